Source: an optimization exercise on an open RTL-to-GDS flow (aim: small area, a short achievable clock period and few clock cycles). Production flows keep margins and buffers that such runs may drop.
At most, simulation tests tie the RTL to the original design; equivalence was not proved.
The runs stand in the order in which they began. Some may have run side by side, so a run need not build on the results above it, and the first need not be the original design.
The series may have gaps, and a smaller design here may also do less where the tests do not look.
The RTL of runs 5 and 6 was laid out without a check of its function.
No activity file was given, so power comes from the tool's default toggle rates.

--- design/flow/config.mk ---
export PLATFORM = sky130hd
export DESIGN_NAME = VSCPU
export DESIGN_NICKNAME = VSCPU
export VERILOG_FILES = /design/flow/design.v
export SDC_FILE = /design/flow/constraint.sdc
export NUM_CORES = 4
export LEC_CHECK = 0
export CAP_MARGIN = 20
export CORE_MARGIN = 2
export CORE_UTILIZATION = 40
export SETUP_SLACK_MARGIN = 0.3
export SLEW_MARGIN = 20
--- design/flow/constraint.sdc ---
create_clock -name core_clock -period 14.0 [get_ports {clk}]
set_input_delay 2.8000 -clock core_clock [delete_from_list [all_inputs] [get_ports {clk}]]
set_output_delay 2.8000 -clock core_clock [all_outputs]
set_load 0.01 [all_outputs]
--- design/flow/design.v ---
module VSCPU (clk, rst, data_fromRAM, wrEn, addr_toRAM, data_toRAM);
input clk, rst;
input [31:0] data_fromRAM;
output reg wrEn;
output reg [13:0] addr_toRAM;
output reg [31:0] data_toRAM;
reg [2:0] st, stN;
reg [13:0] PC, PCN;
reg [31:0] IW, IWN;
reg [31:0] R1, R1N;
parameter OP_ADD_SUB = 3'b000;  
parameter OP_NAND    = 3'b001;
parameter OP_SRL     = 3'b010;
parameter OP_LT      = 3'b011;
parameter OP_CP      = 3'b100;
parameter OP_MUL     = 3'b101;
parameter OP_BZJ     = 3'b110;
parameter OP_CPI     = 3'b111;
always @(posedge clk) begin
    st <= stN;
    PC <= PCN;
    IW <= IWN;
    R1 <= R1N;
end
always @ * begin
    stN = st;
    PCN = PC;
    IWN = IW;
    R1N = R1;
    wrEn = 1'b0;
    addr_toRAM = 14'h0;
    data_toRAM = 32'h0;
    if (rst) begin
        stN = 3'd0;
        PCN = 14'd0;
    end
    else begin
        case (st)
            3'd0: begin
                addr_toRAM = PC;
                stN = 3'd1;
            end
            3'd1: begin
                IWN = data_fromRAM;  
                case (data_fromRAM[31:29])
                    OP_ADD_SUB, OP_NAND, OP_SRL, OP_LT, OP_MUL, OP_CP, OP_CPI: begin
                        if (data_fromRAM[28] == 1'b0) begin
                            addr_toRAM = data_fromRAM[13:0];  
                            stN = 3'd2;
                        end
                        else begin
                            if (data_fromRAM[31:29] == OP_CP) begin
                                stN = 3'd2;
                            end else begin
                                addr_toRAM = data_fromRAM[27:14];  
                                stN = 3'd2;
                            end
                        end
                    end
                    OP_BZJ: begin
                         addr_toRAM = data_fromRAM[13:0];  
                         stN = 3'd2;
                    end
                endcase
            end
            3'd2: begin
                case (IW[31:29])
                    OP_ADD_SUB: begin
                        if (IW[13] == 1'b1) begin 
                            if (IW[28] == 1'b0) begin  
                                R1N = data_fromRAM;  
                                addr_toRAM = IW[27:14];  
                                stN = 3'd3;
                            end else begin  
                                wrEn = 1;
                                addr_toRAM = IW[27:14];
                                data_toRAM = data_fromRAM - (~IW[13:0]);
                                PCN = PC + 1;
                                stN = 3'd0;
                            end
                        end 
                        else begin 
                            if (IW[28] == 1'b0) begin  
                                R1N = data_fromRAM;  
                                addr_toRAM = IW[27:14];  
                                stN = 3'd3;
                            end else begin  
                                wrEn = 1;
                                addr_toRAM = IW[27:14];
                                data_toRAM = data_fromRAM + IW[13:0]; 
                                PCN = PC + 1;
                                stN = 3'd0;
                            end
                        end
                    end
                    OP_NAND: begin
                         if (IW[28] == 0) begin  
                             R1N = data_fromRAM;
                             addr_toRAM = IW[27:14];
                             stN = 3'd3;
                         end else begin  
                             wrEn = 1;
                             addr_toRAM = IW[27:14];
                             data_toRAM = ~(data_fromRAM & {18'b0, IW[13:0]});
                             PCN = PC + 1;
                             stN = 3'd0;
                         end
                    end
                    OP_SRL: begin
                         if (IW[28] == 0) begin  
                             R1N = data_fromRAM;
                             addr_toRAM = IW[27:14];
                             stN = 3'd3;
                         end else begin  
                             wrEn = 1;
                             addr_toRAM = IW[27:14];
                             data_toRAM = data_fromRAM >> IW[13:0];
                             PCN = PC + 1;
                             stN = 3'd0;
                         end
                    end
                    OP_LT: begin
                         if (IW[28] == 0) begin  
                             R1N = data_fromRAM;
                             addr_toRAM = IW[27:14];
                             stN = 3'd3;
                         end else begin  
                             wrEn = 1;
                             addr_toRAM = IW[27:14];
                             data_toRAM = (data_fromRAM < IW[13:0]) ? 1 : 0;
                             PCN = PC + 1;
                             stN = 3'd0;
                         end
                    end
                    OP_MUL: begin
                         if (IW[28] == 0) begin  
                             R1N = data_fromRAM;
                             addr_toRAM = IW[27:14];
                             stN = 3'd3;
                         end else begin  
                             wrEn = 1;
                             addr_toRAM = IW[27:14];
                             data_toRAM = data_fromRAM * IW[13:0];
                             PCN = PC + 1;
                             stN = 3'd0;
                         end
                    end
                    OP_CP: begin
                         if (IW[28] == 0) begin  
                             wrEn = 1;
                             addr_toRAM = IW[27:14];
                             data_toRAM = data_fromRAM; 
                             PCN = PC + 1;
                             stN = 3'd0;
                         end else begin  
                             wrEn = 1;
                             addr_toRAM = IW[27:14];
                             data_toRAM = IW[13:0];
                             PCN = PC + 1;
                             stN = 3'd0;
                         end
                    end
                    OP_CPI: begin
                         if (IW[28] == 0) begin  
                             R1N = data_fromRAM;  
                             addr_toRAM = IW[27:14];  
                             stN = 3'd3;
                         end else begin  
                             wrEn = 1;
                             addr_toRAM = data_fromRAM[13:0];  
                             data_toRAM = IW[13:0];
                             PCN = PC + 1;
                             stN = 3'd0;
                         end
                    end
                    OP_BZJ: begin
                        if (data_fromRAM == 0) begin
                            if (IW[28] == 0) PCN = IW[27:14];  
                            else PCN = PC + IW[13:0];        
                        end else begin
                            PCN = PC + 1;
                        end
                        stN = 3'd0;
                    end
                endcase
            end
            3'd3: begin
                wrEn = 1;
                if (IW[31:29] == OP_CPI) begin
                     addr_toRAM = data_fromRAM[13:0];
                     data_toRAM = R1;  
                end
                else begin
                     addr_toRAM = IW[27:14];  
                     case (IW[31:29])
                         OP_ADD_SUB: begin
                             if (IW[13]) data_toRAM = data_fromRAM - (~R1);  
                             else        data_toRAM = data_fromRAM + R1;  
                         end
                         OP_NAND: data_toRAM = ~(data_fromRAM & R1);
                         OP_SRL:  data_toRAM = data_fromRAM >> R1;
                         OP_LT:   data_toRAM = (data_fromRAM < R1) ? 1 : 0;
                         OP_MUL:  data_toRAM = data_fromRAM * R1;
                     endcase
                end
                PCN = PC + 1;
                stN = 3'd0;
            end
        endcase
    end
end
endmodule
--- design/flow/run.sh ---
#!/bin/bash
# synth_recipe.tcl (not shown) runs the flow's synth.tcl, then flattens the netlist and writes it again
# the make line also repeats each setting of config.mk as NAME=value (left out here)
make -C /OpenROAD-flow-scripts/flow DESIGN_CONFIG=/design/flow/config.mk WORK_HOME=/design/flow/orfs CLKGATE_MAP_FILE= SYNTH_SCRIPT=/design/flow/synth_recipe.tcl finish
==> notes.md, run 1 <==
outcome finished clean; drt total wl 179,000 µm; initial core utilization 0.403; Setup TNS 0 ns; top-count cell post-synth inv_1; fin cells between 6,000 and 7,000; mean post-synth cell area 8.16 µm²; vias in the first global route 38,300; pwr/cell area roughly 270 nW/µm²; Slew Viols, Final 0; internal power between 4 and 5 mW; clock latency (worst-skew pair) 0.41 ns; Routed Antenna Nets 0; gp weighted congestion roughly 1.0; row cnt roughly 120; Yosys cell types between 80 and 90; port buffer count 80; Final Hold Fails 0; via count between 30,000 and 40,000; met3 wire length between 15,000 and 20,000 µm; CP arrival ~11 ns; Layout area overhead 7.18%; type of origin of the critical path input pin; max cap viols 0; Iteration-0 DRC Markers 4,185; Max Fanout on Critical Path 17; CTS Sinks 80; dpl cells a little over 6,000; Nets 5,911; met1 wire length slightly above 70,000 µm; r2r worst-path depth 9; achievable clock frequency between 70 and 80 MHz; period utilization 0.973; Reg2Reg Launch Point IW[28]; CTS tree built; crit end category primary output; Post-route DRC 0; metal2 WL 80,800 µm; final setup fails 0; Flop pwr share 0.024; min-delay src PC[4]; CTS Buf Count 9; Hold/Removal Path Class reg2reg; DR pass1 iterations 6; relative slew slack 0.262; largest net degree at the start of global routing ~60; post-CTS setup buffer count 0; initial antenna violation count 18; Die Ht about 320 µm; clock share of power 0.024; dpl hpwl between 100,000 and 150,000 µm; Die W approximately 320 µm; Switching Share 0.604; first-pass GRT wire length around 260,000 µm; RSZ-0062 raised after global routing true; Max Used Layer met5; most frequent cells after synthesis 733 x inv_1, 684 x fa_1, 635 x nand2_1; H-tree levels 3; ranking of synthesized cells by area fa_1 34%, ha_1 9.9%, inv_1 6.8%; Final Skew about 0.018 ns; Mapped Area 40,300 µm²; deepest clock path buffer count 2; flop2flop setup slack a little under 10 ns; CP Data Required Time approximately 11 ns; cells after synthesis around 4,900; VDD IR max roughly 1100 µV; sequential area share after synthesis 0.0556; number of synthesized register bits 80; Net Sw Power 7.09 mW; R2R Path End PC[13]; layout cell share with drive strength beyond 1 0.0592; GR Overflow Total 0; Warnings, synthesis 1; I/O Pins roughly 80; Synthesized Nets about 6,000; Core ar. ~100,000 µm²; Via density approximately 6.1; drt wl/cell approximately 29 µm; Post-synth top flop edfxtp_1; top cell type's share of synthesized area 0.340; Post-synth EDFFs 64; Yosys top cell by area fa_1; leak pwr around 20 nW; Setup crit start data_fromRAM[0]; CTS Hold Bufs 0; root buffer cell clkbuf_16; Reg clk slew, reported paths 0.07 ns; critical path class in2out; CP endpoint data_toRAM[21]; FFs w/ async S/R, synth 0; gr usage total 0.349; die area 103,000 µm²; worst slew pin tran about 1.1 ns; combinational share of power 0.953; Final min period ~14 ns
==> final cells by class <==
type | count | area [µm²]
Fill cell | 10100 | 56800
Clock buffer | 9 | 225
Timing Repair Buffer | 255 | 2140
Tap cell | 1298 | 1620
Sequential cell | 80 | 2240
Clock inverter | 7 | 76.3
Multi-Input combinational cell | 3786 | 34100
Inverter | 742 | 2790
Antenna cell | 11 | 27.5
==> what timing repair did <==
action                     4_1_cts  5_1_grt
gates resized for setup          1       15
hold endpoints to repair         0        0
setup endpoints to repair        1       10
==> metrics by stage <==
stage                      util  setup WS (ns)  hold slack, ns  cell area, µm²  power, mW
final                     0.432          0.382           0.578           43200       11.7
after floorplan               -           1.74           0.503           40300       7.06
after global routing      0.432          0.228           0.609           43200       12.4
after detailed placement  0.428          0.107           0.559           42800       10.9
after CTS                 0.431          0.321           0.570           43100       11.2
after global placement    0.428         0.0798           0.544           42800       10.8
==> critical path, cell delays in order <==
cell	delay (ns)
clkdlybuf4s50_1	0.57
buf_6	0.36
nand2_1	0.13
fa_1	0.53
inv_1	0.05
fa_1	0.37
fa_1	0.48
inv_1	0.05
fa_1	0.47
inv_1	0.04
ha_1	0.27
ha_1	0.29
fa_1	0.50
fa_1	0.41
ha_1	0.34
o21a_1	0.21
o21a_1	0.17
o21ai_0	0.15
o211a_1	0.35
nor2_1	0.11
a31oi_1	0.32
xnor2_1	0.32
a21oi_1	0.31
nor4_1	0.39
buf_4	0.24
clkdlybuf4s50_1	0.55
==> metal layers <==
| metal | vias to the layer above | track usage |
|---|---|---|
| met5 | - | 0 |
| met4 | 8 | 0.192 |
| met3 | 460 | 0.0499 |
| met2 | 2144 | 0.551 |
| met1 | 19000 | 0.461 |
| li1 | 15800 | - |
==> worst min path at each step <==
| stage | slack, ns | depth (start not counted) | endpoint |
|---|---|---|---|
| 3_5_place_dp | 0.56 | 2 | PC[4] |
| 6_report | 0.58 | 2 | PC[4] |
| 5_1_grt | 0.61 | 2 | PC[4] |
| 2_1_floorplan | 0.50 | 2 | PC[4] |
| 3_3_place_gp | 0.54 | 2 | PC[4] |
| 4_1_cts | 0.57 | 2 | PC[4] |
==> cell usage in the layout, fill, tap and decap left out, types with 64 or more instances in the layout <==
cell type / netlist / final
a21oi_1: 264 / 264
and2_1: 357 / 357
buf_4: 0 / 164
edfxtp_1: 64 / 64
fa_1: 684 / 684
ha_1: 319 / 319
inv_1: 733 / 733
nand2_1: 635 / 635
nor2_1: 293 / 289
nor3_1: 65 / 64
o21ai_0: 181 / 181
xnor2_1: 163 / 161
==> power by group through the flow <==
stage | clock, mW | sequential (mW) | combinational [mW]
floorplan | 0 | 0.273 | 6.79
global placement | 0 | 0.281 | 10.5
detailed placement | 0 | 0.281 | 10.6
CTS | 0.278 | 0.276 | 10.7
global route | 0.286 | 0.277 | 11.9
finish | 0.280 | 0.276 | 11.2
==> cell families (layout without fill, tap and decap cells) <==
group / after synthesis / in the layout / share of synthesized area
AND/OR/NAND/NOR: 1596 / 1596 / 0.188
buffers and inverters: 1071 / 1013 / 0.101
adder cells (fa/ha/maj): 1003 / 1003 / 0.439
AO/OA/AOI/OAI: 893 / 893 / 0.141
XOR/XNOR: 213 / 213 / 0.0463
multiplexers: 81 / 81 / 0.0293
flip-flops: 80 / 80 / 0.0556
other: 0 / 11 / 0
==> registers in the layout, summed over array words and instances, names as in the netlist <==
signal  count
IW         32
R1         32
PC         14
st          2
Testbench counts, summed over its fixed seeds: cycles 197,851.
==> run 2, diff against run 1 <==
==> design/flow/design.v (replaced) <==
module VSCPU (clk, rst, data_fromRAM, wrEn, addr_toRAM, data_toRAM);
input clk, rst;
input [31:0] data_fromRAM;
output wrEn;
output [13:0] addr_toRAM;
output [31:0] data_toRAM;
localparam K = 2;
localparam [2:0] OP_ADD = 3'd0, OP_NAND = 3'd1, OP_SRL = 3'd2, OP_LT = 3'd3,
                 OP_CP = 3'd4, OP_MUL = 3'd5, OP_BZJ = 3'd6, OP_CPI = 3'd7;
localparam [2:0] S_START = 3'd0, S_RB = 3'd1, S_W1 = 3'd2, S_EX = 3'd3,
                 S_BZ1 = 3'd4, S_BZ2 = 3'd5, S_WAITF = 3'd6, S_MUL = 3'd7;
reg [2:0]  st;
reg [13:0] PC;
reg [31:0] IW;        
reg [31:0] R1;        
reg [31:0] D;         
reg [13:0] AO;        
reg        WE;
reg [13:0] lwa;       
reg        lwv;
reg        conflict;  
reg        latchR1;
reg        xselD;
reg        mlast;
assign wrEn = WE & ~rst;
assign addr_toRAM = AO;
assign data_toRAM = D;
wire [2:0]  d_op = data_fromRAM[31:29];
wire        d_im = data_fromRAM[28];
wire [13:0] d_A  = data_fromRAM[27:14];
wire [13:0] d_B  = data_fromRAM[13:0];
wire        hitA = lwv & (d_A == lwa);
wire        hitB = lwv & (d_B == lwa);
wire [13:0] PC1  = PC + 14'd1;
wire        d_cp = (d_op == OP_CP);
wire        d_readB = ~d_im & ~hitB & ~d_cp;
wire        d_readX = d_cp ? (~d_im & ~hitB) : (d_readB | ~hitA);
wire [2:0]  op = IW[31:29];
wire        mul = (st == S_MUL);
wire [31:0] X = xselD ? D : data_fromRAM;
wire [31:0] Y = R1;
wire [31:0] pa = R1[0] ? IW : 32'd0;
wire [31:0] pb = R1[1] ? {IW[30:0], 1'b0} : 32'd0;
wire [31:0] cs_s = D ^ pa ^ pb;
wire [31:0] cs_c = (D & pa) | (D & pb) | (pa & pb);
wire        is_lt = (op == OP_LT);
wire [31:0] P = xselD ? (mul ? cs_s : D) : data_fromRAM;
wire [31:0] Q = mul ? {cs_c[30:0], 1'b0} : (is_lt ? ~R1 : R1);
wire        cin = ~mul & (is_lt | IW[13]);
wire [32:0] sum = {1'b0, P} + {1'b0, Q} + {32'd0, cin};
reg  [31:0] res;
always @* begin
    case (op)
        OP_ADD:  res = sum[31:0];
        OP_NAND: res = ~(X & Y);
        OP_SRL:  res = X >> Y;
        OP_LT:   res = {31'd0, ~sum[32]};
        OP_CP:   res = IW[28] ? Y : X;
        default: res = Y;
    endcase
end
wire [13:0] waddr = (op == OP_CPI) ? X[13:0] : IW[27:14];
wire [1:0] Xc = (X[31:8] == 24'd0) ? 2'd0 : (X[31:16] == 16'd0) ? 2'd1 :
                (X[31:24] == 8'd0) ? 2'd2 : 2'd3;
wire [1:0] Yc = (Y[31:8] == 24'd0) ? 2'd0 : (Y[31:16] == 16'd0) ? 2'd1 :
                (Y[31:24] == 8'd0) ? 2'd2 : 2'd3;
wire       swap = Xc < Yc;
wire       lastX = (X[31:K] == 0);
wire       lastY = (Y[31:K] == 0);
wire [31:0] mstep = sum[31:0];
wire        mnext_last = (R1[31:2*K] == 0);
wire [13:0] d_tgt = d_im ? (PC + d_B) : d_A;
wire bz_pred = 0;
always @(posedge clk) begin
    WE <= 1'b0;
    if (rst) begin
        st <= S_WAITF;
        AO <= 14'd0;
        PC <= 14'd0;
        lwv <= 1'b0;
        conflict <= 1'b0;
    end else begin
        case (st)
        S_START: begin
            if (conflict) begin
                AO <= PC;
                conflict <= 1'b0;
                st <= S_WAITF;
            end else begin
                IW <= data_fromRAM;
                if (d_op == OP_BZJ) begin
                    R1[13:0] <= d_tgt;
                    if (hitB) begin
                        AO <= (D == 32'd0) ? d_tgt : PC1;
                        PC <= (D == 32'd0) ? d_tgt : PC1;
                        st <= S_WAITF;
                    end else begin
                        AO <= d_B;
                        st <= S_BZ1;
                    end
                end else begin
                    R1 <= d_im ? {18'd0, d_B} : D;
                    xselD <= ~d_readX;
                    latchR1 <= d_readB;
                    if (d_readB) begin
                        AO <= d_B;
                        st <= S_RB;
                    end else if (d_readX) begin
                        AO <= d_cp ? d_B : d_A;
                        st <= S_W1;
                    end else begin
                        if (d_op != OP_MUL) begin
                            AO <= PC1;
                            PC <= PC1;
                        end
                        st <= S_EX;
                    end
                end
            end
        end
        S_RB: begin
            AO <= IW[27:14];
            st <= S_W1;
        end
        S_W1: begin
            if (latchR1) R1 <= data_fromRAM;
            if (op != OP_MUL) begin
                AO <= PC1;
                PC <= PC1;
            end
            st <= S_EX;
        end
        S_EX: begin
            if (op == OP_MUL) begin
                IW <= swap ? Y : X;
                R1 <= swap ? X : Y;
                D <= 32'd0;
                xselD <= 1'b1;
                lwa <= IW[27:14];
                lwv <= 1'b0;
                mlast <= swap ? lastX : lastY;
                if (swap ? lastX : lastY) begin
                    AO <= PC1;
                    PC <= PC1;
                end
                st <= S_MUL;
            end else begin
                D <= res;
                AO <= waddr;
                WE <= 1'b1;
                lwa <= waddr;
                lwv <= 1'b1;
                conflict <= (waddr == PC);
                st <= S_START;
            end
        end
        S_MUL: begin
            D <= mstep;
            IW <= IW << K;
            R1 <= R1 >> K;
            if (mlast) begin
                AO <= lwa;
                WE <= 1'b1;
                lwv <= 1'b1;
                conflict <= (lwa == PC);
                st <= S_START;
            end else if (mnext_last) begin
                AO <= PC1;
                PC <= PC1;
                mlast <= 1'b1;
            end
        end
        S_BZ1: begin
            AO <= bz_pred ? R1[13:0] : PC1;
            PC <= bz_pred ? R1[13:0] : PC1;
            if (bz_pred) R1[13:0] <= PC1;
            st <= S_BZ2;
        end
        S_BZ2: begin
            if ((data_fromRAM == 32'd0) == bz_pred) begin
                st <= S_START;
            end else begin
                AO <= R1[13:0];
                PC <= R1[13:0];
                st <= S_WAITF;
            end
        end
        default: begin  
            st <= S_START;
        end
        endcase
    end
end
endmodule
==> notes.md, run 2 <==
period utilization 0.507 (-0.466); critical path class in2out; Mapped Area 18,400 µm² (-54%); Core ar. 45,400 µm² (-55%); flop2flop setup slack 7.64 ns (-2.19 ns); Hold Crit Endpoint AO[5]; FFs w/ async S/R, synth 0 (unchanged); row cnt 78 (-33%); top-count cell post-synth nand2_1; Nets 2,531 (-57%); total power 2.51 mW (-79%); Hold/Removal Path Class reg2reg; type of origin of the critical path input pin; most frequent cells after synthesis 333 x nand2_1, 255 x o21ai_0, 247 x a21oi_1; Die Ht 218 µm (-32%); CP Data Required Time 11.20 ns (about the same); GR Overflow Total 0 (unchanged); Slew Viols, Final 0 (unchanged); Setup crit start rst; sequential area share after synthesis 0.222 (+0.166); Max Fanout on Critical Path 32 (+15); Reg clk slew, reported paths 0.07 ns (about the same); via count 21,000 (-44%); I/O Pins 81 (unchanged); first-pass GRT wire length 136,000 µm (-48%); largest net degree at the start of global routing 141 (+130%); VDD IR max 103 µV (-90%); H-tree levels 4 (+1); Post-Synth XOR/XNOR Area 0.0592 (+0.0129); DR pass1 iterations 9 (+3); Final Skew 0.0227 ns (+0.00483 ns); ranking of synthesized cells by area edfxtp_1 18%, o21ai_0 7.0%, nand2_1 6.8%; Hold Path Stages 2 (unchanged); initial core utilization 0.404 (+0.00148); clock latency (worst-skew pair) 0.52 ns (+0.11 ns); root buffer cell clkbuf_16; largest family of logic cells by synthesized area compound AO/OA/AOI/OAI gates; relative slew slack 0.198 (-0.0644); final setup fails 0 (unchanged); CTS Hold Bufs 0 (unchanged); mux cell area share after synthesis 0.0950 (+0.0657); pwr/cell area 125 nW/µm² (-54%); min-delay src AO[5]; R2R Path End D[30]; post-synthesis compound-gate area fraction 0.295 (+0.154); outcome finished clean; CTS tree built; drt total wl 95,300 µm (-47%); layout cell share with drive strength beyond 1 0.0778 (+0.0185); cells after synthesis 2,495 (-49%); max cap viols 0 (unchanged); Post-synth top flop edfxtp_1; Synthesized Nets 2,609 (-56%); deepest clock path buffer count 2 (unchanged); gr usage total 0.394 (+0.0448); CP arrival 4.29 ns (-6.53 ns); commonest non-fill, non-tap cell in the layout nand2_1; initial antenna violation count 1 (-17); Post-synth EDFFs 113 (+77%); mean post-synth cell area 7.36 µm² (-9.9%); Reg2Reg Launch Point IW[29]; leak pwr 7.44 nW (-62%); worst slew pin tran 1.19 ns (+0.0880 ns); Yosys cell types 80 (-5.9%); gp weighted congestion 1.09 (+5.6%); Yosys top cell by area edfxtp_1; vias in the first global route 18,800 (-51%); port buffer count 80 (unchanged); cts repair resizes 0 (-1); CTS Buf Count 17 (+8); Die W 218 µm (-32%); simple-gate area share of the yosys netlist 0.186 (-0.00219); Sequential Area 4080 µm² (+82%); Via density 6.93 (+15%); dpl hpwl 67,600 µm (-51%); Warnings, synthesis 1 (unchanged); Post-Synth Adder-Cell Area 0.0680 (-0.371); post-CTS setup buffer count 0 (unchanged); Routed Antenna Nets 0 (unchanged); Iteration-0 DRC Markers 3,874 (-7.4%); RSZ-0062 raised after global routing false; top cell type's share of synthesized area 0.185 (-0.155); CTS Sinks 147 (+84%); Final min period 7.09 ns (-6.53 ns); achievable clock frequency 141 MHz (+92%); top flop regs D (32), IW (32), R1 (32); Setup TNS 0 ns (unchanged); drt wl/cell 31.5 µm (+8.5%); multi-input gate area in the final layout 13,000 µm² (-62%); # fillers 4,652 (-54%); Layout area overhead 9.75%; Post-route DRC 0 (unchanged); r2r worst-path depth 16 (+7); crit end category primary output; die area 47,600 µm² (-54%); most frequent cells in the layout 331 x nand2_1, 254 x o21ai_0, 245 x a21oi_1, 203 x nor2_1, 118 x mux2i_1; number of synthesized register bits 147 (+84%); Final Hold Fails 0 (unchanged)
run 2: logic make-up after synthesis:
kind of cell / Yosys count
AO/OA/AOI/OAI: 870
XOR/XNOR: 124
adder cells (fa/ha/maj): 80
buffers and inverters: 354
flip-flops: 147
multiplexers: 158
AND/OR/NAND/NOR: 762
run 2: power by group:
part / internal (mW) / leakage (nW) / total, mW / switching (mW)
clock network: 0.233 / 0.253 / 0.471 / 0.239
logic: 0.478 / 5.87 / 1.36 / 0.881
registers: 0.550 / 1.32 / 0.680 / 0.130
total: 1.26 / 7.44 / 2.51 / 1.25
run 2: layer usage:
metal,global-route usage,vias to the layer above,routed length [µm]
li1,-,8930,-
met1,0.535,10100,37600
met2,0.535,1734,37700
met3,0.164,284,15100
met4,0.182,0,4840
met5,0,-,0
run 2: per-stage QoR:
step	hold slack (ns)	cell area (µm²)	instances	util	setup slack (ns)
after global placement	0.446	19600	2998	0.432	6.73
after floorplan	0.476	18400	2495	-	6.48
final	0.459	20100	3031	0.444	6.91
after CTS	0.457	20100	3030	0.444	6.93
after detailed placement	0.447	19600	2998	0.432	6.64
after global routing	0.482	20100	3031	0.444	6.84
run 2: worst max path at each step:
stage	to	slack, ns	cells past startpoint
after CTS	wrEn	6.93	4
final	wrEn	6.91	4
after global placement	D[30]	6.73	15
after detailed placement	PC[11]	6.64	11
after floorplan	R1[14]	6.48	10
after global routing	D[0]	6.84	15
run 2: final cells by class:
cell class / instances / share of cell area
antenna: 1 / 0.000124
clock buffer: 19 / 0.0220
clock inverter: 13 / 0.00497
inverter: 100 / 0.0186
multi-input combinational: 1994 / 0.645
sequential: 147 / 0.202
tap: 600 / 0.0373
timing repair buffer: 157 / 0.0694
run 2: worst max-delay path, cell delays in order:
cell	delay, ns
clkdlybuf4s50_1	0.45
buf_4	0.43
nor2b_1	0.10
clkdlybuf4s50_1	0.50
Testbench counts for the RTL of run 2, summed over its fixed seeds: cycles 210,760.
==> run 3, diff against run 2 <==
==> design/flow/flow/run.sh (new file) <==
#!/bin/bash
set -euo pipefail
bash standard.sh synth > synth.log 2>&1
bash standard.sh SETUP_SLACK_MARGIN=7.5 finish > layout.log 2>&1
==> design/flow/standard.sh (new file) <==
#!/bin/bash
# synth_recipe.tcl (not shown) runs the flow's synth.tcl, then flattens the netlist and writes it again
# the make line also repeats each setting of config.mk as NAME=value (left out here)
make -C /OpenROAD-flow-scripts/flow DESIGN_CONFIG=/design/flow/config.mk WORK_HOME=/design/flow/orfs CLKGATE_MAP_FILE= SYNTH_SCRIPT=/design/flow/synth_recipe.tcl "${@:-finish}"
removed: design/flow/run.sh
==> notes.md, run 3 <==
die area 47,600 µm² (unchanged); Slew Viols, Final 0 (unchanged); GR Overflow Total 0 (unchanged); Final min period 6.49 ns (-0.603 ns); Iteration-0 DRC Markers 3,814 (-1.5%); number of synthesized register bits 147 (unchanged); Reg2Reg Launch Point st[1]; CTS Sinks 147 (unchanged); dpl cells 3,000 (+0.067%); Mapped Area 18,400 µm² (unchanged); gp weighted congestion 1.08 (-0.97%); Setup WS pre-CTS 6.39 ns (-0.252 ns); Post-synth top flop edfxtp_1; most frequent CP cell nor3_1; leak pwr 7.57 nW (+1.8%); first-pass GRT wire length 143,000 µm (+5.4%); CTS Buf Count 17 (unchanged); Max Fanout on Critical Path 16 (-50%); root buffer cell clkbuf_16; CP Depth 11 (+7); achievable clock frequency 154 MHz (+9.3%); Synthesized Nets 2,609 (unchanged); dpl hpwl 72,300 µm (+7.0%); mean post-synth cell area 7.36 µm² (unchanged); Setup crit start data_fromRAM[21]; I/O Pins 81 (unchanged); Die Ht 218 µm (unchanged); total power 2.59 mW (+3.3%); design area 20,400 µm² (+1.2%); drt total wl 102,000 µm (+6.6%); Final Hold Slack 0.459 ns (+0.0000220 ns); type of origin of the critical path input pin; r2r worst-path depth 19 (+3); fin util 0.449 (+0.00554); most frequent cells after synthesis 333 x nand2_1, 255 x o21ai_0, 247 x a21oi_1; CP endpoint AO[3]; deepest clock path buffer count 2 (unchanged); Nets 2,542 (+0.43%); CP Cell Sequence clkdlybuf4s50_1 > xnor2_1 > nand4_1 > nor4_1 > nor2_1 > buf_4 > mux2_2 > nor3_1 > nor3_1 > a311oi_2 > nor3_1; Slowest-stage cell, CP nor3_1; Final Hold Fails 0 (unchanged); RSZ-0062 raised after global routing true; CP arrival 6.93 ns (+2.64 ns); VDD IR max 86.7 µV (-16%); CP Data Required Time 14.44 ns (+3.24 ns); Core ar. 45,400 µm² (unchanged); most frequent cells in the layout 331 x nand2_1, 252 x o21ai_0, 243 x a21oi_1, 203 x nor2_1, 117 x mux2i_1; Layout area overhead 11.1%; final setup fails 0 (unchanged); port buffer count 80 (unchanged); crit-path max cell delay 0.91 ns (+0.41 ns); min-delay src AO[10]; max cap viols 0 (unchanged); Yosys top cell by area edfxtp_1; crit end category flip-flop; cells after synthesis 2,495 (unchanged); FFs w/ async S/R, synth 0 (unchanged); Yosys cell types 80 (unchanged); vias in the first global route 19,200 (+2.1%); pwr/cell area 127 nW/µm² (+2.0%); Post-route DRC 0 (unchanged); top-count cell post-synth nand2_1; row cnt 78 (unchanged); CTS tree built; gr usage total 0.420 (+0.0260); Critical path buffers and inverters 2 (-1); via count 21,400 (+2.0%); placed instance area 19,600 µm² (about the same); flop2flop setup slack 8.23 ns (+0.59 ns); R2R Path End D[31]; largest net degree at the start of global routing 141 (unchanged); worst slew pin tran 1.11 ns (-0.0813 ns); Die W 218 µm (unchanged); relative slew slack 0.255 (+0.0569); Warnings, synthesis 1 (unchanged); DR pass1 iterations 8 (-1); Reg clk slew, reported paths 0.07 ns (about the same); period utilization 0.464 (-0.0431); Top Family by Delay on Critical Path simple AND/OR/NAND/NOR gates; Setup WS post-layout 7.51 ns (+0.603 ns); top flop regs D (32), IW (32), R1 (32); top cell type's share of synthesized area 0.185 (unchanged); Post-synth EDFFs 113 (unchanged); fin cells 3,045 (+0.46%); critical path class in2reg; # fillers 4,604 (-1.0%); layout cell share with drive strength beyond 1 0.0868 (+0.00907); Via density 7.03 (+1.5%); Setup TNS 0 ns (unchanged); Final Skew 0.0152 ns (-0.00756 ns); initial core utilization 0.404 (unchanged); ranking of synthesized cells by area edfxtp_1 18%, o21ai_0 7.0%, nand2_1 6.8%; commonest non-fill, non-tap cell in the layout nand2_1; CTS Hold Bufs 0 (unchanged); sequential area share after synthesis 0.222 (unchanged); H-tree levels 4 (unchanged); initial antenna violation count 8 (+7); Hold/Removal Path Class reg2reg; clock latency (worst-skew pair) 0.52 ns (about the same); drt wl/cell 33.4 µm (+6.2%); outcome finished clean; Routed Antenna Nets 0 (unchanged)
## run 3: report_power, final
group          leakage, nW  total (mW)  switching [mW]  internal, mW
combinational         5.98        1.41           0.922         0.490
clock                0.272       0.495           0.233         0.262
sequential            1.32       0.687           0.137         0.550
## run 3: cells by family (layout without fill, tap and decap cells)
logic type / after synthesis / count (layout) / share of synthesized area
buffers and inverters: 354 / 299 / 0.0751
multiplexers: 158 / 158 / 0.0950
XOR/XNOR: 124 / 124 / 0.0592
flip-flops: 147 / 147 / 0.222
other: 0 / 4 / 0
AND/OR/NAND/NOR: 762 / 762 / 0.186
adder cells (fa/ha/maj): 80 / 80 / 0.0680
AO/OA/AOI/OAI: 870 / 871 / 0.295
## run 3: routing by layer
metal,up-vias,part of all wire,GRT usage
li1,8964,-,-
met1,10300,0.41,0.588
met2,1812,0.39,0.562
met3,288,0.15,0.158
met4,8,0.051,0.192
met5,-,0.00076,0.00729
## run 3: layout make-up
| cell class | instances | area (µm²) | area share |
|---|---|---|---|
| clock inverters | 15 | 158 | 0.00773 |
| diodes | 4 | 10.0 | 0.000491 |
| clock buffers | 17 | 425 | 0.0209 |
| well taps | 600 | 751 | 0.0368 |
| multi-input cells | 1995 | 13100 | 0.641 |
| flip-flops and latches | 147 | 4080 | 0.200 |
| inverters | 100 | 375 | 0.0184 |
| repair buffers | 167 | 1520 | 0.0744 |
## run 3: worst min path at each step
stage                  end  depth (start not counted)
floorplan            AO[9]                          2
global placement    AO[10]                          2
detailed placement  AO[10]                          2
CTS                 AO[10]                          2
global route        AO[10]                          2
finish              AO[10]                          2
## run 3: tightest hold or removal path: stages, from the launching register on
cell     delay [ns]
dfxtp_1        0.31
nand2_1        0.05
a21oi_1        0.05
## run 3: timing repair
action / 4_1_cts / 5_1_grt
hold endpoints to repair: 0 / 0
resized for setup: 11 / 13
pin swaps: 3 / 3
setup buffers: 2 / 4
endpoints found under the setup margin: 46 / 51
cloned: 2 / 0
==> run 4, diff against run 3 <==
--- a/design/flow/design.v
+++ b/design/flow/design.v
@@ -4,7 +4,6 @@
 output wrEn;
 output [13:0] addr_toRAM;
 output [31:0] data_toRAM;
-localparam K = 2;
 localparam [2:0] OP_ADD = 3'd0, OP_NAND = 3'd1, OP_SRL = 3'd2, OP_LT = 3'd3,
                  OP_CP = 3'd4, OP_MUL = 3'd5, OP_BZJ = 3'd6, OP_CPI = 3'd7;
 localparam [2:0] S_START = 3'd0, S_RB = 3'd1, S_W1 = 3'd2, S_EX = 3'd3,
@@ -22,6 +21,7 @@
 reg        latchR1;
 reg        xselD;
 reg        mlast;
+reg        bprev;     
 assign wrEn = WE & ~rst;
 assign addr_toRAM = AO;
 assign data_toRAM = D;
@@ -39,15 +39,16 @@
 wire        mul = (st == S_MUL);
 wire [31:0] X = xselD ? D : data_fromRAM;
 wire [31:0] Y = R1;
-wire [31:0] pa = R1[0] ? IW : 32'd0;
-wire [31:0] pb = R1[1] ? {IW[30:0], 1'b0} : 32'd0;
-wire [31:0] cs_s = D ^ pa ^ pb;
-wire [31:0] cs_c = (D & pa) | (D & pb) | (pa & pb);
 wire        is_lt = (op == OP_LT);
-wire [31:0] P = xselD ? (mul ? cs_s : D) : data_fromRAM;
-wire [31:0] Q = mul ? {cs_c[30:0], 1'b0} : (is_lt ? ~R1 : R1);
-wire        cin = ~mul & (is_lt | IW[13]);
-wire [32:0] sum = {1'b0, P} + {1'b0, Q} + {32'd0, cin};
+wire        b_one = R1[0] ^ bprev;
+wire        b_two = (R1[1] & ~R1[0] & ~bprev) | (~R1[1] & R1[0] & bprev);
+wire        b_neg = R1[1] & ~(R1[0] & bprev);
+wire [31:0] b_sel = b_two ? {IW[30:0], 1'b0} : (b_one ? IW : 32'd0);
+wire [31:0] Qb = mul ? b_sel : R1;
+wire        inv = mul ? b_neg : is_lt;
+wire [31:0] Q = inv ? ~Qb : Qb;
+wire        cin = mul ? b_neg : (is_lt | IW[13]);
+wire [32:0] sum = {1'b0, X} + {1'b0, Q} + {32'd0, cin};
 reg  [31:0] res;
 always @* begin
     case (op)
@@ -60,15 +61,17 @@
     endcase
 end
 wire [13:0] waddr = (op == OP_CPI) ? X[13:0] : IW[27:14];
-wire [1:0] Xc = (X[31:8] == 24'd0) ? 2'd0 : (X[31:16] == 16'd0) ? 2'd1 :
-                (X[31:24] == 8'd0) ? 2'd2 : 2'd3;
-wire [1:0] Yc = (Y[31:8] == 24'd0) ? 2'd0 : (Y[31:16] == 16'd0) ? 2'd1 :
-                (Y[31:24] == 8'd0) ? 2'd2 : 2'd3;
-wire       swap = Xc < Yc;
-wire       lastX = (X[31:K] == 0);
-wire       lastY = (Y[31:K] == 0);
+function [1:0] mclass(input [31:0] v);
+    if (v[31:7] == 25'd0 || v[31:7] == {25{1'b1}}) mclass = 2'd0;
+    else if (v[31:15] == 17'd0 || v[31:15] == {17{1'b1}}) mclass = 2'd1;
+    else if (v[31:23] == 9'd0 || v[31:23] == {9{1'b1}}) mclass = 2'd2;
+    else mclass = 2'd3;
+endfunction
+wire       swap = mclass(X) < mclass(Y);
+wire       lastX = (X[31:1] == 31'd0) | (X[31:1] == {31{1'b1}});
+wire       lastY = (Y[31:1] == 31'd0) | (Y[31:1] == {31{1'b1}});
 wire [31:0] mstep = sum[31:0];
-wire        mnext_last = (R1[31:2*K] == 0);
+wire        mnext_last = (R1[31:3] == 29'd0) | (R1[31:3] == {29{1'b1}});
 wire [13:0] d_tgt = d_im ? (PC + d_B) : d_A;
 wire bz_pred = 0;
 always @(posedge clk) begin
@@ -136,6 +139,7 @@
                 R1 <= swap ? X : Y;
                 D <= 32'd0;
                 xselD <= 1'b1;
+                bprev <= 1'b0;
                 lwa <= IW[27:14];
                 lwv <= 1'b0;
                 mlast <= swap ? lastX : lastY;
@@ -156,8 +160,9 @@
         end
         S_MUL: begin
             D <= mstep;
-            IW <= IW << K;
-            R1 <= R1 >> K;
+            IW <= IW << 2;
+            R1 <= {R1[31], R1[31], R1[31:2]};
+            bprev <= R1[1];
             if (mlast) begin
                 AO <= lwa;
                 WE <= 1'b1;
==> design/flow/flow/run.sh (replaced) <==
#!/bin/bash
set -euo pipefail
bash standard.sh synth > synth.log 2>&1
bash standard.sh SETUP_SLACK_MARGIN=8 "BUFFER_PORTS_ARGS=-buffer_cell sky130_fd_sc_hd__buf_4" finish > layout.log 2>&1
==> notes.md, run 4 <==
dpl cells 3,009 (+0.30%); Via density 7.29 (+3.7%); layout cell share with drive strength beyond 1 0.125 (+0.0383); Setup crit start rst; Final min period 5.99 ns (-0.501 ns); Yosys top cell by area edfxtp_1; CP arrival 3.19 ns (-3.74 ns); # fillers 4,674 (+1.5%); I/O Pins 81 (unchanged); pwr/cell area 133 nW/µm² (+4.7%); die area 47,400 µm² (-0.37%); Reg2Reg Launch Point st[0]; relative slew slack 0.209 (-0.0459); Die Ht 218 µm (-0.19%); RSZ-0062 raised after global routing true; most frequent cells in the layout 328 x a21oi_1, 230 x nand2_1, 205 x o21ai_0, 193 x nor2_1, 158 x buf_4; flop2flop setup slack 8.21 ns (-0.02 ns); r2r worst-path depth 21 (+2); deepest clock path buffer count 2 (unchanged); Setup WS pre-CTS 7.11 ns (+0.718 ns); ranking of synthesized cells by area edfxtp_1 19%, a21oi_1 9.0%, mux2i_1 5.7%; Warnings, synthesis 1 (unchanged); fin util 0.449 (about the same); Max Fanout on Critical Path 19 (+3); placed instance area 19,500 µm² (-0.66%); CTS Hold Bufs 0 (unchanged); commonest non-fill, non-tap cell in the layout a21oi_1; Yosys cell types 89 (+11%); Routed Antenna Nets 0 (unchanged); CTS Buf Count 17 (unchanged); gr usage total 0.441 (+0.0210); initial core utilization 0.404 (-0.000648); outcome finished clean; crit end category primary output; Synthesized Nets 2,572 (-1.4%); root buffer cell clkbuf_16; Hold Crit Endpoint AO[5]; initial antenna violation count 10 (+2); port buffer count 80 (unchanged); gp weighted congestion 1.05 (-2.8%); Iteration-0 DRC Markers 3,952 (+3.6%); R2R Path End D[0]; type of origin of the critical path input pin; GR Overflow Total 0 (unchanged); Hold/Removal Path Class reg2reg; Post-synth EDFFs 114 (+0.88%); clock latency (worst-skew pair) 0.48 ns (-0.04 ns); Hold Path Stages 2 (unchanged); Core ar. 45,300 µm² (-0.22%); achievable clock frequency 167 MHz (+8.4%); VDD IR max 82.7 µV (-4.7%); row cnt 78 (unchanged); period utilization 0.428 (-0.0358); fin cells 3,049 (+0.13%); CP Data Required Time 11.20 ns (-3.24 ns); Post-route DRC 0 (unchanged); Mapped Area 18,300 µm² (-0.37%); drt total wl 107,000 µm (+5.0%); leak pwr 7.46 nW (-1.5%); top-count cell post-synth a21oi_1; mean post-synth cell area 7.35 µm² (about the same); dpl hpwl 76,700 µm (+6.0%); Setup TNS 0 ns (unchanged); worst slew pin tran 1.18 ns (+0.0734 ns); Setup WS post-layout 8.01 ns (+0.501 ns); FFs w/ async S/R, synth 0 (unchanged); Post-synth top flop edfxtp_1; largest net degree at the start of global routing 81 (-43%); Final Skew 0.00884 ns (-0.00632 ns); sequential area share after synthesis 0.224 (+0.00248); final setup fails 0 (unchanged); first-pass GRT wire length 150,000 µm (+5.1%); Reg clk slew, reported paths 0.06 ns (about the same); vias in the first global route 20,400 (+6.2%); DR pass1 iterations 6 (-2); top cell type's share of synthesized area 0.187 (+0.00234); Nets 2,517 (-0.98%); H-tree levels 4 (unchanged); number of synthesized register bits 148 (+0.68%); CTS tree built; via count 22,200 (+3.8%); Final Hold Fails 0 (unchanged); critical path class in2out; design area 20,300 µm² (-0.27%); Layout area overhead 11.2%; most frequent cells after synthesis 330 x a21oi_1, 232 x nand2_1, 208 x o21ai_0; Die W 218 µm (-0.19%); CTS Sinks 148 (+0.68%); Slew Viols, Final 0 (unchanged); cells after synthesis 2,488 (-0.28%); drt wl/cell 35.0 µm (+4.8%); min-delay src AO[5]; top flop regs D (32), IW (32), R1 (32); max cap viols 0 (unchanged)
run 4: changes by cell type in the layout (fill, tap and decap cells not counted), moves of 20 or more:
cell,before,now
fa_1,33,3
inv_1,96,66
a21oi_1,243,328
o211ai_1,45,65
nand3_1,37,102
clkdlybuf4s50_1,74,0
o21ai_0,252,205
nand2_1,331,230
a211oi_1,44,64
buf_4,81,158
run 4: layout make-up:
class                           instances  area (µm²)  share of cell area
Antenna cell                            3        7.51            0.000369
Clock buffer                           27         571              0.0280
Clock inverter                          5        55.1             0.00271
Inverter                               73         274              0.0135
Multi-Input combinational cell       2026       13200               0.650
Sequential cell                       148        4110               0.202
Tap cell                              600         751              0.0369
Timing Repair Buffer                  167        1340              0.0660
run 4: worst max-delay path by stage:
stage	to	slack, ns	depth (start not counted)
finish	wrEn	8.01	3
global route	D[0]	7.91	14
CTS	D[0]	7.94	12
detailed placement	D[0]	7.11	12
global placement	PC[1]	6.85	11
floorplan	R1[14]	8.02	11
run 4: stage by stage:
step / total power [mW] / hold WS [ns]
global placement: 2.09 / 0.446
CTS: 2.61 / 0.466
finish: 2.71 / 0.463
global route: 2.80 / 0.487
floorplan: 1.58 / 0.479
detailed placement: 2.10 / 0.455
run 4: routing by layer:
layer | global-route usage | vias up | wire [µm]
met2 | 0.662 | 1928 | 45400
li1 | - | 9279 | -
met5 | 0 | - | 37
met1 | 0.545 | 10500 | 39000
met3 | 0.111 | 512 | 12800
met4 | 0.327 | 6 | 9460
run 4: logic make-up (layout without fill, tap and decap cells):
family / count (synthesis) / count (layout) / share of synthesized area
AO/OA/AOI/OAI: 953 / 953 / 0.328
buffers and inverters: 314 / 272 / 0.0666
XOR/XNOR: 117 / 117 / 0.0560
adder cells (fa/ha/maj): 50 / 50 / 0.0354
flip-flops: 148 / 148 / 0.224
AND/OR/NAND/NOR: 765 / 765 / 0.200
other: 0 / 3 / 0
multiplexers: 141 / 141 / 0.0901
run 4: what timing repair did:
item                                    CTS  global route
gates cloned                              1             0
setup buffers                             1             3
resized for setup                        15            15
pin swaps                                 0             1
endpoints found under the setup margin   68            73
run 4: power by group:
part	total, mW	internal (mW)	switching [mW]
sequential	0.686	0.556	0.130
clock	0.508	0.298	0.211
combinational	1.51	0.531	0.984
run 4: worst max-delay path, stage by stage:
cell and delay [ns]:
buf_16 0.15, nor2b_4 0.11, buf_4 0.11
Testbench counts for the RTL of run 4, summed over its fixed seeds: cycles 208,481.
==> run 5, diff against run 4 <==
--- a/design/flow/design.v
+++ b/design/flow/design.v
@@ -6,9 +6,10 @@
 output [31:0] data_toRAM;
 localparam [2:0] OP_ADD = 3'd0, OP_NAND = 3'd1, OP_SRL = 3'd2, OP_LT = 3'd3,
                  OP_CP = 3'd4, OP_MUL = 3'd5, OP_BZJ = 3'd6, OP_CPI = 3'd7;
-localparam [2:0] S_START = 3'd0, S_RB = 3'd1, S_W1 = 3'd2, S_EX = 3'd3,
-                 S_BZ1 = 3'd4, S_BZ2 = 3'd5, S_WAITF = 3'd6, S_MUL = 3'd7;
-reg [2:0]  st;
+localparam [3:0] S_START = 4'd0, S_RB = 4'd1, S_W1 = 4'd2, S_EX = 4'd3,
+                 S_BZ1 = 4'd4, S_BZ2 = 4'd5, S_WAITF = 4'd6, S_MUL = 4'd7,
+                 S_RST = 4'd8;
+reg [3:0]  st;
 reg [13:0] PC;
 reg [31:0] IW;        
 reg [31:0] R1;        
@@ -77,11 +78,7 @@
 always @(posedge clk) begin
     WE <= 1'b0;
     if (rst) begin
-        st <= S_WAITF;
-        AO <= 14'd0;
-        PC <= 14'd0;
-        lwv <= 1'b0;
-        conflict <= 1'b0;
+        st <= S_RST;
     end else begin
         case (st)
         S_START: begin
@@ -190,6 +187,13 @@
                 st <= S_WAITF;
             end
         end
+        S_RST: begin
+            AO <= 14'd0;
+            PC <= 14'd0;
+            lwv <= 1'b0;
+            conflict <= 1'b0;
+            st <= S_WAITF;
+        end
         default: begin  
             st <= S_START;
         end
==> design/flow/flow/run.sh (replaced) <==
#!/bin/bash
set -euo pipefail
bash standard.sh synth > synth.log 2>&1
bash standard.sh SETUP_SLACK_MARGIN=8 "BUFFER_PORTS_ARGS=-buffer_cell sky130_fd_sc_hd__buf_2" finish > layout.log 2>&1
==> notes.md, run 5 <==
Yosys top cell by area edfxtp_1; Die Ht 213 µm (-2.2%); top cell type's share of synthesized area 0.248 (+0.0603); Nets 2,272 (-9.7%); via count 20,300 (-8.7%); commonest non-fill, non-tap cell in the layout a21oi_1; layout cell share with drive strength beyond 1 0.130 (+0.00529); gr usage total 0.404 (-0.0372); Final Skew 0.0160 ns (+0.00720 ns); final setup fails 0 (unchanged); worst slew pin tran 1.15 ns (-0.0344 ns); I/O Pins 81 (unchanged); Flop pwr share 0.282 (+0.029); multi-input gate area in the final layout 12,200 µm² (-8.2%); Final Hold Fails 0 (unchanged); critical path class in2out; Warnings, synthesis 1 (unchanged); internal power 1.30 mW (-6.1%); Post-synth EDFFs 144 (+26%); DR pass1 iterations 8 (+2); fin util 0.446 (-0.00281); pwr/cell area 131 nW/µm² (-1.5%); Post-route DRC 0 (unchanged); sequential area share after synthesis 0.253 (+0.0288); GR Overflow Total 0 (unchanged); leak pwr 6.99 nW (-6.3%); deepest clock path buffer count 2 (unchanged); Synthesized Nets 2,328 (-9.5%); crit end category primary output; Hold/Removal Path Class reg2reg; drt wl/cell 33.4 µm (-4.5%); drt total wl 93,200 µm (-13%); mean post-synth cell area 7.78 µm² (+5.9%); gp weighted congestion 1.07 (+1.7%); vias in the first global route 18,300 (-10%); type of origin of the critical path input pin; Sequential Area 4430 µm² (+7.7%); dpl hpwl 68,200 µm (-11%); CTS Sinks 149 (+0.68%); first-pass GRT wire length 131,000 µm (-13%); RSZ-0062 raised after global routing false; FFs w/ async S/R, synth 0 (unchanged); root buffer cell clkbuf_16; Setup TNS 0 ns (unchanged); Switching Share 0.485 (-0.00400); outcome finished clean; Iteration-0 DRC Markers 3,685 (-6.8%); initial core utilization 0.406 (+0.00172); Die W 213 µm (-2.2%); max cap viols 0 (unchanged); top-count cell post-synth a21oi_1; Setup WS pre-CTS 6.26 ns (-0.846 ns); port buffer count 80 (unchanged); most frequent cells in the layout 282 x a21oi_1, 210 x o21ai_0, 173 x nand2_1, 156 x nor2_1, 144 x edfxtp_1; row cnt 76 (-2.6%); Core ar. 43,100 µm² (-4.9%); Setup WS post-layout 8.03 ns (+0.0211 ns); die area 45,400 µm² (-4.4%); Yosys cell types 72 (-19%); largest net degree at the start of global routing 86 (+6.2%); H-tree levels 4 (unchanged); Slew Viols, Final 0 (unchanged); Final min period 5.97 ns (-0.0211 ns); combinational share of power 0.521 (-0.038); top flop regs D (32), IW (32), R1 (32); Routed Antenna Nets 0 (unchanged); Net Sw Power 1.22 mW (-7.6%); VDD IR max 84.3 µV (+2.0%); clock share of power 0.198 (+0.010); fin cells 2,789 (-8.5%); dpl cells 2,743 (-8.8%); Mapped Area 17,500 µm² (-4.5%); relative slew slack 0.233 (+0.0238); # fillers 4,328 (-7.4%); CTS Buf Count 17 (unchanged); initial antenna violation count 3 (-7); CP arrival 3.17 ns (-0.02 ns); CP Data Required Time 11.20 ns (about the same); Reg clk slew, reported paths 0.07 ns (about the same); Layout area overhead 10.1%; most frequent cells after synthesis 284 x a21oi_1, 212 x o21ai_0, 195 x clkbuf_1; CTS tree built; Max Fanout on Critical Path 12 (-7); clock latency (worst-skew pair) 0.47 ns (about the same); cells after synthesis 2,244 (-9.8%); Via density 7.28 (-0.14%); achievable clock frequency 168 MHz (+0.35%); period utilization 0.426 (-0.00151); ranking of synthesized cells by area edfxtp_1 25%, a21oi_1 8.1%, mux2i_1 7.4%; Post-synth top flop edfxtp_1; number of synthesized register bits 149 (+0.68%)
[run 5: path summary, 6_finish.rpt]
path	startpoint	to	slack, ns	cells past startpoint
setup / recovery	rst	wrEn	8.03	3
setup reg to reg	st[1]	D[28]	8.29	17
hold reg to reg	IW[0]	IW[2]	0.68	2
hold / removal	IW[0]	IW[2]	0.68	2
[run 5: logic make-up (layout without fill, tap and decap cells)]
family,Yosys count,in the layout,synth area share
AOI/OAI and AO/OA,806,806,0.283
xor gates and xnor gates,122,122,0.0612
adders and majority gates,50,50,0.0371
buffers and inverters,298,255,0.0663
DFF,149,149,0.253
muxes,175,175,0.123
other,0,3,0
and+or+nand+nor,644,644,0.175
[run 5: critical path, cell delays in order]
cell	delay, ns
buf_6	0.13
nor2b_1	0.10
buf_2	0.13
[run 5: power by group through the flow]
stage	Sequential, mW	Clock [mW]	Combinational [mW]
5_1_grt	0.708	0.508	1.38
2_1_floorplan	0.628	0	0.852
4_1_cts	0.700	0.494	1.24
6_report	0.711	0.499	1.31
3_5_place_dp	0.710	0	1.22
3_3_place_gp	0.710	0	1.22
[run 5: area by class of cell]
| class | instances | area share |
|---|---|---|
| multi-input combinational | 1797 | 0.632 |
| inverter | 70 | 0.0137 |
| tap | 585 | 0.0381 |
| timing repair buffer | 153 | 0.0548 |
| clock buffer | 17 | 0.0221 |
| sequential | 149 | 0.230 |
| antenna | 3 | 0.000390 |
| clock inverter | 15 | 0.00885 |
[run 5: through the flow]
stage	hold slack, ns	power, mW	cell area, µm²
2_1_floorplan	0.575	1.48	17500
3_3_place_gp	0.653	1.93	18300
3_5_place_dp	0.660	1.93	18400
4_1_cts	0.675	2.44	19100
5_1_grt	0.703	2.60	19200
6_report	0.684	2.52	19200
[run 5: layer usage]
layer,global-route usage,share of wire
met5,0,0.00028
met4,0.255,0.077
met3,0.145,0.15
met2,0.570,0.40
met1,0.520,0.37
[run 5: timing repair]
item / CTS / global route
pin swaps: 4 / 6
endpoints found under the setup margin: 94 / 74
resized for setup: 17 / 16
buffers inserted: 4 / 6
hold buffers: 0 / 0
gates cloned: 0 / 1
==> run 6, diff against run 5 <==
--- a/design/flow/design.v
+++ b/design/flow/design.v
@@ -8,7 +8,7 @@
                  OP_CP = 3'd4, OP_MUL = 3'd5, OP_BZJ = 3'd6, OP_CPI = 3'd7;
 localparam [3:0] S_START = 4'd0, S_RB = 4'd1, S_W1 = 4'd2, S_EX = 4'd3,
                  S_BZ1 = 4'd4, S_BZ2 = 4'd5, S_WAITF = 4'd6, S_MUL = 4'd7,
-                 S_RST = 4'd8;
+                 S_RST = 4'd8, S_SRL = 4'd9;
 reg [3:0]  st;
 reg [13:0] PC;
 reg [31:0] IW;        
@@ -55,9 +55,10 @@
     case (op)
         OP_ADD:  res = sum[31:0];
         OP_NAND: res = ~(X & Y);
-        OP_SRL:  res = X >> Y;
+        OP_SRL:  res = (Y[31:5] != 27'd0) ? 32'd0 : X;    
         OP_LT:   res = {31'd0, ~sum[32]};
         OP_CP:   res = IW[28] ? Y : X;
+        OP_MUL:  res = 32'd0;
         default: res = Y;
     endcase
 end
@@ -134,7 +135,7 @@
             if (op == OP_MUL) begin
                 IW <= swap ? Y : X;
                 R1 <= swap ? X : Y;
-                D <= 32'd0;
+                D <= res;
                 xselD <= 1'b1;
                 bprev <= 1'b0;
                 lwa <= IW[27:14];
@@ -145,6 +146,13 @@
                     PC <= PC1;
                 end
                 st <= S_MUL;
+            end else if (op == OP_SRL && Y[31:5] == 27'd0 && Y[4:0] != 5'd0) begin
+                D <= X;
+                lwa <= IW[27:14];
+                lwv <= 1'b0;
+                mlast <= (Y[4:0] == 5'd1);
+                if (Y[4:0] == 5'd1) AO <= PC;
+                st <= S_SRL;
             end else begin
                 D <= res;
                 AO <= waddr;
@@ -172,6 +180,20 @@
                 mlast <= 1'b1;
             end
         end
+        S_SRL: begin
+            D <= {1'b0, D[31:1]};
+            R1[4:0] <= R1[4:0] - 5'd1;
+            if (mlast) begin
+                AO <= lwa;
+                WE <= 1'b1;
+                lwv <= 1'b1;
+                conflict <= (lwa == PC);
+                st <= S_START;
+            end else if (R1[4:0] == 5'd2) begin
+                AO <= PC;
+                mlast <= 1'b1;
+            end
+        end
         S_BZ1: begin
             AO <= bz_pred ? R1[13:0] : PC1;
             PC <= bz_pred ? R1[13:0] : PC1;
--- a/design/flow/config.mk
+++ b/design/flow/config.mk
@@ -8,5 +8,8 @@
 export CAP_MARGIN = 20
 export CORE_MARGIN = 2
 export CORE_UTILIZATION = 40
+export CTS_BUF_LIST = sky130_fd_sc_hd__clkbuf_8
+export CTS_CLUSTER_DIAMETER = 80
+export CTS_CLUSTER_SIZE = 20
 export SETUP_SLACK_MARGIN = 0.3
 export SLEW_MARGIN = 20
==> notes.md, run 6 <==
outcome finished clean; drt wl/cell 32.5 µm (-2.9%); Reg2Reg Launch Point IW[30]; relative slew slack 0.235 (+0.00172); Yosys cell types 75 (+4.2%); Setup TNS 0 ns (unchanged); Warnings, synthesis 1 (unchanged); VDD IR max 86.2 µV (+2.3%); fin cells 2,571 (-7.8%); top flop regs D (32), IW (32), R1 (32); Via density 7.19 (-1.2%); CTS Buf Count 17 (unchanged); first-pass GRT wire length 120,000 µm (-8.6%); ranking of synthesized cells by area edfxtp_1 26%, a21oi_1 7.2%, xnor2_1 5.1%; max cap viols 0 (unchanged); initial core utilization 0.403 (-0.00294); root buffer cell clkbuf_8; Hold Path Stages 2 (unchanged); H-tree levels 4 (unchanged); mean post-synth cell area 7.90 µm² (+1.5%); RSZ-0062 raised after global routing true; Layout area overhead 7.49%; flop2flop setup slack 8.49 ns (+0.20 ns); post-CTS setup buffer count 0 (-4); Die Ht 206 µm (-3.2%); layout cell share with drive strength beyond 1 0.123 (-0.00773); Post-synth EDFFs 144 (unchanged); Post-route DRC 0 (unchanged); type of origin of the critical path input pin; CP Data Required Time 11.20 ns (about the same); pwr/cell area 100 nW/µm² (-23%); crit end category primary output; Mapped Area 16,400 µm² (-6.3%); achievable clock frequency 168 MHz (+0.32%); r2r worst-path depth 16 (-1); period utilization 0.425 (-0.00135); R2R Path End D[30]; die area 42,500 µm² (-6.2%); top-count cell post-synth a21oi_1; Setup crit start rst; dpl cells 2,537 (-7.5%); gr usage total 0.391 (-0.0123); Hold/Removal Path Class reg2reg; DR pass1 iterations 8 (unchanged); Slew Viols, Final 0 (unchanged); row cnt 74 (-2.6%); most frequent cells in the layout 235 x a21oi_1, 203 x nand2_1, 152 x o21ai_0, 144 x edfxtp_1, 128 x nor2_1; critical path class in2out; dpl hpwl 59,200 µm (-13%); Post-synth top flop edfxtp_1; via count 18,500 (-8.9%); I/O Pins 81 (unchanged); cells after synthesis 2,071 (-7.7%); sequential area share after synthesis 0.270 (+0.0171); deepest clock path buffer count 2 (unchanged); CTS Sinks 149 (unchanged); Max Fanout on Critical Path 16 (+4); CTS tree built; drt total wl 83,500 µm (-10%); gp weighted congestion 1.04 (-2.6%); Yosys top cell by area edfxtp_1; CTS Hold Bufs 0 (unchanged); final setup fails 0 (unchanged); top cell type's share of synthesized area 0.264 (+0.0167); Reg clk slew, reported paths 0.09 ns (+0.02 ns); leak pwr 6.61 nW (-5.5%); Iteration-0 DRC Markers 3,205 (-13%); GR Overflow Total 0 (unchanged); clock latency (worst-skew pair) 0.59 ns (+0.12 ns); Synthesized Nets 2,158 (-7.3%); commonest non-fill, non-tap cell in the layout a21oi_1; Routed Antenna Nets 0 (unchanged); Die W 206 µm (-3.2%); # fillers 4,169 (-3.7%); Final Hold Fails 0 (unchanged); worst slew pin tran 1.14 ns (-0.0103 ns); most frequent cells after synthesis 237 x a21oi_1, 203 x nand2_1, 180 x clkbuf_1; Final Skew 0.0274 ns (+0.0113 ns); vias in the first global route 17,100 (-6.4%); CP endpoint wrEn; largest net degree at the start of global routing 57 (-34%); Nets 2,112 (-7.0%); CP arrival 3.15 ns (-0.02 ns); port buffer count 80 (unchanged); initial antenna violation count 5 (+2); Final min period 5.95 ns (-0.0190 ns); number of synthesized register bits 149 (unchanged); Core ar. 40,600 µm² (-5.6%); FFs w/ async S/R, synth 0 (unchanged)
[run 6: cell count changes after synthesis, moves of 15 or more]
| cell | delta |
|---|---|
| o21ai_0 | -60 |
| mux2i_1 | -54 |
| a21oi_1 | -47 |
| inv_1 | -31 |
| mux4_2 | -30 |
| nor2_1 | -30 |
| nand2_1 | +28 |
| mux2_2 | +25 |
| a22oi_1 | +23 |
| o221ai_1 | +23 |
| o22ai_1 | -23 |
| a222oi_1 | +19 |
| and3_1 | -18 |
| clkbuf_1 | -15 |
[run 6: what timing repair did]
item	CTS	global route
endpoints found under the setup margin	21	58
gates resized for setup	4	10
cloned	0	0
[run 6: logic make-up after synthesis]
logic type | after synthesis | share of synthesized area
multiplexers | 117 | 0.0756
AND/OR/NAND/NOR | 631 | 0.185
adder cells (fa/ha/maj) | 53 | 0.0419
AO/OA/AOI/OAI | 757 | 0.303
flip-flops | 149 | 0.270
buffers and inverters | 239 | 0.0566
XOR/XNOR | 125 | 0.0669
[run 6: layout make-up]
class                   instances  area, µm²  share of cell area
multi-input cells            1683      11200               0.635
flip-flops and latches        149       4420               0.252
repair buffers                139        866              0.0492
well taps                     532        666              0.0378
clock buffers                  18        248              0.0141
inverters                      35        131             0.00747
clock inverters                14       75.1             0.00427
diodes                          1       2.50            0.000142
[run 6: how the worst min path moves through the flow]
| stage | startpoint | endpoint | slack (ns) |
|---|---|---|---|
| after global placement | IW[8] | IW[10] | 0.64 |
| after global routing | IW[12] | IW[14] | 0.70 |
| final | IW[8] | IW[10] | 0.68 |
| after floorplan | IW[4] | IW[6] | 0.58 |
| after detailed placement | IW[12] | IW[14] | 0.63 |
| after CTS | IW[8] | IW[10] | 0.67 |
[run 6: per-layer routing]
metal / track usage / routed length [µm] / up-vias
li1: - / - / 7830
met1: 0.499 / 31100 / 8722
met2: 0.581 / 35500 / 1551
met3: 0.0938 / 10400 / 383
met4: 0.272 / 6460 / 8
met5: 0 / 56 / -
[run 6: report_power, final]
group | internal, mW | switching, mW
registers | 0.552 | 0.0760
clock network | 0.123 | 0.207
logic | 0.280 | 0.529
total | 0.954 | 0.812
[run 6: stage by stage]
stage / instance area [µm²] / utilization / hold slack, ns / setup slack [ns] / total power [mW]
floorplan: 16400 / - / 0.581 / 8.07 / 1.13
global placement: 17200 / 0.422 / 0.641 / 7.23 / 1.40
detailed placement: 17200 / 0.422 / 0.634 / 7.20 / 1.40
CTS: 17500 / 0.431 / 0.666 / 7.95 / 1.73
global route: 17600 / 0.433 / 0.704 / 7.97 / 1.83
finish: 17600 / 0.433 / 0.681 / 8.05 / 1.77
[run 6: worst max-delay path: stages]
cell and delay, ns:
buf_12 0.13, nor2b_4 0.09, buf_2 0.12
==> run 7, diff against run 6 <==
==> design/flow/design.v (replaced) <==
module VSCPU (clk, rst, data_fromRAM, wrEn, addr_toRAM, data_toRAM);
input clk, rst;
input [31:0] data_fromRAM;
output wrEn;
output [13:0] addr_toRAM;
output [31:0] data_toRAM;
localparam [2:0] OP_ADD = 3'd0, OP_NAND = 3'd1, OP_SRL = 3'd2, OP_LT = 3'd3,
                 OP_CP = 3'd4, OP_MUL = 3'd5, OP_BZJ = 3'd6, OP_CPI = 3'd7;
localparam [3:0] S_START = 4'd0, S_RB = 4'd1, S_W1 = 4'd2, S_EX = 4'd3,
                 S_BZ1 = 4'd4, S_BZ2 = 4'd5, S_WAITF = 4'd6, S_MUL = 4'd7,
                 S_RST = 4'd8, S_SRL = 4'd9;
reg [3:0]  st;
reg [13:0] PC;
reg [31:0] IW;        
reg [31:0] R1;        
reg [31:0] D;         
reg [13:0] AO;        
reg        WE;
reg [13:0] lwa;       
reg        lwv;
reg        conflict;  
reg        latchR1;
reg        xselD;
reg        mlast;
reg        bprev;     
assign wrEn = WE & ~rst;
assign addr_toRAM = AO;
assign data_toRAM = D;
wire [2:0]  d_op = data_fromRAM[31:29];
wire        d_im = data_fromRAM[28];
wire [13:0] d_A  = data_fromRAM[27:14];
wire [13:0] d_B  = data_fromRAM[13:0];
wire        hitA = lwv & (d_A == lwa);
wire        hitB = lwv & (d_B == lwa);
wire [13:0] PC1  = PC + 14'd1;
wire        d_cp = (d_op == OP_CP);
wire        d_readB = ~d_im & ~hitB & ~d_cp;
wire        d_readX = d_cp ? (~d_im & ~hitB) : (d_readB | ~hitA);
wire [2:0]  op = IW[31:29];
wire        mul = (st == S_MUL);
wire [31:0] X = xselD ? D : data_fromRAM;
wire [31:0] Y = R1;
wire        is_lt = (op == OP_LT);
wire        b_one = R1[0] ^ bprev;
wire        b_two = (R1[1] & ~R1[0] & ~bprev) | (~R1[1] & R1[0] & bprev);
wire        b_neg = R1[1] & ~(R1[0] & bprev);
wire [31:0] b_sel = b_two ? {IW[30:0], 1'b0} : (b_one ? IW : 32'd0);
wire [31:0] Qb = mul ? b_sel : R1;
wire        inv = mul ? b_neg : is_lt;
wire [31:0] Q = inv ? ~Qb : Qb;
wire        cin = mul ? b_neg : (is_lt | IW[13]);
wire [32:0] sum = {1'b0, X} + {1'b0, Q} + {32'd0, cin};
reg  [31:0] res;
always @* begin
    case (op)
        OP_ADD:  res = sum[31:0];
        OP_NAND: res = ~(X & Y);
        OP_SRL:  res = (Y[31:5] != 27'd0) ? 32'd0 : X;    
        OP_LT:   res = {31'd0, ~sum[32]};
        OP_CP:   res = IW[28] ? Y : X;
        OP_MUL:  res = 32'd0;
        default: res = Y;
    endcase
end
wire [13:0] waddr = (op == OP_CPI) ? X[13:0] : IW[27:14];
function [1:0] mclass(input [31:0] v);
    if (v[31:7] == 25'd0 || v[31:7] == {25{1'b1}}) mclass = 2'd0;
    else if (v[31:15] == 17'd0 || v[31:15] == {17{1'b1}}) mclass = 2'd1;
    else if (v[31:23] == 9'd0 || v[31:23] == {9{1'b1}}) mclass = 2'd2;
    else mclass = 2'd3;
endfunction
wire       swap = mclass(X) < mclass(Y);
wire       lastX = (X[31:1] == 31'd0) | (X[31:1] == {31{1'b1}});
wire       lastY = (Y[31:1] == 31'd0) | (Y[31:1] == {31{1'b1}});
wire [31:0] mstep = sum[31:0];
wire        mnext_last = (R1[31:3] == 29'd0) | (R1[31:3] == {29{1'b1}});
wire [13:0] d_tgt = d_im ? (PC + d_B) : d_A;
wire bz_pred = 0;
always @(posedge clk) begin
    WE <= 1'b0;
    case (st)
    S_START: begin
        if (conflict) begin
            AO <= PC;
            conflict <= 1'b0;
            st <= S_WAITF;
        end else begin
            IW <= data_fromRAM;
            if (d_op == OP_BZJ) begin
                R1[13:0] <= d_tgt;
                if (hitB) begin
                    AO <= (D == 32'd0) ? d_tgt : PC1;
                    PC <= (D == 32'd0) ? d_tgt : PC1;
                    st <= S_WAITF;
                end else begin
                    AO <= d_B;
                    st <= S_BZ1;
                end
            end else begin
                R1 <= d_im ? {18'd0, d_B} : D;
                xselD <= ~d_readX;
                latchR1 <= d_readB;
                if (d_readB) begin
                    AO <= d_B;
                    st <= S_RB;
                end else if (d_readX) begin
                    AO <= d_cp ? d_B : d_A;
                    st <= S_W1;
                end else begin
                    if (d_op != OP_MUL) begin
                        AO <= PC1;
                        PC <= PC1;
                    end
                    st <= S_EX;
                end
            end
        end
    end
    S_RB: begin
        AO <= IW[27:14];
        st <= S_W1;
    end
    S_W1: begin
        if (latchR1) R1 <= data_fromRAM;
        if (op != OP_MUL) begin
            AO <= PC1;
            PC <= PC1;
        end
        st <= S_EX;
    end
    S_EX: begin
        if (op == OP_MUL) begin
            IW <= swap ? Y : X;
            R1 <= swap ? X : Y;
            D <= res;
            xselD <= 1'b1;
            bprev <= 1'b0;
            lwa <= IW[27:14];
            lwv <= 1'b0;
            mlast <= swap ? lastX : lastY;
            if (swap ? lastX : lastY) begin
                AO <= PC1;
                PC <= PC1;
            end
            st <= S_MUL;
        end else if (op == OP_SRL && Y[31:5] == 27'd0 && Y[4:0] != 5'd0) begin
            D <= X;
            lwa <= IW[27:14];
            lwv <= 1'b0;
            mlast <= (Y[4:0] == 5'd1);
            if (Y[4:0] == 5'd1) AO <= PC;
            st <= S_SRL;
        end else begin
            D <= res;
            AO <= waddr;
            WE <= 1'b1;
            lwa <= waddr;
            lwv <= 1'b1;
            conflict <= (waddr == PC);
            st <= S_START;
        end
    end
    S_MUL: begin
        D <= mstep;
        IW <= IW << 2;
        R1 <= {R1[31], R1[31], R1[31:2]};
        bprev <= R1[1];
        if (mlast) begin
            AO <= lwa;
            WE <= 1'b1;
            lwv <= 1'b1;
            conflict <= (lwa == PC);
            st <= S_START;
        end else if (mnext_last) begin
            AO <= PC1;
            PC <= PC1;
            mlast <= 1'b1;
        end
    end
    S_SRL: begin
        D <= {1'b0, D[31:1]};
        R1[4:0] <= R1[4:0] - 5'd1;
        if (mlast) begin
            AO <= lwa;
            WE <= 1'b1;
            lwv <= 1'b1;
            conflict <= (lwa == PC);
            st <= S_START;
        end else if (R1[4:0] == 5'd2) begin
            AO <= PC;
            mlast <= 1'b1;
        end
    end
    S_BZ1: begin
        AO <= bz_pred ? R1[13:0] : PC1;
        PC <= bz_pred ? R1[13:0] : PC1;
        if (bz_pred) R1[13:0] <= PC1;
        st <= S_BZ2;
    end
    S_BZ2: begin
        if ((data_fromRAM == 32'd0) == bz_pred) begin
            st <= S_START;
        end else begin
            AO <= R1[13:0];
            PC <= R1[13:0];
            st <= S_WAITF;
        end
    end
    S_RST: begin
        AO <= 14'd0;
        PC <= 14'd0;
        lwv <= 1'b0;
        conflict <= 1'b0;
        st <= S_WAITF;
    end
    default: begin  
        st <= S_START;
    end
    endcase
    if (rst) begin
        st <= S_RST;
        WE <= 1'b0;
    end
end
endmodule
==> notes.md, run 7 <==
crit-path max cell delay 0.46 ns (+0.33 ns); Final Skew 0.0238 ns (-0.00354 ns); CTS Buf Count 17 (unchanged); CP Depth 15 (+12); Iteration-0 DRC Markers 3,247 (+1.3%); drt total wl 82,200 µm (-1.5%); Switching Share 0.525 (+0.0653); dpl cells 2,453 (-3.3%); r2r worst-path depth 17 (+1); Post-synth top flop edfxtp_1; critical path class in2reg; achievable clock frequency 168 MHz (-0.24%); number of synthesized register bits 149 (unchanged); layout cell share with drive strength beyond 1 0.129 (+0.00680); RSZ-0062 raised after global routing true; Post-synth EDFFs 144 (unchanged); Setup TNS 0 ns (unchanged); most frequent cells after synthesis 218 x a21oi_1, 210 x nand2_1, 169 x o21ai_0; worst slew pin tran 1.12 ns (-0.0163 ns); CP Data Required Time 14.30 ns (+3.10 ns); leak pwr 6.20 nW (-6.2%); deepest clock path buffer count 2 (unchanged); sequential area share after synthesis 0.279 (+0.00864); outcome finished clean; via count 17,900 (-3.1%); I/O Pins 81 (unchanged); most frequent cells in the layout 218 x a21oi_1, 210 x nand2_1, 166 x o21ai_0, 144 x edfxtp_1, 120 x nor2_1; Warnings, synthesis 1 (unchanged); CP endpoint D[28]; dpl hpwl 58,400 µm (-1.4%); Top Family by Delay on Critical Path compound AO/OA/AOI/OAI gates; Via density 7.16 (-0.49%); first-pass GRT wire length 119,000 µm (-0.97%); final setup fails 0 (unchanged); Layout area overhead 8.33%; CP Cell Sequence buf_2 > inv_2 > o21ai_1 > inv_1 > fa_2 > inv_1 > fa_1 > a21o_1 > a311o_1 > a2111o_1 > a211o_1 > a31o_2 > a21oi_2 > xnor2_1 > a221o_1; Hold/Removal Path Class reg2reg; Post-route DRC 0 (unchanged); Slowest-stage cell, CP fa_1; internal power 1.47 mW (+54%); flop2flop setup slack 8.22 ns (-0.27 ns); CTS tree built; Routed Antenna Nets 0 (unchanged); period utilization 0.426 (+0.00103); mean post-synth cell area 7.97 µm² (+0.85%); Synthesized Nets 2,078 (-3.7%); Die Ht 203 µm (-1.5%); CP arrival 6.26 ns (+3.11 ns); Slew Viols, Final 0 (unchanged); ranking of synthesized cells by area edfxtp_1 27%, a21oi_1 6.9%, xnor2_1 5.7%; initial core utilization 0.407 (+0.00487); pwr/cell area 180 nW/µm² (+79%); clock latency (worst-skew pair) 0.54 ns (-0.05 ns); Nets 2,060 (-2.5%); CTS Sinks 149 (unchanged); die area 41,300 µm² (-3.0%); Final min period 5.96 ns (+0.0145 ns); vias in the first global route 16,700 (-2.0%); Yosys top cell by area edfxtp_1; cells after synthesis 1,990 (-3.9%); gr usage total 0.394 (+0.00218); Final Hold Fails 0 (unchanged); GR Overflow Total 0 (unchanged); combinational share of power 0.581 (+0.123); Mapped Area 15,900 µm² (-3.1%); CTS Hold Bufs 0 (unchanged); drt wl/cell 32.8 µm (+1.2%); gp weighted congestion 1.03 (-0.74%); H-tree levels 4 (unchanged); fin cells 2,504 (-2.6%); commonest non-fill, non-tap cell in the layout a21oi_1; Die W 203 µm (-1.5%); max cap viols 0 (unchanged); Flop pwr share 0.292 (-0.064); initial antenna violation count 3 (-2); FFs w/ async S/R, synth 0 (unchanged); Reg2Reg Launch Point st[3]; type of origin of the critical path input pin; top flop regs D (32), IW (32), R1 (32); Yosys cell types 80 (+6.7%); largest net degree at the start of global routing 56 (-1.8%); Core ar. 38,900 µm² (-4.3%); port buffer count 80 (unchanged); top cell type's share of synthesized area 0.273 (+0.00844); crit end category flip-flop; relative slew slack 0.250 (+0.0151); root buffer cell clkbuf_8; R2R Path End D[28]; row cnt 72 (-2.7%); clock share of power 0.127 (-0.060); VDD IR max 74.9 µV (-13%); Reg clk slew, reported paths 0.11 ns (+0.02 ns); top-count cell post-synth a21oi_1; DR pass1 iterations 8 (unchanged); Critical path buffers and inverters 4 (+2); Setup crit start data_fromRAM[0]; most frequent CP cell inv_1; Max Fanout on Critical Path 7 (-9); Net Sw Power 1.62 mW (+100%)
==> run 7: changes by cell type after synthesis, sizes merged, moves of 11 or more <==
cell    before  now
nand2b      27   12
a21o        34   20
clkbuf     180  148
a21oi      237  219
a222oi      32   43
inv         34   54
o21ai      158  178
==> run 7: per-stage QoR <==
| step | hold slack [ns] | instance area, µm² | setup WS, ns | utilization | power [mW] |
|---|---|---|---|---|---|
| 2_1_floorplan | 0.581 | 15900 | 8.01 | - | 1.96 |
| 3_3_place_gp | 0.638 | 16600 | 7.45 | 0.426 | 2.58 |
| 3_5_place_dp | 0.635 | 16600 | 7.38 | 0.426 | 2.59 |
| 4_1_cts | 0.659 | 17100 | 7.98 | 0.439 | 3.00 |
| 5_1_grt | 0.703 | 17200 | 7.91 | 0.441 | 3.22 |
| 6_report | 0.663 | 17200 | 8.04 | 0.441 | 3.09 |
==> run 7: how the worst min path moves through the flow <==
stage                 from  endpoint  slack, ns  cells after the start
floorplan           IW[10]    IW[12]       0.58                      2
global placement     IW[2]     IW[4]       0.64                      2
detailed placement   IW[2]     IW[4]       0.63                      2
CTS                  IW[2]     IW[4]       0.66                      2
global route         IW[2]     IW[4]       0.70                      2
finish               IW[2]     IW[4]       0.66                      2
==> run 7: kinds of logic after synthesis <==
kind of cell | after synthesis | share of synthesized area
AOI/OAI and AO/OA | 731 | 0.301
and+or+nand+nor | 590 | 0.176
buffers and inverters | 235 | 0.0606
DFF | 149 | 0.279
xor gates and xnor gates | 124 | 0.0685
muxes | 107 | 0.0715
adders and majority gates | 54 | 0.0440
==> run 7: worst register-to-register path, cell delays in order (launching register included) <==
cell      delay (ns)
dfxtp_1         0.51
nand2b_1        0.35
or2_2           0.57
or3_1           0.47
o21ai_4         0.08
buf_6           0.37
xor2_1          0.26
fa_2            0.25
inv_1           0.06
fa_1            0.46
a21o_1          0.21
a311o_1         0.34
a2111o_1        0.47
a211o_1         0.34
a31o_2          0.28
a21oi_2         0.14
xnor2_1         0.07
a221o_1         0.32
==> run 7: power by group through the flow <==
stage                     registers [mW]  logic [mW]  clock network, mW
after floorplan                    0.746        1.22                  0
after global routing               0.906        1.91              0.410
after global placement             0.894        1.69                  0
after CTS                          0.884        1.72              0.391
final                              0.902        1.80              0.394
after detailed placement           0.893        1.70                  0
==> run 7: cell type report <==
class	instances	area (µm²)
repair buffers	144	895
clock inverters	15	179
fillers	3987	21700
clock buffers	17	234
flip-flops and latches	149	4430
inverters	54	206
diodes	1	2.50
well taps	518	648
multi-input cells	1606	10600
==> run 7: layer usage <==
metal  global-route usage  vias up  wire length [µm]
li1                     -     7587                 -
met2                0.581     1483             34700
met4                0.272        4              6480
met1                0.504     8533             30400
met3               0.0987      316             10600
met5                    0        -                25
==> run 7: timing repair <==
action	in CTS	in global routing
setup endpoints to repair	4	40
resized for setup	6	10
pin swaps	3	2
setup buffers	12	6
Testbench counts for the RTL of run 7, summed over its fixed seeds: cycles 214,860.
==> run 8, diff against run 7 <==
==> design/flow/flow/run.sh (replaced) <==
#!/bin/bash
set -euo pipefail
bash standard.sh synth > synth.log 2>&1
bash standard.sh SETUP_SLACK_MARGIN=8 "BUFFER_PORTS_ARGS=-buffer_cell sky130_fd_sc_hd__buf_1" finish > layout.log 2>&1
==> design/flow/config.mk (replaced) <==
export PLATFORM = sky130hd
export DESIGN_NAME = VSCPU
export DESIGN_NICKNAME = VSCPU
export VERILOG_FILES = /design/flow/design.v
export SDC_FILE = /design/flow/constraint.sdc
export NUM_CORES = 4
export LEC_CHECK = 0
export CAP_MARGIN = 10
export CORE_MARGIN = 2
export CORE_UTILIZATION = 40
export CTS_BUF_LIST = sky130_fd_sc_hd__clkbuf_8
export CTS_CLUSTER_DIAMETER = 80
export CTS_CLUSTER_SIZE = 20
export SETUP_SLACK_MARGIN = 0.3
export SLEW_MARGIN = 10
==> notes.md, run 8 <==
mean post-synth cell area 7.97 µm² (unchanged); number of synthesized register bits 149 (unchanged); Net Sw Power 1.63 mW (+0.19%); clock share of power 0.130 (+0.003); Yosys cell types 80 (unchanged); Setup TNS 0 ns (unchanged); Die W 203 µm (unchanged); Nets 2,071 (+0.53%); Die Ht 203 µm (unchanged); Layout area overhead 8.53%; layout cell share with drive strength beyond 1 0.101 (-0.0287); CP arrival 6.23 ns (-0.03 ns); gp weighted congestion 1.10 (+6.7%); # fillers 3,954 (-0.83%); commonest non-fill, non-tap cell in the layout a21oi_1; Setup WS post-layout 8.01 ns (-0.0234 ns); Post-synth EDFFs 144 (unchanged); sequential area share after synthesis 0.279 (unchanged); final setup fails 0 (unchanged); Final Hold Fails 0 (unchanged); Switching Share 0.524 (-0.000909); most frequent cells in the layout 218 x a21oi_1, 210 x nand2_1, 166 x o21ai_0, 144 x edfxtp_1, 119 x nor2_1; Warnings, synthesis 1 (unchanged); Hold/Removal Path Class reg2reg; CTS tree built; die area 41,300 µm² (unchanged); top-count cell post-synth a21oi_1; Final Skew 0.0265 ns (+0.00263 ns); deepest clock path buffer count 2 (unchanged); port buffer count 80 (unchanged); Routed Antenna Nets 0 (unchanged); critical path class in2reg; GR Overflow Total 0 (unchanged); Final min period 5.99 ns (+0.0234 ns); VDD IR max 78.1 µV (+4.3%); crit end category flip-flop; largest net degree at the start of global routing 81 (+45%); Yosys top cell by area edfxtp_1; period utilization 0.428 (+0.00167); clock latency (worst-skew pair) 0.53 ns (about the same); Iteration-0 DRC Markers 3,338 (+2.8%); outcome finished clean; Via density 7.31 (+2.1%); row cnt 72 (unchanged); Slew Viols, Final 0 (unchanged); top flop regs D (32), IW (32), R1 (32); Core ar. 38,900 µm² (unchanged); type of origin of the critical path input pin; root buffer cell clkbuf_8; RSZ-0062 raised after global routing true; vias in the first global route 16,900 (+1.1%); relative slew slack 0.191 (-0.0588); Post-route DRC 0 (unchanged); top cell type's share of synthesized area 0.273 (unchanged); drt total wl 82,300 µm (about the same); via count 18,400 (+2.5%); gr usage total 0.392 (-0.00144); leak pwr 6.07 nW (-2.0%); internal power 1.48 mW (+0.55%); I/O Pins 81 (unchanged); Mapped Area 15,900 µm² (unchanged); Setup WS pre-CTS 7.15 ns (-0.235 ns); DR pass1 iterations 10 (+2); placed instance area 16,600 µm² (about the same); most frequent cells after synthesis 218 x a21oi_1, 210 x nand2_1, 169 x o21ai_0; drt wl/cell 32.7 µm (-0.31%); CTS Buf Count 17 (unchanged); FFs w/ async S/R, synth 0 (unchanged); ranking of synthesized cells by area edfxtp_1 27%, a21oi_1 6.9%, xnor2_1 5.7%; design area 17,200 µm² (+0.18%); Max Fanout on Critical Path 6 (-1); CTS Sinks 149 (unchanged); worst slew pin tran 1.21 ns (+0.0924 ns); dpl cells 2,468 (+0.61%); Post-synth top flop edfxtp_1; combinational share of power 0.583 (+0.002); fin cells 2,514 (+0.40%); H-tree levels 4 (unchanged); CP Data Required Time 14.24 ns (-0.06 ns); dpl hpwl 57,200 µm (-2.1%); cells after synthesis 1,990 (unchanged); first-pass GRT wire length 118,000 µm (about the same); achievable clock frequency 167 MHz (-0.39%); Reg clk slew, reported paths 0.11 ns (about the same); Flop pwr share 0.287 (-0.005); initial core utilization 0.407 (unchanged); pwr/cell area 180 nW/µm² (+0.18%); max cap viols 0 (unchanged); Synthesized Nets 2,078 (unchanged); initial antenna violation count 7 (+4)
-- run 8: power by group through the flow --
stage                     sequential, mW  combinational, mW  clock (mW)
after floorplan                    0.746               1.22           0
after CTS                          0.868               1.72       0.396
final                              0.889               1.81       0.404
after global routing               0.891               1.91       0.416
after detailed placement           0.877               1.69           0
after global placement             0.876               1.69           0
-- run 8: logic make-up after synthesis --
logic type                 after synthesis  share of synthesized area
AOI/OAI and AO/OA                      731                      0.301
DFF                                    149                      0.279
buffers and inverters                  235                     0.0606
muxes                                  107                     0.0715
adders and majority gates               54                     0.0440
xor gates and xnor gates               124                     0.0685
and+or+nand+nor                        590                      0.176
-- run 8: area by class of cell --
| class | instances | area [µm²] | share of cell area |
|---|---|---|---|
| multi-input combinational | 1606 | 10600 | 0.615 |
| sequential | 149 | 4430 | 0.257 |
| timing repair buffer | 155 | 915 | 0.0531 |
| tap | 518 | 648 | 0.0377 |
| clock buffer | 17 | 234 | 0.0136 |
| inverter | 54 | 203 | 0.0118 |
| clock inverter | 14 | 188 | 0.0109 |
| antenna | 1 | 2.50 | 0.000145 |
-- run 8: repair_timing --
action                                  in CTS  in global routing
pin swaps                                    3                  2
hold buffers                                 0                  0
buffers inserted                            12                  2
gates resized for setup                     15                 24
endpoints found under the setup margin      42                 45
-- run 8: metal layers --
metal	track usage	up-vias	wire length, µm
met4	0.269	6	7090
met2	0.571	1760	33900
met3	0.117	419	11900
li1	-	7594	-
met1	0.498	8588	29400
met5	0	-	35
-- run 8: final timing paths --
kind	from	depth (start not counted)	endpoint	slack, ns
max	data_fromRAM[1]	10	AO[13]	8.01
min	IW[2]	2	IW[4]	0.68
max reg2reg	st[3]	18	D[28]	8.22
min reg2reg	IW[2]	2	IW[4]	0.68
-- run 8: critical path, stage by stage --
cell      delay (ns)
buf_1           0.41
ha_1            0.35
a211oi_1        0.47
o211ai_1        0.22
a41oi_1         0.43
o21ai_0         0.23
and4_1          0.25
nor3_1          0.69
a211o_1         0.23
a31oi_1         0.15
-- run 8: through the flow --
stage / utilization / power (mW) / hold slack [ns]
global route: 0.442 / 3.22 / 0.694
global placement: 0.426 / 2.57 / 0.620
detailed placement: 0.426 / 2.57 / 0.617
floorplan: - / 1.96 / 0.581
finish: 0.442 / 3.10 / 0.677
CTS: 0.440 / 2.98 / 0.648
==> run 9, diff against run 8 <==
--- a/design/flow/design.v
+++ b/design/flow/design.v
@@ -14,7 +14,7 @@
 reg [31:0] IW;        
 reg [31:0] R1;        
 reg [31:0] D;         
-reg [13:0] AO;        
+reg [1:0]  asel;      
 reg        WE;
 reg [13:0] lwa;       
 reg        lwv;
@@ -24,7 +24,9 @@
 reg        mlast;
 reg        bprev;     
 assign wrEn = WE & ~rst;
-assign addr_toRAM = AO;
+localparam [1:0] A_PC = 2'd0, A_B = 2'd1, A_A = 2'd2, A_LW = 2'd3;
+assign addr_toRAM = (asel == A_B) ? IW[13:0] : (asel == A_A) ? IW[27:14] :
+                    (asel == A_LW) ? lwa : PC;
 assign data_toRAM = D;
 wire [2:0]  d_op = data_fromRAM[31:29];
 wire        d_im = data_fromRAM[28];
@@ -81,7 +83,7 @@
     case (st)
     S_START: begin
         if (conflict) begin
-            AO <= PC;
+            asel <= A_PC;
             conflict <= 1'b0;
             st <= S_WAITF;
         end else begin
@@ -89,11 +91,11 @@
             if (d_op == OP_BZJ) begin
                 R1[13:0] <= d_tgt;
                 if (hitB) begin
-                    AO <= (D == 32'd0) ? d_tgt : PC1;
+                    asel <= A_PC;
                     PC <= (D == 32'd0) ? d_tgt : PC1;
                     st <= S_WAITF;
                 end else begin
-                    AO <= d_B;
+                    asel <= A_B;
                     st <= S_BZ1;
                 end
             end else begin
@@ -101,14 +103,14 @@
                 xselD <= ~d_readX;
                 latchR1 <= d_readB;
                 if (d_readB) begin
-                    AO <= d_B;
+                    asel <= A_B;
                     st <= S_RB;
                 end else if (d_readX) begin
-                    AO <= d_cp ? d_B : d_A;
+                    asel <= d_cp ? A_B : A_A;
                     st <= S_W1;
                 end else begin
                     if (d_op != OP_MUL) begin
-                        AO <= PC1;
+                        asel <= A_PC;
                         PC <= PC1;
                     end
                     st <= S_EX;
@@ -117,13 +119,13 @@
         end
     end
     S_RB: begin
-        AO <= IW[27:14];
+        asel <= A_A;
         st <= S_W1;
     end
     S_W1: begin
         if (latchR1) R1 <= data_fromRAM;
         if (op != OP_MUL) begin
-            AO <= PC1;
+            asel <= A_PC;
             PC <= PC1;
         end
         st <= S_EX;
@@ -139,7 +141,7 @@
             lwv <= 1'b0;
             mlast <= swap ? lastX : lastY;
             if (swap ? lastX : lastY) begin
-                AO <= PC1;
+                asel <= A_PC;
                 PC <= PC1;
             end
             st <= S_MUL;
@@ -148,11 +150,11 @@
             lwa <= IW[27:14];
             lwv <= 1'b0;
             mlast <= (Y[4:0] == 5'd1);
-            if (Y[4:0] == 5'd1) AO <= PC;
+            if (Y[4:0] == 5'd1) asel <= A_PC;
             st <= S_SRL;
         end else begin
             D <= res;
-            AO <= waddr;
+            asel <= A_LW;
             WE <= 1'b1;
             lwa <= waddr;
             lwv <= 1'b1;
@@ -166,13 +168,13 @@
         R1 <= {R1[31], R1[31], R1[31:2]};
         bprev <= R1[1];
         if (mlast) begin
-            AO <= lwa;
+            asel <= A_LW;
             WE <= 1'b1;
             lwv <= 1'b1;
             conflict <= (lwa == PC);
             st <= S_START;
         end else if (mnext_last) begin
-            AO <= PC1;
+            asel <= A_PC;
             PC <= PC1;
             mlast <= 1'b1;
         end
@@ -181,18 +183,18 @@
         D <= {1'b0, D[31:1]};
         R1[4:0] <= R1[4:0] - 5'd1;
         if (mlast) begin
-            AO <= lwa;
+            asel <= A_LW;
             WE <= 1'b1;
             lwv <= 1'b1;
             conflict <= (lwa == PC);
             st <= S_START;
         end else if (R1[4:0] == 5'd2) begin
-            AO <= PC;
+            asel <= A_PC;
             mlast <= 1'b1;
         end
     end
     S_BZ1: begin
-        AO <= bz_pred ? R1[13:0] : PC1;
+        asel <= A_PC;
         PC <= bz_pred ? R1[13:0] : PC1;
         if (bz_pred) R1[13:0] <= PC1;
         st <= S_BZ2;
@@ -201,13 +203,13 @@
         if ((data_fromRAM == 32'd0) == bz_pred) begin
             st <= S_START;
         end else begin
-            AO <= R1[13:0];
+            asel <= A_PC;
             PC <= R1[13:0];
             st <= S_WAITF;
         end
     end
     S_RST: begin
-        AO <= 14'd0;
+        asel <= A_PC;
         PC <= 14'd0;
         lwv <= 1'b0;
         conflict <= 1'b0;
==> design/flow/flow/run.sh (replaced) <==
#!/bin/bash
set -euo pipefail
bash standard.sh synth > synth.log 2>&1
bash standard.sh SETUP_SLACK_MARGIN=8 "BUFFER_PORTS_ARGS=-buffer_cell sky130_fd_sc_hd__buf_2" finish > layout.log 2>&1
==> design/flow/config.mk (replaced) <==
export PLATFORM = sky130hd
export DESIGN_NAME = VSCPU
export DESIGN_NICKNAME = VSCPU
export VERILOG_FILES = /design/flow/design.v
export SDC_FILE = /design/flow/constraint.sdc
export NUM_CORES = 4
export LEC_CHECK = 0
export CAP_MARGIN = 20
export CORE_MARGIN = 2
export CORE_UTILIZATION = 40
export CTS_BUF_LIST = sky130_fd_sc_hd__clkbuf_8
export CTS_CLUSTER_DIAMETER = 80
export CTS_CLUSTER_SIZE = 20
export SETUP_SLACK_MARGIN = 0.3
export SLEW_MARGIN = 20
==> notes.md, run 9 <==
pwr/cell area 144 nW/µm² (-20%); Final Hold Fails 0 (unchanged); top cell type's share of synthesized area 0.285 (+0.0118); Top Family by Delay on Critical Path buffers and inverters; GR Overflow Total 0 (unchanged); most frequent cells after synthesis 171 x nand2_1, 139 x o21ai_0, 132 x edfxtp_1; commonest non-fill, non-tap cell in the layout nand2_1; deepest clock path buffer count 2 (unchanged); CP Data Required Time 11.20 ns (-3.04 ns); Final min period 5.97 ns (-0.0163 ns); VDD IR max 61.3 µV (-21%); CP arrival 3.17 ns (-3.06 ns); CP Cell Sequence buf_2 > nor2b_1 > buf_2; Reg clk slew, reported paths 0.10 ns (about the same); CTS Buf Count 17 (unchanged); CTS Sinks 137 (-8.1%); outcome finished clean; RSZ-0062 raised after global routing false; dpl cells 2,077 (-16%); H-tree levels 4 (unchanged); CTS tree built; port buffer count 80 (unchanged); drt total wl 62,000 µm (-25%); fin util 0.439 (-0.00356); root buffer cell clkbuf_8; Max Fanout on Critical Path 6 (unchanged); max cap viols 0 (unchanged); achievable clock frequency 167 MHz (+0.27%); Via density 6.98 (-4.4%); clock latency (worst-skew pair) 0.51 ns (-0.02 ns); Synthesized Nets 1,717 (-17%); largest net degree at the start of global routing 83 (+2.5%); Post-synth EDFFs 132 (-8.3%); Mapped Area 13,900 µm² (-12%); Setup TNS 0 ns (unchanged); Final Hold Slack 0.652 ns (-0.0254 ns); Nets 1,729 (-17%); cells after synthesis 1,630 (-18%); layout cell share with drive strength beyond 1 0.138 (+0.0370); worst slew pin tran 1.14 ns (-0.0716 ns); Post-route DRC 0 (unchanged); vias in the first global route 13,700 (-19%); initial antenna violation count 1 (-6); FFs w/ async S/R, synth 0 (unchanged); Post-synth top flop edfxtp_1; via count 14,700 (-20%); multi-input gate area in the final layout 9300 µm² (-12%); drt wl/cell 29.4 µm (-10%); DR pass1 iterations 12 (+2); crit-path max cell delay 0.13 ns (-0.56 ns); initial core utilization 0.404 (-0.00315); Warnings, synthesis 1 (unchanged); gp weighted congestion 0.989 (-10%); period utilization 0.426 (-0.00116); relative slew slack 0.231 (+0.0407); die area 36,300 µm² (-12%); Layout area overhead 8.50% (about the same); sequential area share after synthesis 0.292 (+0.0127); fin cells 2,112 (-16%); first-pass GRT wire length 91,300 µm (-23%); Iteration-0 DRC Markers 2,525 (-24%); Die W 191 µm (-6.1%); gr usage total 0.337 (-0.0550); dpl hpwl 44,100 µm (-23%); Routed Antenna Nets 0 (unchanged); final setup fails 0 (unchanged); most frequent cells in the layout 171 x nand2_1, 139 x o21ai_0, 132 x edfxtp_1, 114 x a21oi_1, 99 x nand3_1; Critical path buffers and inverters 2 (+1); Yosys cell types 81 (+1.3%); leak pwr 5.70 nW (-6.1%); ranking of synthesized cells by area edfxtp_1 28%, xnor2_1 5.5%, o21ai_0 5.0%; Slowest-stage cell, CP buf_2; number of synthesized register bits 137 (-8.1%); critical path class in2out; top flop regs D (32), IW (32), R1 (32); Final Skew 0.0319 ns (+0.00545 ns); type of origin of the critical path input pin; Sequential Area 4070 µm² (-8.2%); Hold/Removal Path Class reg2reg; mean post-synth cell area 8.55 µm² (+7.3%); most frequent CP cell buf_2; Core ar. 34,500 µm² (-11%); Yosys top cell by area edfxtp_1; row cnt 68 (-5.6%); crit end category primary output; Die Ht 191 µm (-6.1%); top-count cell post-synth nand2_1; I/O Pins 81 (unchanged); Slew Viols, Final 0 (unchanged); # fillers 3,472 (-12%)
## run 9: changes by cell type after synthesis, sizes merged, moves of 21 or more
cell	delta
nor2	-24
a221oi	-26
a21oi	-102
nand2	-39
nand3	+32
o21ai	-27
clkbuf	-64
inv	-21
## run 9: tightest hold or removal path: stages (launching register included)
cell	delay [ns]
edfxtp_1	0.42
nand2_1	0.07
nand2_1	0.06
## run 9: path summary, 6_finish.rpt
check / start / end / slack, ns / cells past startpoint
max: rst / wrEn / 8.03 / 3
min: D[27] / R1[27] / 0.65 / 2
max reg2reg: st[0] / D[0] / 8.41 / 15
min reg2reg: D[27] / R1[27] / 0.65 / 2
## run 9: what timing repair did
item | 4_1_cts | 5_1_grt
buffers inserted | 0 | 1
endpoints found under the setup margin | 1 | 6
hold buffers | 0 | 0
gates resized for setup | 1 | 5
endpoints found under the hold margin | 0 | 0
## run 9: routing by layer
metal	track usage	vias to the layer above	wire length, µm
met5	0	-	0
met4	0.148	0	3070
met3	0.0685	192	7930
met2	0.513	1173	26400
met1	0.461	7090	24600
li1	-	6289	-
## run 9: kinds of logic after synthesis
| kind of cell | share of synthesized area |
|---|---|
| AOI/OAI and AO/OA | 0.250 |
| and+or+nand+nor | 0.180 |
| buffers and inverters | 0.0466 |
| DFF | 0.292 |
| xor gates and xnor gates | 0.0767 |
| muxes | 0.105 |
| adders and majority gates | 0.0492 |
## run 9: layout make-up
cell class / count / share of cell area
multi-input cells: 1341 / 0.616
flip-flops and latches: 137 / 0.269
repair buffers: 110 / 0.0416
well taps: 455 / 0.0377
clock buffers: 17 / 0.0155
clock inverters: 15 / 0.0118
inverters: 35 / 0.00869
diodes: 2 / 0.000331
## run 9: per-stage QoR
| stage | area (µm²) | worst slack, ns | power, mW |
|---|---|---|---|
| final | 15100 | 8.03 | 2.17 |
| after global routing | 15100 | 8.01 | 2.28 |
| after global placement | 14700 | 7.65 | 1.75 |
| after CTS | 15100 | 8.03 | 2.13 |
| after detailed placement | 14700 | 7.62 | 1.76 |
| after floorplan | 13900 | 8.01 | 1.41 |
## run 9: report_power, final
| part | switching, mW | internal (mW) |
|---|---|---|
| combinational | 0.648 | 0.439 |
| clock | 0.197 | 0.177 |
| sequential | 0.160 | 0.552 |
Testbench counts for the RTL of run 9, summed over its fixed seeds: cycles 214,860.
==> run 10, diff against run 9 <==
--- a/design/flow/design.v
+++ b/design/flow/design.v
@@ -18,7 +18,6 @@
 reg        WE;
 reg [13:0] lwa;       
 reg        lwv;
-reg        conflict;  
 reg        latchR1;
 reg        xselD;
 reg        mlast;
@@ -82,9 +81,8 @@
     WE <= 1'b0;
     case (st)
     S_START: begin
-        if (conflict) begin
-            asel <= A_PC;
-            conflict <= 1'b0;
+        if (WE && lwa == PC) begin
+            asel <= A_PC;
             st <= S_WAITF;
         end else begin
             IW <= data_fromRAM;
@@ -158,7 +156,6 @@
             WE <= 1'b1;
             lwa <= waddr;
             lwv <= 1'b1;
-            conflict <= (waddr == PC);
             st <= S_START;
         end
     end
@@ -171,7 +168,6 @@
             asel <= A_LW;
             WE <= 1'b1;
             lwv <= 1'b1;
-            conflict <= (lwa == PC);
             st <= S_START;
         end else if (mnext_last) begin
             asel <= A_PC;
@@ -186,7 +182,6 @@
             asel <= A_LW;
             WE <= 1'b1;
             lwv <= 1'b1;
-            conflict <= (lwa == PC);
             st <= S_START;
         end else if (R1[4:0] == 5'd2) begin
             asel <= A_PC;
@@ -212,7 +207,6 @@
         asel <= A_PC;
         PC <= 14'd0;
         lwv <= 1'b0;
-        conflict <= 1'b0;
         st <= S_WAITF;
     end
     default: begin  
==> notes.md, run 10 <==
critical path class in2reg; top cell type's share of synthesized area 0.271 (-0.0131); type of origin of the critical path input pin; largest family of logic cells by synthesized area compound AO/OA/AOI/OAI gates; FFs w/ async S/R, synth 0 (unchanged); Reg2Reg Launch Point st[0]; CP Data Required Time 14.24 ns (+3.04 ns); initial core utilization 0.407 (+0.00225); design area 15,900 µm² (+5.2%); gp weighted congestion 1.03 (+4.7%); Final Hold Fails 0 (unchanged); Reg clk slew, reported paths 0.09 ns (about the same); cells after synthesis 1,830 (+12%); ranking of synthesized cells by area edfxtp_1 27%, a21oi_1 7.5%, xnor2_1 5.6%; Slowest-stage cell, CP fa_1; RSZ-0062 raised after global routing true; Hold/Removal Path Class reg2reg; Via density 6.96 (-0.35%); CTS tree built; Final Hold Slack 0.753 ns (+0.102 ns); Yosys top cell by area edfxtp_1; Yosys cell types 77 (-4.9%); Final min period 6.01 ns (+0.0427 ns); worst slew pin tran 1.14 ns (-0.00636 ns); row cnt 69 (+1.5%); crit-path max cell delay 0.48 ns (+0.35 ns); Final Skew 0.0241 ns (-0.00777 ns); Iteration-0 DRC Markers 2,445 (-3.2%); Top Family by Delay on Critical Path compound AO/OA/AOI/OAI gates; top flop regs D (32), IW (32), R1 (32); I/O Pins 81 (unchanged); Layout area overhead 9.74%; post-synthesis compound-gate area fraction 0.274 (+0.0237); R2R Path End D[30]; min-delay src IW[26]; initial antenna violation count 0 (-1); period utilization 0.430 (+0.00305); gr usage total 0.353 (+0.0159); Nets 1,919 (+11%); Mapped Area 14,500 µm² (+4.1%); achievable clock frequency 166 MHz (-0.71%); GR Overflow Total 0 (unchanged); Die W 194 µm (+2.0%); max cap viols 0 (unchanged); H-tree levels 4 (unchanged); number of synthesized register bits 136 (-0.73%); Critical path buffers and inverters 3 (+1); commonest non-fill, non-tap cell in the layout a21oi_1; Hold Crit Endpoint lwa[12]; root buffer cell clkbuf_8; relative slew slack 0.240 (+0.00846); flop2flop setup slack 8.17 ns (-0.24 ns); most frequent cells in the layout 212 x a21oi_1, 196 x nand2_1, 163 x nor2_1, 157 x o21ai_0, 131 x edfxtp_1; outcome finished clean; mean post-synth cell area 7.92 µm² (-7.3%); placed instance area 15,300 µm² (+4.2%); dpl hpwl 48,500 µm (+9.8%); Hold Path Stages 3 (+1); vias in the first global route 15,000 (+9.6%); Post-route DRC 0 (unchanged); Slew Viols, Final 0 (unchanged); largest net degree at the start of global routing 71 (-14%); Max Fanout on Critical Path 7 (+1); Post-Synth Adder-Cell Area 0.0473 (-0.00192); leak pwr 5.77 nW (+1.2%); clock latency (worst-skew pair) 0.50 ns (about the same); r2r worst-path depth 21 (+6); deepest clock path buffer count 2 (unchanged); top-count cell post-synth a21oi_1; layout cell share with drive strength beyond 1 0.139 (+0.00161); most frequent cells after synthesis 216 x a21oi_1, 197 x nand2_1, 169 x nor2_1; VDD IR max 58.4 µV (-4.8%); via count 16,000 (+8.8%); final setup fails 0 (unchanged); CTS Buf Count 17 (unchanged); Routed Antenna Nets 0 (unchanged); die area 37,800 µm² (+4.0%); Die Ht 194 µm (+2.0%); first-pass GRT wire length 99,600 µm (+9.1%); simple-gate area share of the yosys netlist 0.188 (+0.00827); mux cell area share after synthesis 0.0923 (-0.0131); CTS Sinks 136 (-0.73%); Post-synth EDFFs 131 (-0.76%); pwr/cell area 136 nW/µm² (-5.3%); drt wl/cell 29.6 µm (+1.0%); CP arrival 6.25 ns (+3.08 ns); total power 2.16 mW (-0.38%); Core ar. 35,700 µm² (+3.5%); Ant. Diodes 0 (-2); Post-synth top flop edfxtp_1; Post-Synth XOR/XNOR Area 0.0677 (-0.00903); Setup TNS 0 ns (unchanged); Warnings, synthesis 1 (unchanged); drt total wl 68,300 µm (+10%); most frequent CP cell fa_1; crit end category flip-flop; Synthesized Nets 1,917 (+12%); sequential area share after synthesis 0.278 (-0.0134); DR pass1 iterations 23 (+11); CP Cell Sequence buf_2 > mux2_2 > inv_1 > fa_1 > fa_1 > nand2b_1 > a21oi_2 > o21ai_2 > a311oi_2 > buf_4 > o31a_1 > o21a_2 > a311o_1 > nand3_1 > a221o_1; port buffer count 80 (unchanged)
==> run 10: worst max path at each step <==
stage	start	slack, ns	end	cells past startpoint
finish	data_fromRAM[0]	7.99	D[30]	15
global route	data_fromRAM[0]	7.85	D[30]	15
global placement	data_fromRAM[28]	6.91	R1[27]	13
CTS	data_fromRAM[22]	8.01	R1[4]	13
floorplan	data_fromRAM[22]	7.84	R1[14]	12
detailed placement	data_fromRAM[28]	6.81	R1[26]	13
==> run 10: cell families (layout without fill, tap and decap cells) <==
kind of cell               after synthesis  after routing
buffers and inverters                  190            202
adders and majority gates               53             53
DFF                                    136            136
xor gates and xnor gates               112            112
AOI/OAI and AO/OA                      637            639
and+or+nand+nor                        593            593
muxes                                  109            109
==> run 10: final cells by class <==
| cell class | count | area, µm² |
|---|---|---|
| Fill cell | 3571 | 19700 |
| Multi-Input combinational cell | 1506 | 9880 |
| Sequential cell | 136 | 4040 |
| Timing Repair Buffer | 132 | 843 |
| Tap cell | 461 | 577 |
| Clock buffer | 17 | 234 |
| Clock inverter | 14 | 185 |
| Inverter | 39 | 146 |
==> run 10: repair_timing <==
action                                  4_1_cts  5_1_grt
setup buffers                                 7        1
pin swaps                                     4        2
hold buffers                                  0        0
endpoints found under the setup margin       49       50
resized for setup                             8       15
gates cloned                                  2        1
==> run 10: worst min-delay path: cells and delay by family (launching register included) <==
family	cells	cell delay, ns
flops	1	0.33
buf+inv	1	0.19
simple gates	1	0.07
compound gates	1	0.07
==> run 10: power breakdown <==
part	internal, mW	switching, mW
logic	0.432	0.657
registers	0.540	0.156
clock network	0.191	0.188
total	1.16	1.00
==> run 10: metal layers <==
layer,vias to the layer above,track usage,share of wire
met4,0,0.195,0.060
met3,243,0.0810,0.13
met2,1281,0.526,0.42
met1,7618,0.473,0.38
li1,6893,-,-
met5,-,0,0
==> run 10: per-stage QoR <==
| step | util | std cells | setup slack [ns] |
|---|---|---|---|
| floorplan | - | 1830 | 7.84 |
| global route | 0.446 | 2305 | 7.85 |
| finish | 0.446 | 2305 | 7.99 |
| CTS | 0.444 | 2303 | 8.01 |
| global placement | 0.428 | 2263 | 6.91 |
| detailed placement | 0.428 | 2263 | 6.81 |
Testbench counts for the RTL of run 10, summed over its fixed seeds: cycles 214,860.
==> run 11, diff against run 10 <==
--- a/design/flow/design.v
+++ b/design/flow/design.v
@@ -18,6 +18,7 @@
 reg        WE;
 reg [13:0] lwa;       
 reg        lwv;
+reg        conflict;  
 reg        latchR1;
 reg        xselD;
 reg        mlast;
@@ -76,13 +77,14 @@
 wire [31:0] mstep = sum[31:0];
 wire        mnext_last = (R1[31:3] == 29'd0) | (R1[31:3] == {29{1'b1}});
 wire [13:0] d_tgt = d_im ? (PC + d_B) : d_A;
-wire bz_pred = 0;
+reg         bz_pred;   
 always @(posedge clk) begin
     WE <= 1'b0;
     case (st)
     S_START: begin
-        if (WE && lwa == PC) begin
-            asel <= A_PC;
+        if (conflict) begin
+            asel <= A_PC;
+            conflict <= 1'b0;
             st <= S_WAITF;
         end else begin
             IW <= data_fromRAM;
@@ -147,8 +149,8 @@
             D <= X;
             lwa <= IW[27:14];
             lwv <= 1'b0;
-            mlast <= (Y[4:0] == 5'd1);
-            if (Y[4:0] == 5'd1) asel <= A_PC;
+            mlast <= (Y[4:0] == 5'd1 || Y[4:0] == 5'd4);
+            if (Y[4:0] == 5'd1 || Y[4:0] == 5'd4) asel <= A_PC;
             st <= S_SRL;
         end else begin
             D <= res;
@@ -156,6 +158,7 @@
             WE <= 1'b1;
             lwa <= waddr;
             lwv <= 1'b1;
+            conflict <= (waddr == PC);
             st <= S_START;
         end
     end
@@ -168,6 +171,7 @@
             asel <= A_LW;
             WE <= 1'b1;
             lwv <= 1'b1;
+            conflict <= (lwa == PC);
             st <= S_START;
         end else if (mnext_last) begin
             asel <= A_PC;
@@ -176,14 +180,20 @@
         end
     end
     S_SRL: begin
-        D <= {1'b0, D[31:1]};
-        R1[4:0] <= R1[4:0] - 5'd1;
+        if (R1[4:2] != 3'd0) begin
+            D <= {4'd0, D[31:4]};
+            R1[4:0] <= R1[4:0] - 5'd4;
+        end else begin
+            D <= {1'b0, D[31:1]};
+            R1[4:0] <= R1[4:0] - 5'd1;
+        end
         if (mlast) begin
             asel <= A_LW;
             WE <= 1'b1;
             lwv <= 1'b1;
-            st <= S_START;
-        end else if (R1[4:0] == 5'd2) begin
+            conflict <= (lwa == PC);
+            st <= S_START;
+        end else if (R1[4:0] == 5'd2 || R1[4:0] == 5'd5 || R1[4:0] == 5'd8) begin
             asel <= A_PC;
             mlast <= 1'b1;
         end
@@ -195,6 +205,7 @@
         st <= S_BZ2;
     end
     S_BZ2: begin
+        bz_pred <= (data_fromRAM == 32'd0);
         if ((data_fromRAM == 32'd0) == bz_pred) begin
             st <= S_START;
         end else begin
@@ -204,9 +215,11 @@
         end
     end
     S_RST: begin
+        bz_pred <= 1'b0;
         asel <= A_PC;
         PC <= 14'd0;
         lwv <= 1'b0;
+        conflict <= 1'b0;
         st <= S_WAITF;
     end
     default: begin  
==> notes.md, run 11 <==
outcome finished clean; drt wl/cell 29.5 µm (-0.45%); vias in the first global route 15,100 (+0.70%); relative slew slack 0.292 (+0.0518); first-pass GRT wire length 101,000 µm (+1.4%); Routed Antenna Nets 0 (unchanged); Switching Share 0.479 (+0.0166); fin util 0.439 (-0.00743); CTS tree built; commonest non-fill, non-tap cell in the layout a21oi_1; leak pwr 5.88 nW (+1.9%); max cap viols 0 (unchanged); VDD IR max 83.8 µV (+44%); type of origin of the critical path input pin; CTS Sinks 138 (+1.5%); achievable clock frequency 168 MHz (+1.2%); CTS Buf Count 17 (unchanged); # fillers 3,762 (+5.3%); number of synthesized register bits 138 (+1.5%); Reg clk slew, reported paths 0.08 ns (about the same); Layout area overhead 8.06%; pwr/cell area 152 nW/µm² (+12%); CTS Hold Bufs 0 (unchanged); clock share of power 0.162 (-0.013); post-CTS setup buffer count 0 (-7); Yosys cell types 86 (+12%); Sequential Area 4100 µm² (+1.5%); top cell type's share of synthesized area 0.262 (-0.00957); Iteration-0 DRC Markers 2,515 (+2.9%); final setup fails 0 (unchanged); CP Cell Sequence buf_6 > nor2b_1 > buf_2; Final Hold Fails 0 (unchanged); Setup WS pre-CTS 7.58 ns (+0.772 ns); critical path class in2out; H-tree levels 4 (unchanged); gp weighted congestion 1.02 (-1.2%); initial core utilization 0.406 (-0.000582); CP Data Required Time 11.20 ns (-3.04 ns); ranking of synthesized cells by area edfxtp_1 26%, mux2i_1 8.4%, a21oi_1 7.3%; Hold/Removal Path Class reg2reg; CP arrival 3.14 ns (-3.11 ns); GR Overflow Total 0 (unchanged); Setup WS post-layout 8.06 ns (+0.0741 ns); root buffer cell clkbuf_8; Synthesized Nets 1,918 (+0.052%); Slew Viols, Final 0 (unchanged); crit end category primary output; I/O Pins 81 (unchanged); cells after synthesis 1,826 (-0.22%); via count 16,300 (+1.9%); Mapped Area 15,300 µm² (+5.2%); Post-synth EDFFs 133 (+1.5%); Nets 1,902 (-0.89%); Post-synth top flop edfxtp_1; initial antenna violation count 1 (+1); Net Sw Power 1.20 mW (+20%); RSZ-0062 raised after global routing true; Final Skew 0.0241 ns (-0.0000161 ns); Slowest-stage cell, CP buf_2; port buffer count 80 (unchanged); row cnt 71 (+2.9%); multi-input gate area in the final layout 10,400 µm² (+5.5%); internal power 1.31 mW (+13%); Final min period 5.94 ns (-0.0741 ns); top-count cell post-synth a21oi_1; crit-path max cell delay 0.13 ns (-0.35 ns); top flop regs D (32), IW (32), R1 (32); gr usage total 0.346 (-0.00741); most frequent cells after synthesis 223 x a21oi_1, 150 x nor2_1, 134 x nand2_1; FFs w/ async S/R, synth 0 (unchanged); worst slew pin tran 1.06 ns (-0.0772 ns); drt total wl 68,900 µm (+0.85%); total power 2.51 mW (+16%); Setup TNS 0 ns (unchanged); Flop pwr share 0.305 (-0.017); die area 39,700 µm² (+5.1%); Core ar. 37,600 µm² (+5.4%); cts repair resizes 1 (-7); combinational share of power 0.533 (+0.030); layout cell share with drive strength beyond 1 0.132 (-0.00772); dpl hpwl 48,900 µm (+0.78%); most frequent cells in the layout 221 x a21oi_1, 150 x nor2_1, 133 x edfxtp_1, 132 x nand2_1, 126 x mux2i_1; Via density 7.00 (+0.64%); Post-route DRC 0 (unchanged); Die Ht 199 µm (+2.5%); DR pass1 iterations 6 (-74%); Max Fanout on Critical Path 6 (-1); Yosys top cell by area edfxtp_1; mean post-synth cell area 8.35 µm² (+5.5%); clock latency (worst-skew pair) 0.52 ns (+0.02 ns); period utilization 0.424 (-0.00529); deepest clock path buffer count 2 (unchanged); Warnings, synthesis 1 (unchanged); largest net degree at the start of global routing 71 (unchanged); sequential area share after synthesis 0.268 (-0.00992); Die W 199 µm (+2.5%)
==> run 11: final timing paths <==
check	startpoint	endpoint	slack (ns)	cells after the start
hold / removal	st[1]	bz_pred	0.75	1
setup reg to reg	st[3]	D[20]	8.26	19
setup / recovery	rst	wrEn	8.06	3
hold reg to reg	st[1]	bz_pred	0.75	1
==> run 11: logic make-up after synthesis <==
logic type,Yosys count,share of synthesized area
flip-flops,138,0.268
multiplexers,182,0.137
AND/OR/NAND/NOR,540,0.173
buffers and inverters,193,0.0536
adder cells (fa/ha/maj),58,0.0490
XOR/XNOR,123,0.0706
AO/OA/AOI/OAI,592,0.248
==> run 11: per-layer routing <==
metal / up-vias / wire [µm] / part of all wire / global-route usage
li1: 6923 / - / - / -
met1: 7895 / 27300 / 0.40 / 0.471
met5: - / 13 / 0.00019 / 0
met3: 234 / 8740 / 0.13 / 0.0803
met2: 1293 / 28800 / 0.42 / 0.504
met4: 2 / 4090 / 0.059 / 0.187
==> run 11: area by class of cell <==
cell class | count | share of cell area
well taps | 511 | 0.0388
diodes | 1 | 0.000152
flip-flops and latches | 138 | 0.249
inverters | 40 | 0.00911
clock buffers | 17 | 0.0142
multi-input cells | 1495 | 0.633
clock inverters | 15 | 0.0126
repair buffers | 118 | 0.0439
==> run 11: power by group through the flow <==
stage / registers, mW / logic [mW] / clock network, mW
floorplan: 0.630 / 0.996 / 0
global placement: 0.761 / 1.28 / 0
detailed placement: 0.762 / 1.28 / 0
CTS: 0.752 / 1.29 / 0.402
global route: 0.770 / 1.44 / 0.417
finish: 0.766 / 1.34 / 0.406
==> run 11: worst max-delay path: cells and delay by family <==
family / cells / cell delay, ns
buf+inv: 2 / 0.24
simple gates: 1 / 0.10
==> run 11: stage by stage <==
| stage | hold WS, ns | cell area [µm²] | std cells |
|---|---|---|---|
| floorplan | 0.619 | 15300 | 1826 |
| global placement | 0.726 | 16000 | 2300 |
| detailed placement | 0.737 | 16000 | 2300 |
| CTS | 0.768 | 16400 | 2332 |
| global route | 0.780 | 16500 | 2334 |
| finish | 0.746 | 16500 | 2335 |
Testbench counts for the RTL of run 11, summed over its fixed seeds: cycles 210,153.
==> run 12, diff against run 11 <==
--- a/design/flow/design.v
+++ b/design/flow/design.v
@@ -65,19 +65,15 @@
     endcase
 end
 wire [13:0] waddr = (op == OP_CPI) ? X[13:0] : IW[27:14];
-function [1:0] mclass(input [31:0] v);
-    if (v[31:7] == 25'd0 || v[31:7] == {25{1'b1}}) mclass = 2'd0;
-    else if (v[31:15] == 17'd0 || v[31:15] == {17{1'b1}}) mclass = 2'd1;
-    else if (v[31:23] == 9'd0 || v[31:23] == {9{1'b1}}) mclass = 2'd2;
-    else mclass = 2'd3;
-endfunction
-wire       swap = mclass(X) < mclass(Y);
+wire       smallX = (X[31:7] == 25'd0) | (X[31:7] == {25{1'b1}});
+wire       smallY = (Y[31:7] == 25'd0) | (Y[31:7] == {25{1'b1}});
+wire       swap = smallX & ~smallY;
 wire       lastX = (X[31:1] == 31'd0) | (X[31:1] == {31{1'b1}});
 wire       lastY = (Y[31:1] == 31'd0) | (Y[31:1] == {31{1'b1}});
 wire [31:0] mstep = sum[31:0];
 wire        mnext_last = (R1[31:3] == 29'd0) | (R1[31:3] == {29{1'b1}});
 wire [13:0] d_tgt = d_im ? (PC + d_B) : d_A;
-reg         bz_pred;   
+wire bz_pred = 0;
 always @(posedge clk) begin
     WE <= 1'b0;
     case (st)
@@ -149,8 +145,8 @@
             D <= X;
             lwa <= IW[27:14];
             lwv <= 1'b0;
-            mlast <= (Y[4:0] == 5'd1 || Y[4:0] == 5'd4);
-            if (Y[4:0] == 5'd1 || Y[4:0] == 5'd4) asel <= A_PC;
+            mlast <= (Y[4:0] == 5'd1);
+            if (Y[4:0] == 5'd1) asel <= A_PC;
             st <= S_SRL;
         end else begin
             D <= res;
@@ -180,20 +176,15 @@
         end
     end
     S_SRL: begin
-        if (R1[4:2] != 3'd0) begin
-            D <= {4'd0, D[31:4]};
-            R1[4:0] <= R1[4:0] - 5'd4;
-        end else begin
-            D <= {1'b0, D[31:1]};
-            R1[4:0] <= R1[4:0] - 5'd1;
-        end
+        D <= {1'b0, D[31:1]};
+        R1[4:0] <= R1[4:0] - 5'd1;
         if (mlast) begin
             asel <= A_LW;
             WE <= 1'b1;
             lwv <= 1'b1;
             conflict <= (lwa == PC);
             st <= S_START;
-        end else if (R1[4:0] == 5'd2 || R1[4:0] == 5'd5 || R1[4:0] == 5'd8) begin
+        end else if (R1[4:0] == 5'd2) begin
             asel <= A_PC;
             mlast <= 1'b1;
         end
@@ -205,7 +196,6 @@
         st <= S_BZ2;
     end
     S_BZ2: begin
-        bz_pred <= (data_fromRAM == 32'd0);
         if ((data_fromRAM == 32'd0) == bz_pred) begin
             st <= S_START;
         end else begin
@@ -215,7 +205,6 @@
         end
     end
     S_RST: begin
-        bz_pred <= 1'b0;
         asel <= A_PC;
         PC <= 14'd0;
         lwv <= 1'b0;
==> notes.md, run 12 <==
outcome finished clean; type of origin of the critical path input pin; gr usage total 0.347 (+0.00187); CTS Buf Count 17 (unchanged); Yosys cell types 68 (-21%); Synthesized Nets 1,733 (-9.6%); Routed Antenna Nets 0 (unchanged); I/O Pins 81 (unchanged); Slew Viols, Final 0 (unchanged); Warnings, synthesis 1 (unchanged); Via density 6.94 (-0.84%); Post-synth EDFFs 132 (-0.75%); layout cell share with drive strength beyond 1 0.149 (+0.0171); Die W 190 µm (-4.6%); most frequent cells in the layout 178 x a21oi_1, 172 x nand2_1, 132 x edfxtp_1, 98 x nor2_1, 96 x xnor2_1; Reg clk slew, reported paths 0.10 ns (+0.02 ns); Final Hold Fails 0 (unchanged); CTS Sinks 137 (-0.72%); leak pwr 5.56 nW (-5.4%); relative slew slack 0.343 (+0.0511); clock latency (worst-skew pair) 0.50 ns (-0.02 ns); Sequential Area 4060 µm² (-0.88%); Core ar. 34,300 µm² (-8.8%); min-delay src D[25]; deepest clock path buffer count 2 (unchanged); root buffer cell clkbuf_8; gp weighted congestion 1.01 (-1.1%); pwr/cell area 181 nW/µm² (+19%); initial antenna violation count 1 (unchanged); Max Used Layer met5; die area 36,100 µm² (-9.0%); Nets 1,741 (-8.5%); commonest non-fill, non-tap cell in the layout a21oi_1; fin cells 2,122 (-9.1%); critical path class in2reg; ranking of synthesized cells by area edfxtp_1 29%, a21oi_1 6.5%, xnor2_1 6.1%; CTS Hold Bufs 0 (unchanged); metal2 WL 27,700 µm (-3.8%); fin util 0.443 (+0.00439); Post-route DRC 0 (unchanged); met1 wire length 24,300 µm (-11%); Hold Crit Endpoint R1[25]; Yosys top cell by area edfxtp_1; GR Overflow Total 0 (unchanged); cells after synthesis 1,646 (-9.9%); Reg2Reg Launch Point st[2]; r2r worst-path depth 17 (-2); top-count cell post-synth a21oi_1; Setup WS pre-CTS 6.18 ns (-1.41 ns); number of synthesized register bits 137 (-0.72%); CP arrival 6.28 ns (+3.14 ns); mean post-synth cell area 8.42 µm² (+0.75%); Iteration-0 DRC Markers 2,447 (-2.7%); row cnt 68 (-4.2%); CP Data Required Time 14.25 ns (+3.05 ns); port buffer count 80 (unchanged); achievable clock frequency 166 MHz (-1.4%); met3 wire length 8140 µm (-6.9%); via count 14,700 (-9.9%); drt total wl 63,700 µm (-7.6%); vias in the first global route 13,900 (-8.3%); Final Skew 0.0246 ns (+0.000456 ns); FFs w/ async S/R, synth 0 (unchanged); multi-input gate area in the final layout 9260 µm² (-11%); R2R Path End D[29]; Setup TNS 0 ns (unchanged); Ant. Diodes 0 (-1); top cell type's share of synthesized area 0.286 (+0.0243); sequential area share after synthesis 0.293 (+0.0249); CTS tree built; Final min period 6.02 ns (+0.0845 ns); largest net degree at the start of global routing 75 (+5.6%); Hold Path Stages 2 (+1); Layout area overhead 9.65%; first-pass GRT wire length 92,600 µm (-8.2%); Hold/Removal Path Class reg2reg; H-tree levels 4 (unchanged); dpl cells 2,082 (-9.5%); Die Ht 190 µm (-4.6%); VDD IR max 81.1 µV (-3.2%); crit-path max cell delay 0.50 ns (+0.37 ns); top flop regs D (32), IW (32), R1 (32); Max Fanout on Critical Path 7 (+1); flop2flop setup slack 8.12 ns (-0.14 ns); Slowest-stage cell, CP mux2i_1; final setup fails 0 (unchanged); placed instance area 14,600 µm² (-8.4%); # fillers 3,479 (-7.5%); worst slew pin tran 0.982 ns (-0.0765 ns); CP Cell Sequence buf_2 > mux2i_1 > inv_1 > ha_1 > o21a_1 > o31a_1 > o32ai_1 > o311ai_2 > a211oi_1 > nor2_1 > a221oi_1 > xor2_1 > o21ai_1; DR pass1 iterations 9 (+3); dpl hpwl 45,500 µm (-7.0%); drt wl/cell 30.0 µm (+1.7%); crit end category flip-flop; RSZ-0062 raised after global routing true; Setup WS post-layout 7.98 ns (-0.0845 ns); design area 15,200 µm² (-7.8%); most frequent cells after synthesis 179 x a21oi_1, 172 x nand2_1, 132 x edfxtp_1; Post-synth top flop edfxtp_1; period utilization 0.430 (+0.00603); initial core utilization 0.404 (-0.00189); max cap viols 0 (unchanged); Mapped Area 13,900 µm² (-9.2%)
run 12: routing by layer:
layer,track usage,vias to the layer above
met3,0.0839,214
met5,0.00137,-
li1,-,6289
met2,0.531,1184
met4,0.183,2
met1,0.455,7042
run 12: cell type report:
class	instances	share of cell area
multi-input combinational	1338	0.610
sequential	137	0.267
timing repair buffer	124	0.0496
tap	455	0.0375
clock buffer	18	0.0163
clock inverter	14	0.0105
inverter	36	0.00914
run 12: cell families (layout without fill, tap and decap cells):
group | count (synthesis) | count (layout) | share of synthesized area
AOI/OAI and AO/OA | 547 | 547 | 0.257
and+or+nand+nor | 492 | 492 | 0.167
buffers and inverters | 171 | 192 | 0.0486
DFF | 137 | 137 | 0.293
xor gates and xnor gates | 126 | 126 | 0.0796
muxes | 120 | 120 | 0.105
adders and majority gates | 53 | 53 | 0.0495
run 12: how the worst max path moves through the flow:
stage	from	end	slack [ns]	depth (start not counted)
CTS	data_fromRAM[1]	D[29]	8.01	14
floorplan	data_fromRAM[31]	PC[0]	8.17	8
finish	data_fromRAM[2]	D[29]	7.98	13
detailed placement	data_fromRAM[28]	PC[11]	6.18	10
global route	data_fromRAM[1]	D[29]	7.91	14
global placement	data_fromRAM[28]	PC[11]	6.25	10
run 12: through the flow:
step,power (mW),hold WS (ns)
2_1_floorplan,1.80,0.600
3_3_place_gp,2.29,0.653
3_5_place_dp,2.31,0.649
4_1_cts,2.69,0.674
5_1_grt,2.89,0.715
6_report,2.76,0.684
run 12: worst max-delay path, delay by kind of cell:
kind                       cells  cell delay [ns]
AOI/OAI and AO/OA              7             1.80
muxes                          1             0.50
buffers and inverters          2             0.42
adders and majority gates      1             0.38
and+or+nand+nor                1             0.20
xor gates and xnor gates       1             0.18
run 12: what timing repair did:
| action | in CTS | in global routing |
|---|---|---|
| pin swaps | 5 | 3 |
| hold endpoints to repair | 0 | 0 |
| buffers inserted | 3 | 5 |
| endpoints found under the setup margin | 73 | 37 |
| gates resized for setup | 11 | 7 |
run 12: power by group:
group / switching [mW] / internal, mW / total [mW]
Combinational: 0.937 / 0.627 / 1.56
Sequential: 0.235 / 0.598 / 0.833
Clock: 0.180 / 0.180 / 0.360
Total: 1.35 / 1.40 / 2.76
Testbench counts for the RTL of run 12, summed over its fixed seeds: cycles 215,167.

[afterwards: timing with drivers on the ports]
No port has a modelled driver above. Below, the same layouts with a new extraction and two added sets of constraints.
Step 1, drivers: a clkbuf_16 drives clk and a buf_2 each remaining input, both assumed.
Step 2 adds t to the input delays and takes it off the output delays; t is the mean of the earliest and latest rising clock arrival at the registers after step 1. Input paths then give back, and output paths get back, about the clock's delay inside the block.
Three values: ideal, step 1, step 2; two values: the first two.
run | t (ns) | setup WS [ns] | worst setup path at the end | latest minus earliest clock arrival (ns)
run 1 | 0.464 | 0.382 / 0.258 / 0.258 | input to output | 0.018 / 0.018
run 2 | 0.562 | 6.908 / 6.885 / 6.379 | input to register | 0.023 / 0.023
run 3 | 0.567 | 7.510 / 7.540 / 6.974 | input to register | 0.015 / 0.015
run 4 | 0.534 | 8.011 / 7.865 / 7.574 | input to register | 0.009 / 0.009
run 5 | 0.515 | 8.032 / 8.002 / 7.573 | input to register | 0.016 / 0.016
run 6 | 0.635 | 8.051 / 8.001 / 7.509 | input to register | 0.027 / 0.028
run 7 | 0.579 | 8.037 / 8.025 / 7.481 | input to register | 0.024 / 0.024
run 8 | 0.572 | 8.013 / 8.031 / 7.461 | input to register | 0.026 / 0.027
run 9 | 0.541 | 8.030 / 8.011 / 7.640 | input to register | 0.032 / 0.032
run 10 | 0.540 | 7.987 / 8.004 / 7.479 | input to register | 0.024 / 0.024
run 11 | 0.553 | 8.061 / 8.026 / 7.643 | input to register | 0.024 / 0.024
run 12 | 0.533 | 7.977 / 8.002 / 7.469 | input to register | 0.024 / 0.024
After both steps setup and hold are still met in every run listed. For run 7, which loses most, drivers alone change the setup slack by -0.012 ns; drivers and shift together by -0.556 ns.
